This design comes from an exercise in tuning for a short achievable clock period and few clock cycles on the open sky130 flow, not from production work. The RTL was checked by simulation tests, not by an equivalence proof against the original design. The runs stand in the order in which they began. Some may have run side by side, so a run need not build on the results above it, and the first need not be the original design. Some runs may be left out. An edit can pass the tests and still lose a function that they never use.

==> design/flow/run.sh <==
#!/bin/bash
# synth_recipe.tcl (not shown) runs the flow's synth.tcl, then flattens the netlist and writes it again
# the make line also repeats each setting of config.mk as NAME=value (left out here)
make -C /OpenROAD-flow-scripts/flow DESIGN_CONFIG=/design/flow/config.mk WORK_HOME=/design/flow/orfs CLKGATE_MAP_FILE= SYNTH_SCRIPT=/design/flow/synth_recipe.tcl finish
==> design/flow/design.v <==
module Alu #(parameter N = 32)(
    input [N-1 : 0] A, B,
    input [2:0] sel,
    output reg [N-1 : 0] out,
    output reg zero
);
    always@(*) begin
    case(sel)
        3'b000: out = A & B;
        3'b001: out = A | B;
        3'b010: out = A + B;
        3'b100: out = A - B;
        3'b101: out = A * B;
        3'b110: begin 
                  if(A<B)
                        out = 32'b1;
                  else
                        out = 32'b0;
                end
        default: out = 32'b0;   
    endcase
    end
    always@(*)
    begin
        if(out == 0)
            zero = 1;
        else
            zero = 0;
    end
endmodule
module Alu_decoder(
    input [5:0] funct,
    input [1:0] Alu_op,
    output reg [2:0]  Alu_control
);
    always@(*) begin
        if(Alu_op == 0 )
            Alu_control = 3'b010;  
        else if(Alu_op == 1)
            Alu_control = 3'b100;  
        else if(Alu_op == 2)
        begin
            case(funct)
                6'b100000: Alu_control = 3'b010;  
                6'b100010: Alu_control = 3'b100;  
                6'b101010: Alu_control = 3'b110;  
                6'b011100: Alu_control = 3'b101;  
                default: Alu_control = 3'b010;
            endcase
        end
        else
            Alu_control = 3'b010;
    end
endmodule
module main_decoder(
    input [5:0] opcode,
    output reg mem_write, reg_write,
    output reg reg_dest, alu_src,
    output reg memtoreg, branch, jump,
    output reg [1:0] alu_op
);
    always@(*) begin
        alu_op = 2'b00;
        mem_write = 1'b0;
        reg_write = 1'b0;
        reg_dest = 1'b0;
        alu_src = 1'b0;
        memtoreg = 1'b0;
        branch = 1'b0;
        jump = 1'b0;
        case(opcode)
            6'b000000: begin
                         alu_op = 2'b10;
                         reg_write = 1'b1;
                         reg_dest = 1'b1;
                       end
            6'b100011: begin
                         alu_src = 1'b1;
                         reg_write = 1'b1;
                         memtoreg = 1'b1;
                       end
            6'b101011: begin
                          mem_write = 1'b1;
                          alu_src = 1'b1;
                          memtoreg = 1'b1;
                       end
            6'b000100: begin
                         alu_op = 2'b01;
                         branch = 1'b1; 
                       end
            6'b001000: begin
                         reg_write = 1'b1;
                         alu_src = 1'b1;
                       end
            6'b000010: begin
                         jump = 1'b1;
                       end
            default: begin
                         alu_op = 2'b00;
                         mem_write = 1'b0;
                         reg_write = 1'b0;
                         reg_dest = 1'b0;
                         alu_src = 1'b0;
                         memtoreg = 1'b0;
                         branch = 1'b0;
                         jump = 1'b0;
                     end
        endcase 
    end
endmodule
module controller(
    input [5:0] funct, opcode,
    output mem_write, reg_write,
    output reg_dest, alu_src,
    output memtoreg, jump,
    output pcsrc,
    input zero,
    output [2:0] Alu_control
);
    wire [1:0] Alu_op;
    wire branch;
    main_decoder mde1(
        .opcode(opcode),
        .mem_write(mem_write),
        .reg_write(reg_write),
        .reg_dest(reg_dest),
        .alu_src(alu_src),
        .memtoreg(memtoreg),
        .branch(branch),
        .jump(jump),
        .alu_op(Alu_op)
    );
    Alu_decoder alucont1(
        .funct(funct),
        .Alu_op(Alu_op),
        .Alu_control(Alu_control)
    );
    assign pcsrc = branch & zero;
endmodule
module reg_file(
    input clk, we3, reset,
    input [4:0] A1, A2, A3,
    input [31:0] WD3,
    output reg [31:0] RD1, RD2
);
    reg [31:0] memory [31:0] ;
    integer I ;
    always @(posedge clk or negedge reset)
    begin
    if(reset==0)   
        begin
          for (I = 0 ; I < 32 ; I = I +1)
            begin
              memory[I] <= 32'b0; 
            end
         end
    else if (we3) 
       memory[A3] <= WD3 ;
    end 
    always @*
    begin
       RD1 = memory[A1] ;
       RD2 = memory[A2] ;
    end
endmodule 
module PC #(parameter N = 32)(
    input clk, reset,
    input [N-1:0] Pc_in,
    output reg [N-1:0] Pc_out
);
    always@(posedge clk, negedge reset)
    begin
        if(~reset)
            Pc_out <= 32'b0;
        else
            Pc_out <= Pc_in;
    end
endmodule
module adder(
    input [31:0] a,b,
    output [31:0] c
);
    assign c = a + b;
endmodule
module mux_2N #(parameter N = 2)(
    input  [N-1:0] a0, a1,
    input sel,
    output [N-1:0] y
);
    assign y = sel ? a1 : a0;
endmodule
module left_shifter(
    input [31:0] x,
    output [31:0] y
);
    assign y = x << 2;
endmodule
module sign_ex(
    input [15:0] x,
    output [31:0] y
);
    assign y = {{16{x[15]}}, x};
endmodule
module data_path(
    input clk, reset,
    input reg_write, reg_dest,
    input alu_src, pcsrc,
    input memtoreg, jump,
    input [2:0] Alu_control,
    input [31:0] read_data, instr,
    output [31:0] PC, Alu_Result,
    output [31:0] Witre_data,
    output zero
);
    wire [4:0] Write_reg;
    wire [31:0] SrcA, SrcB;
    wire [31:0] Result, Signlmm;
    wire [31:0] shift_out1, shift_out2;
    wire [31:0] PcBranch, PcPlus4;
    wire [31:0] mux_4out, mux_Pc;
    reg_file regfile1(
        .clk(clk),
        .reset(reset),
        .we3(reg_write),
        .A1(instr[25:21]),
        .A2(instr[20:16]),
        .A3(Write_reg),
        .WD3(Result),
        .RD1(SrcA),
        .RD2(Witre_data)
    );
    left_shifter sh1(
        .x(Signlmm),
        .y(shift_out1)
    );
    left_shifter sh2(
        .x({6'd0 ,instr[25:0]}),
        .y(shift_out2)
    );
    Alu #(.N(32)) ALu1(
        .A(SrcA),
        .B(SrcB),
        .sel(Alu_control),
        .out(Alu_Result),
        .zero(zero)
    );
    sign_ex sign_ex1(
        .x(instr[15:0]),
        .y(Signlmm)
    );
    mux_2N #(.N(32)) mux1(
        .a0(Alu_Result),
        .a1(read_data),
        .sel(memtoreg),
        .y(Result)
    );
    mux_2N #(.N(32)) mux2(
        .a0(Witre_data),
        .a1(Signlmm),
        .sel(alu_src),
        .y(SrcB)
    );
    mux_2N #(.N(5)) mux3(
        .a0(instr[20:16]),
        .a1(instr[15:11]),
        .sel(reg_dest),
        .y(Write_reg)
    );
    mux_2N #(.N(32)) mux4(
        .a0(PcPlus4),
        .a1(PcBranch),
        .sel(pcsrc),
        .y(mux_4out)
    );
    mux_2N #(.N(32)) mux5(
        .a0(mux_4out),
        .a1({PcPlus4[31:28] ,shift_out2[27:0]}),
        .sel(jump),
        .y(mux_Pc)
    );
    adder add1(
        .a(shift_out1),
        .b(PcPlus4),
        .c(PcBranch)
    );
    adder add2(
        .a(PC),
        .b(32'd4),
        .c(PcPlus4)
    );
    PC #(.N(32)) Pcm(
    .clk(clk),
    .reset(reset),
    .Pc_in(mux_Pc),
    .Pc_out(PC)
    );
endmodule
module Mips_Top(
    input clk, reset,
    output [31:0] imem_addr,
    input  [31:0] imem_rdata,
    output        dmem_we,
    output [31:0] dmem_addr,
    output [31:0] dmem_wdata,
    input  [31:0] dmem_rdata
    );
    wire mem_write, reg_write;
    wire reg_dest, alu_src;
    wire memtoreg, jump;
    wire pcsrc, zero;
    wire [2:0] Alu_control;
    wire [31:0] instr;
    wire [31:0] PC;
    wire [31:0] Alu_Result;
    wire [31:0] Witre_data;
    wire [31:0] Read_data;
    data_path datapath(
        .clk(clk),
        .reset(reset),
        .reg_write(reg_write),
        .reg_dest(reg_dest),
        .alu_src(alu_src),
        .pcsrc(pcsrc),
        .memtoreg(memtoreg),
        .jump(jump),
        .Alu_control(Alu_control),
        .read_data(Read_data),
        .instr(instr),
        .PC(PC),
        .Alu_Result(Alu_Result),
        .Witre_data(Witre_data),
        .zero(zero)
    );
    controller controll(
        .funct(instr [5:0]),
        .opcode(instr [31:26]),
        .mem_write(mem_write),
        .reg_write(reg_write),
        .reg_dest(reg_dest),
        .alu_src(alu_src),
        .memtoreg(memtoreg),
        .jump(jump),
        .pcsrc(pcsrc),
        .zero(zero),
        .Alu_control(Alu_control)
    );
    assign imem_addr  = PC;
    assign instr      = imem_rdata;
    assign dmem_we    = mem_write;
    assign dmem_addr  = Alu_Result;
    assign dmem_wdata = Witre_data;
    assign Read_data  = dmem_rdata;
endmodule
==> design/flow/constraint.sdc <==
create_clock -name core_clock -period 17.0 [get_ports {clk}]
set_input_delay 3.4000 -clock core_clock [delete_from_list [all_inputs] [get_ports {clk}]]
set_output_delay 3.4000 -clock core_clock [all_outputs]
set_load 0.01 [all_outputs]
==> design/flow/config.mk <==
export PLATFORM = sky130hd
export DESIGN_NAME = Mips_Top
export DESIGN_NICKNAME = Mips_Top
export VERILOG_FILES = /design/flow/design.v
export SDC_FILE = /design/flow/constraint.sdc
export NUM_CORES = 4
export LEC_CHECK = 0
export CAP_MARGIN = 20
export CORE_MARGIN = 2
export CORE_UTILIZATION = 25
export PLACE_DENSITY = 0.45
export SETUP_SLACK_MARGIN = 0.5
export SLEW_MARGIN = 20
==> results of run 1 <==
## cells in the mapped netlist, types with 38 or more instances
library cell / instances / area, um2
a22oi_1: 607 / 4560
nor2_1: 561 / 2110
nand2b_1: 39 / 244
nor3_1: 82 / 410
buf_2: 150 / 751
nor4_1: 50 / 313
a21oi_1: 201 / 1010
nand3_1: 430 / 2150
mux2i_1: 65 / 651
clkbuf_1: 458 / 1720
mux2_2: 106 / 1190
fa_1: 411 / 8230
a21o_1: 41 / 308
buf_1: 38 / 143
xnor2_1: 104 / 911
dfrtp_1: 1054 / 26400
ha_1: 216 / 2700
nand4_1: 176 / 1100
o21ai_0: 1012 / 5060
inv_1: 636 / 2390
nand2_1: 1357 / 5090
and3_1: 121 / 757
## state kept, by name, indices dropped and copies added (netlist names)
signal and flops:
datapath.Pcm.Pc_out 30, datapath.regfile1.memory 1024
## layout make-up
class,count,area [um2],area share
inverter,656,2470,0.0264
multi-input combinational,6214,43300,0.462
tap,3919,4900,0.0523
antenna,15,37.5,0.000400
sequential,1054,26400,0.281
clock buffer,184,3820,0.0407
timing repair buffer,1248,12000,0.128
clock inverter,55,815,0.00868
## worst max-delay path: cells and delay by family
kind	cells	cell delay (ps)
AO/OA/AOI/OAI	7	1950
XOR/XNOR	1	230
adder cells (fa/ha/maj)	9	3450
buffers and inverters	14	2410
multiplexers	1	290
AND/OR/NAND/NOR	6	1200
## per-layer routing
layer / share of wire / GRT usage / vias to the layer above / wire [um]
li1: - / - / 31261 / -
met1: 0.40 / 0.382 / 37800 / 183000
met2: 0.44 / 0.468 / 4742 / 203000
met3: 0.093 / 0.0698 / 1325 / 42800
met4: 0.070 / 0.172 / 16 / 32400
met5: 0.00023 / 0.000158 / - / 107
## kinds of logic after synthesis
logic type                 after synthesis
and+or+nand+nor                       3032
buffers and inverters                 1360
DFF                                   1054
muxes                                  172
xor gates and xnor gates               141
adders and majority gates              627
other                                    1
AOI/OAI and AO/OA                     2239
## worst paths after layout
kind	from	end
setup / recovery	imem_rdata[19]	dmem_addr[22]
max in group asynchronous	reset	datapath.Pcm.Pc_out[10]
hold reg to reg	datapath.regfile1.memory[10][16]	datapath.regfile1.memory[10][16]
setup reg to reg	datapath.regfile1.memory[12][8]	datapath.Pcm.Pc_out[30]
hold / removal	datapath.regfile1.memory[10][16]	datapath.regfile1.memory[10][16]
min in group asynchronous	reset	datapath.regfile1.memory[3][22]
## per-stage QoR
stage          setup WS [ps]  hold WS [ps]
4_1_cts                  437           500
3_5_place_dp            -369           487
2_1_floorplan           1300           455
6_report                 594           497
3_3_place_gp            -461           479
5_1_grt                  349           521
## timing repair
action | CTS | global route
endpoints found under the setup margin | 13 | 15
setup buffers | 19 | 9
hold endpoints to repair | 0 | 0
gates resized for setup | 60 | 53
pin swaps | 12 | 11
cloned | 1 | 0
==> impl_metrics.yaml, run 1 <==
synth:
  syn_area_um2: 74200
  async_flop_share: 1.00
  synthCells: 8626
  ys.warnings.count: 6
  synth_edf_count: 0
  ys.flop_type: "dfrtp_1"
  synth-simple-area-share: 0.186
  ys_seq_area_frac: 0.356
  synth-xor-area-share: 0.0185
  syn_area_per_cell_um2: 8.60
  synth_top_family_by_area: "compound AO/OA/AOI/OAI gates"
  synth_compound_area_frac: 0.191
  synth_fa_ha_area_frac: 0.147
  ys_seq_elements: 1054
  synth_cell_types: 110
  synthMuxAreaShare: 0.0251
critical_path:
  crit_fanout: 8
  crit_path_max_incr_delay_ps: 600
  cpMaxStageDelayCell: "clkdlybuf4s50_1"
  reg2reg_depth: 40
  rrSetupSlack_ps: 5510
  worstSetupEndpointType: "output port"
  crit_required_ps: 13600
  crit_type: "in2out"
  critical_path.most_common_cell: "buf_4"
  critPathArrivalTime_ps: 13010
  startpoint_type: "input pin"
floorplanning:
  ioPinCount: 163
  die_h_um: 549
  die_area_um2: 301000
  die_w_um: 549
  start_util: 0.252
  rows: 199
  placeableCoreArea_um2: 295000
route:
  drc_errors: 0
  wl_per_cell_um: 34.6
  antenna_left: 0
  vias_per_cell: 5.63
  drt-total-wl_um: 462000
  drt_first_pass_iters: 6
  vias: 75144
  drt_iter0_drc: 10165
cts:
  clk_pin_slew_worst_paths_ps: 60
  hold_buffers: 0
  cts_tree: "done"
  htree_levels: 4
  cts_sinks: 1054
  root_buffer: "clkbuf_16"
  cts_buffer_depth: 3
  clk-insertion-delay-late_ps: 850
  cts_buffers: 133
layout:
  area_delta_synth_final_pct: 26.5
  fillCellCount: 30761
  final_util: 0.318
  nets: 10000
  final_common_cell: "nand2_1"
  fin_cells: 13345
  stdcell_area_um2: 93800
  layout-drive-gt1-share: 0.179
  mostFrequentLayoutCells: "1354 x nand2_1, 1054 x dfrtp_1, 1001 x o21ai_0"
global_routing:
  grt_pass1_wl_um: 629000
  antenna_found_initial: 32
  grt_overflow: 0
  grt_pass1_vias: 73414
  track_usage: 0.301
  grt_max_degree: 156
timing:
  hold_viol: 0
  report.final.slew_viol_count: 0
  fin_skew_ps: 38.6
  period_minus_slack_ps: 16410
  finalCritPeriodShare: 0.965
  setup_viol: 0
  tightest_slew_ps: 1280
  rsz0062_at_grt: "true"
  tns_ps: 0
  slew_headroom: 0.137
  max_freq_ghz: 0.0610
placed_design:
  io_buffers: 160
  gp_congestion: 1.00
  place_area_um2: 88400
  detailed_place_hpwl_um: 343000
  dpl.cell_count: 13061
flow_run:
  cap_violations: 0
run_status:
  status: "complete, no violations"
hold_path:
  hold-path-cell-count: 2
  hold_class: "reg2reg"
Testbench counts, summed over its fixed seeds: cycles 17,389.
Power of run 1 is not shown: the default activity estimate is doubtful for this run.
==> run 2: changes to the inputs <==
==> design/flow/design.v (replaced) <==
module Alu(
    input  [31:0] A, B,
    input  [15:0] imm,
    input  useimm, sub, slt,
    output [31:0] out,
    output eq
);
    wire [31:0] bi   = useimm ? {{16{imm[15]}}, imm} : B;
    wire [31:0] sum  = A + bi;
    wire [31:0] diff = A - B;
    wire        ltu  = A < B;
    assign out = slt ? {31'd0, ltu} : sub ? diff : sum;
    assign eq  = A == B;
endmodule
module main_decoder(
    input  [31:0] ins,
    output wr,       
    output ld, st, mul,
    output br,       
    output jmp,      
    output useimm,   
    output sub, slt,
    output [4:0] dst
);
    wire [5:0] op = ins[31:26];
    wire [5:0] fn = ins[5:0];
    wire is_r    = op == 6'h00;
    wire is_addi = op == 6'h08;
    wire is_beq  = op == 6'h04;
    wire same    = ins[25:21] == ins[20:16];
    assign ld     = op == 6'h23;
    assign st     = op == 6'h2B;
    assign mul    = is_r & (fn == 6'h1C);
    assign sub    = is_r & (fn == 6'h22);
    assign slt    = is_r & (fn == 6'h2A);
    assign wr     = is_r | is_addi | ld;
    assign br     = is_beq & ~same;
    assign jmp    = (op == 6'h02) | (is_beq & same);
    assign useimm = ~is_r;
    assign dst    = is_r ? ins[15:11] : ins[20:16];
endmodule
module reg_file(
    input clk, reset, we,
    input [4:0] wa,
    input [31:0] wd,
    input [4:0] ra1, ra2,
    output [31:0] rd1, rd2
);
    reg [31:0] memory [31:0];
    integer I;
    always @(posedge clk or negedge reset) begin
        if (reset == 0) begin
            for (I = 0; I < 32; I = I + 1)
                memory[I] <= 32'b0;
        end else if (we)
            memory[wa] <= wd;
    end
    assign rd1 = memory[ra1];
    assign rd2 = memory[ra2];
endmodule
module mul_tree_a(
    input  [31:0] a, b,
    output [159:0] rows
);
    wire [31:0] pp0 = a & {32{b[0]}};
    wire [31:0] pp1 = {a[30:0] & {31{b[1]}}, 1'b0};
    wire [31:0] pp2 = {a[29:0] & {30{b[2]}}, 2'b0};
    wire [31:0] pp3 = {a[28:0] & {29{b[3]}}, 3'b0};
    wire [31:0] pp4 = {a[27:0] & {28{b[4]}}, 4'b0};
    wire [31:0] pp5 = {a[26:0] & {27{b[5]}}, 5'b0};
    wire [31:0] pp6 = {a[25:0] & {26{b[6]}}, 6'b0};
    wire [31:0] pp7 = {a[24:0] & {25{b[7]}}, 7'b0};
    wire [31:0] pp8 = {a[23:0] & {24{b[8]}}, 8'b0};
    wire [31:0] pp9 = {a[22:0] & {23{b[9]}}, 9'b0};
    wire [31:0] pp10 = {a[21:0] & {22{b[10]}}, 10'b0};
    wire [31:0] pp11 = {a[20:0] & {21{b[11]}}, 11'b0};
    wire [31:0] pp12 = {a[19:0] & {20{b[12]}}, 12'b0};
    wire [31:0] pp13 = {a[18:0] & {19{b[13]}}, 13'b0};
    wire [31:0] pp14 = {a[17:0] & {18{b[14]}}, 14'b0};
    wire [31:0] pp15 = {a[16:0] & {17{b[15]}}, 15'b0};
    wire [31:0] pp16 = {a[15:0] & {16{b[16]}}, 16'b0};
    wire [31:0] pp17 = {a[14:0] & {15{b[17]}}, 17'b0};
    wire [31:0] pp18 = {a[13:0] & {14{b[18]}}, 18'b0};
    wire [31:0] pp19 = {a[12:0] & {13{b[19]}}, 19'b0};
    wire [31:0] pp20 = {a[11:0] & {12{b[20]}}, 20'b0};
    wire [31:0] pp21 = {a[10:0] & {11{b[21]}}, 21'b0};
    wire [31:0] pp22 = {a[9:0] & {10{b[22]}}, 22'b0};
    wire [31:0] pp23 = {a[8:0] & {9{b[23]}}, 23'b0};
    wire [31:0] pp24 = {a[7:0] & {8{b[24]}}, 24'b0};
    wire [31:0] pp25 = {a[6:0] & {7{b[25]}}, 25'b0};
    wire [31:0] pp26 = {a[5:0] & {6{b[26]}}, 26'b0};
    wire [31:0] pp27 = {a[4:0] & {5{b[27]}}, 27'b0};
    wire [31:0] pp28 = {a[3:0] & {4{b[28]}}, 28'b0};
    wire [31:0] pp29 = {a[2:0] & {3{b[29]}}, 29'b0};
    wire [31:0] pp30 = {a[1:0] & {2{b[30]}}, 30'b0};
    wire [31:0] pp31 = {a[0:0] & {1{b[31]}}, 31'b0};
    wire [31:0] t_s0_0 = pp0 ^ pp1 ^ pp2;
    wire [31:0] t_m0_0 = (pp0 & pp1) | (pp0 & pp2) | (pp1 & pp2);
    wire [31:0] t_c0_0 = {t_m0_0[30:0], 1'b0};
    wire [31:0] t_s0_1 = pp3 ^ pp4 ^ pp5;
    wire [31:0] t_m0_1 = (pp3 & pp4) | (pp3 & pp5) | (pp4 & pp5);
    wire [31:0] t_c0_1 = {t_m0_1[30:0], 1'b0};
    wire [31:0] t_s0_2 = pp6 ^ pp7 ^ pp8;
    wire [31:0] t_m0_2 = (pp6 & pp7) | (pp6 & pp8) | (pp7 & pp8);
    wire [31:0] t_c0_2 = {t_m0_2[30:0], 1'b0};
    wire [31:0] t_s0_3 = pp9 ^ pp10 ^ pp11;
    wire [31:0] t_m0_3 = (pp9 & pp10) | (pp9 & pp11) | (pp10 & pp11);
    wire [31:0] t_c0_3 = {t_m0_3[30:0], 1'b0};
    wire [31:0] t_s0_4 = pp12 ^ pp13 ^ pp14;
    wire [31:0] t_m0_4 = (pp12 & pp13) | (pp12 & pp14) | (pp13 & pp14);
    wire [31:0] t_c0_4 = {t_m0_4[30:0], 1'b0};
    wire [31:0] t_s0_5 = pp15 ^ pp16 ^ pp17;
    wire [31:0] t_m0_5 = (pp15 & pp16) | (pp15 & pp17) | (pp16 & pp17);
    wire [31:0] t_c0_5 = {t_m0_5[30:0], 1'b0};
    wire [31:0] t_s0_6 = pp18 ^ pp19 ^ pp20;
    wire [31:0] t_m0_6 = (pp18 & pp19) | (pp18 & pp20) | (pp19 & pp20);
    wire [31:0] t_c0_6 = {t_m0_6[30:0], 1'b0};
    wire [31:0] t_s0_7 = pp21 ^ pp22 ^ pp23;
    wire [31:0] t_m0_7 = (pp21 & pp22) | (pp21 & pp23) | (pp22 & pp23);
    wire [31:0] t_c0_7 = {t_m0_7[30:0], 1'b0};
    wire [31:0] t_s0_8 = pp24 ^ pp25 ^ pp26;
    wire [31:0] t_m0_8 = (pp24 & pp25) | (pp24 & pp26) | (pp25 & pp26);
    wire [31:0] t_c0_8 = {t_m0_8[30:0], 1'b0};
    wire [31:0] t_s0_9 = pp27 ^ pp28 ^ pp29;
    wire [31:0] t_m0_9 = (pp27 & pp28) | (pp27 & pp29) | (pp28 & pp29);
    wire [31:0] t_c0_9 = {t_m0_9[30:0], 1'b0};
    wire [31:0] t_s1_0 = t_s0_0 ^ t_c0_0 ^ t_s0_1;
    wire [31:0] t_m1_0 = (t_s0_0 & t_c0_0) | (t_s0_0 & t_s0_1) | (t_c0_0 & t_s0_1);
    wire [31:0] t_c1_0 = {t_m1_0[30:0], 1'b0};
    wire [31:0] t_s1_1 = t_c0_1 ^ t_s0_2 ^ t_c0_2;
    wire [31:0] t_m1_1 = (t_c0_1 & t_s0_2) | (t_c0_1 & t_c0_2) | (t_s0_2 & t_c0_2);
    wire [31:0] t_c1_1 = {t_m1_1[30:0], 1'b0};
    wire [31:0] t_s1_2 = t_s0_3 ^ t_c0_3 ^ t_s0_4;
    wire [31:0] t_m1_2 = (t_s0_3 & t_c0_3) | (t_s0_3 & t_s0_4) | (t_c0_3 & t_s0_4);
    wire [31:0] t_c1_2 = {t_m1_2[30:0], 1'b0};
    wire [31:0] t_s1_3 = t_c0_4 ^ t_s0_5 ^ t_c0_5;
    wire [31:0] t_m1_3 = (t_c0_4 & t_s0_5) | (t_c0_4 & t_c0_5) | (t_s0_5 & t_c0_5);
    wire [31:0] t_c1_3 = {t_m1_3[30:0], 1'b0};
    wire [31:0] t_s1_4 = t_s0_6 ^ t_c0_6 ^ t_s0_7;
    wire [31:0] t_m1_4 = (t_s0_6 & t_c0_6) | (t_s0_6 & t_s0_7) | (t_c0_6 & t_s0_7);
    wire [31:0] t_c1_4 = {t_m1_4[30:0], 1'b0};
    wire [31:0] t_s1_5 = t_c0_7 ^ t_s0_8 ^ t_c0_8;
    wire [31:0] t_m1_5 = (t_c0_7 & t_s0_8) | (t_c0_7 & t_c0_8) | (t_s0_8 & t_c0_8);
    wire [31:0] t_c1_5 = {t_m1_5[30:0], 1'b0};
    wire [31:0] t_s1_6 = t_s0_9 ^ t_c0_9 ^ pp30;
    wire [31:0] t_m1_6 = (t_s0_9 & t_c0_9) | (t_s0_9 & pp30) | (t_c0_9 & pp30);
    wire [31:0] t_c1_6 = {t_m1_6[30:0], 1'b0};
    wire [31:0] t_s2_0 = t_s1_0 ^ t_c1_0 ^ t_s1_1;
    wire [31:0] t_m2_0 = (t_s1_0 & t_c1_0) | (t_s1_0 & t_s1_1) | (t_c1_0 & t_s1_1);
    wire [31:0] t_c2_0 = {t_m2_0[30:0], 1'b0};
    wire [31:0] t_s2_1 = t_c1_1 ^ t_s1_2 ^ t_c1_2;
    wire [31:0] t_m2_1 = (t_c1_1 & t_s1_2) | (t_c1_1 & t_c1_2) | (t_s1_2 & t_c1_2);
    wire [31:0] t_c2_1 = {t_m2_1[30:0], 1'b0};
    wire [31:0] t_s2_2 = t_s1_3 ^ t_c1_3 ^ t_s1_4;
    wire [31:0] t_m2_2 = (t_s1_3 & t_c1_3) | (t_s1_3 & t_s1_4) | (t_c1_3 & t_s1_4);
    wire [31:0] t_c2_2 = {t_m2_2[30:0], 1'b0};
    wire [31:0] t_s2_3 = t_c1_4 ^ t_s1_5 ^ t_c1_5;
    wire [31:0] t_m2_3 = (t_c1_4 & t_s1_5) | (t_c1_4 & t_c1_5) | (t_s1_5 & t_c1_5);
    wire [31:0] t_c2_3 = {t_m2_3[30:0], 1'b0};
    wire [31:0] t_s2_4 = t_s1_6 ^ t_c1_6 ^ pp31;
    wire [31:0] t_m2_4 = (t_s1_6 & t_c1_6) | (t_s1_6 & pp31) | (t_c1_6 & pp31);
    wire [31:0] t_c2_4 = {t_m2_4[30:0], 1'b0};
    wire [31:0] t_s3_0 = t_s2_0 ^ t_c2_0 ^ t_s2_1;
    wire [31:0] t_m3_0 = (t_s2_0 & t_c2_0) | (t_s2_0 & t_s2_1) | (t_c2_0 & t_s2_1);
    wire [31:0] t_c3_0 = {t_m3_0[30:0], 1'b0};
    wire [31:0] t_s3_1 = t_c2_1 ^ t_s2_2 ^ t_c2_2;
    wire [31:0] t_m3_1 = (t_c2_1 & t_s2_2) | (t_c2_1 & t_c2_2) | (t_s2_2 & t_c2_2);
    wire [31:0] t_c3_1 = {t_m3_1[30:0], 1'b0};
    wire [31:0] t_s3_2 = t_s2_3 ^ t_c2_3 ^ t_s2_4;
    wire [31:0] t_m3_2 = (t_s2_3 & t_c2_3) | (t_s2_3 & t_s2_4) | (t_c2_3 & t_s2_4);
    wire [31:0] t_c3_2 = {t_m3_2[30:0], 1'b0};
    wire [31:0] t_s4_0 = t_s3_0 ^ t_c3_0 ^ t_s3_1;
    wire [31:0] t_m4_0 = (t_s3_0 & t_c3_0) | (t_s3_0 & t_s3_1) | (t_c3_0 & t_s3_1);
    wire [31:0] t_c4_0 = {t_m4_0[30:0], 1'b0};
    wire [31:0] t_s4_1 = t_c3_1 ^ t_s3_2 ^ t_c3_2;
    wire [31:0] t_m4_1 = (t_c3_1 & t_s3_2) | (t_c3_1 & t_c3_2) | (t_s3_2 & t_c3_2);
    wire [31:0] t_c4_1 = {t_m4_1[30:0], 1'b0};
    assign rows = {t_c2_4, t_c4_1, t_s4_1, t_c4_0, t_s4_0};
endmodule
module mul_tree_b(
    input  [159:0] rows,
    output [31:0] p
);
    wire [31:0] r0 = rows[31:0];
    wire [31:0] r1 = rows[63:32];
    wire [31:0] r2 = rows[95:64];
    wire [31:0] r3 = rows[127:96];
    wire [31:0] r4 = rows[159:128];
    wire [31:0] u_s0_0 = r0 ^ r1 ^ r2;
    wire [31:0] u_m0_0 = (r0 & r1) | (r0 & r2) | (r1 & r2);
    wire [31:0] u_c0_0 = {u_m0_0[30:0], 1'b0};
    wire [31:0] u_s1_0 = u_s0_0 ^ u_c0_0 ^ r3;
    wire [31:0] u_m1_0 = (u_s0_0 & u_c0_0) | (u_s0_0 & r3) | (u_c0_0 & r3);
    wire [31:0] u_c1_0 = {u_m1_0[30:0], 1'b0};
    wire [31:0] u_s2_0 = u_s1_0 ^ u_c1_0 ^ r4;
    wire [31:0] u_m2_0 = (u_s1_0 & u_c1_0) | (u_s1_0 & r4) | (u_c1_0 & r4);
    wire [31:0] u_c2_0 = {u_m2_0[30:0], 1'b0};
    assign p = u_s2_0 + u_c2_0;
endmodule
module Mips_Top(
    input clk, reset,
    output [31:0] imem_addr,
    input  [31:0] imem_rdata,
    output        dmem_we,
    output [31:0] dmem_addr,
    output [31:0] dmem_wdata,
    input  [31:0] dmem_rdata
    );
    reg  [9:0] pc;
    wire [31:0] ins = imem_rdata;
    wire [4:0]  rs = ins[25:21];
    wire [4:0]  rt = ins[20:16];
    wire d_wr, d_ld, d_st, d_mul, d_br, d_jmp, d_useimm, d_sub, d_slt;
    wire [4:0] d_dst;
    main_decoder dec(
        .ins(ins),
        .wr(d_wr), .ld(d_ld), .st(d_st), .mul(d_mul), .br(d_br),
        .jmp(d_jmp), .useimm(d_useimm), .sub(d_sub), .slt(d_slt),
        .dst(d_dst)
    );
    reg        e_wr, e_ld, e_st, e_mul, e_br;
    reg  [4:0] e_rd;
    reg        e_useimm, e_sub, e_slt;
    reg        e_fam, e_faw, e_fbm, e_fbw;
    reg  [9:0] e_bt;
    reg [31:0] e_a, e_b;
    reg [15:0] e_imm;
    reg        m_wr, m_ld, m_mul, m_st;
    reg  [4:0] m_rd;
    reg [31:0] m_res, m_sd;
    reg [159:0] m_rows;
    reg [31:0] w_val;
    wire [31:0] rf_a, rf_b;
    wire [31:0] m_wd;
    reg_file regs(
        .clk(clk), .reset(reset),
        .we(m_wr), .wa(m_rd), .wd(m_wd),
        .ra1(rs), .ra2(rt),
        .rd1(rf_a), .rd2(rf_b)
    );
    wire hazard = e_wr & (e_ld | e_mul) & ((rs == e_rd) | (rt == e_rd)) & ~d_jmp;
    wire taken;
    wire [9:0] pc1 = pc + 10'd1;
    wire [9:0] tgt = pc1 + ins[9:0];
    wire [9:0] jtgt = (ins[31:26] == 6'h02) ? ins[9:0] : tgt;
    wire [9:0] pc_next = taken  ? e_bt :
                         hazard ? pc :
                         d_jmp  ? jtgt : pc1;
    wire issue = ~taken & ~hazard;
    always @(posedge clk or negedge reset) begin
        if (~reset) begin
            pc   <= 10'd0;
            e_wr <= 1'b0; e_ld <= 1'b0; e_st <= 1'b0; e_mul <= 1'b0; e_br <= 1'b0;
            m_wr <= 1'b0; m_ld <= 1'b0; m_mul <= 1'b0; m_st <= 1'b0;
        end else begin
            pc    <= pc_next;
            e_wr  <= issue & d_wr;
            e_ld  <= issue & d_ld;
            e_st  <= issue & d_st;
            e_mul <= issue & d_mul;
            e_br  <= issue & d_br;
            m_wr  <= e_wr;
            m_ld  <= e_ld;
            m_mul <= e_mul;
            m_st  <= e_st;
        end
    end
    always @(posedge clk) begin
        e_rd     <= d_dst;
        e_useimm <= d_useimm;
        e_sub    <= d_sub;
        e_slt    <= d_slt;
        e_bt     <= tgt;
        e_imm    <= ins[15:0];
        e_a      <= rf_a;
        e_b      <= rf_b;
        e_fam    <= e_wr & (rs == e_rd);
        e_faw    <= m_wr & (rs == m_rd);
        e_fbm    <= e_wr & (rt == e_rd);
        e_fbw    <= m_wr & (rt == m_rd);
    end
    wire [31:0] A = e_fam ? m_res : e_faw ? w_val : e_a;
    wire [31:0] B = e_fbm ? m_res : e_fbw ? w_val : e_b;
    wire [31:0] e_res;
    wire        e_eq;
    Alu alu(
        .A(A), .B(B), .imm(e_imm),
        .useimm(e_useimm), .sub(e_sub), .slt(e_slt),
        .out(e_res), .eq(e_eq)
    );
    assign taken = e_br & e_eq;
    wire [159:0] e_rows;
    mul_tree_a mta(.a(A), .b(B), .rows(e_rows));
    always @(posedge clk) begin
        m_rd   <= e_rd;
        m_res  <= e_res;
        m_sd   <= B;
        m_rows <= e_rows;
    end
    wire [31:0] m_prod;
    mul_tree_b mtb(.rows(m_rows), .p(m_prod));
    assign m_wd = m_ld ? dmem_rdata : m_mul ? m_prod : m_res;
    always @(posedge clk)
        w_val <= m_wd;
    assign imem_addr  = {20'd0, pc, 2'b00};
    assign dmem_we    = m_st;
    assign dmem_addr  = m_res;
    assign dmem_wdata = m_sd;
endmodule
==> design/flow/flow/run.sh (new file) <==
#!/bin/bash
# The standard layout, with timing repair aimed well below the clock period.
set -uo pipefail
bash standard.sh SETUP_SLACK_MARGIN=12.5 TNS_END_PERCENT=100 finish > orfs_make.log 2>&1
==> design/flow/standard.sh (new file) <==
#!/bin/bash
# synth_recipe.tcl (not shown) runs the flow's synth.tcl, then flattens the netlist and writes it again
# the make line also repeats each setting of config.mk as NAME=value (left out here)
make -C /OpenROAD-flow-scripts/flow DESIGN_CONFIG=/design/flow/config.mk WORK_HOME=/design/flow/orfs CLKGATE_MAP_FILE= SYNTH_SCRIPT=/design/flow/synth_recipe.tcl "${@:-finish}"
==> design/flow/config.mk (replaced) <==
export PLATFORM = sky130hd
export DESIGN_NAME = Mips_Top
export DESIGN_NICKNAME = Mips_Top
export VERILOG_FILES = /design/flow/design.v
export SDC_FILE = /design/flow/constraint.sdc
export NUM_CORES = 4
export LEC_CHECK = 0
export ABC_CLOCK_PERIOD_IN_PS = 4000
export CAP_MARGIN = 20
export CORE_MARGIN = 2
export CORE_UTILIZATION = 40
export PLACE_DENSITY = 0.6
export SETUP_SLACK_MARGIN = 0.5
export SLEW_MARGIN = 20
removed: design/flow/run.sh
==> run 2 against run 1 <==
Effect of this change:
- die area is 35% lower
- cell area is 3.2% higher
- still clean on timing, DRC and antenna
- count of clock-buffer cells in the layout is 29 higher
- hold slack worse by 150 ps
- cell count is 16% lower
- first-iteration DRC count is 33% higher
- routed wire length is 12% lower
- flip-flop and latch count is 278 higher
- via count is 0.52% higher
- global-route usage is 9.0 points higher
- utilization is 19 points higher
- area after synthesis is 2.9% higher
==> impl_metrics.yaml, run 2 <==
floorplanning:
  die_area_um2: 194000
  start_util: 0.402
  ioPinCount: 163
  die_h_um: 441
  die_w_um: 441
  rows: 160
  placeableCoreArea_um2: 190000
synth:
  ys_seq_area_frac: 0.418
  synth_edf_count: 0
  synth_cell_types: 87
  synth_area_leaders: "dfrtp_1 34%, fa_1 11%, dfxtp_1 7.6%"
  synthCells: 8214
  synth_top_area_cell: "dfrtp_1"
  syn_area_um2: 76300
  ys_seq_elements: 1332
  synth_top_area_share: 0.342
  ys.warnings.count: 3
  synth_commonest_cells: "1413 x nand2_1, 1043 x dfrtp_1, 1016 x o21ai_0"
  ys.flop_type: "dfrtp_1"
  syn_area_per_cell_um2: 9.29
  yosysMostFrequentCell: "nand2_1"
  async_flop_share: 0.783
critical_path:
  startpoint_type: "register"
  critPathArrivalTime_ps: 5680
  crit_required_ps: 17720
  crit_type: "reg2reg"
  worstSetupEndpointType: "register"
  crit_fanout: 8
global_routing:
  grt_overflow: 0
  grt_pass1_vias: 70540
  grt_pass1_wl_um: 538000
  antenna_found_initial: 33
  grt_max_degree: 167
  track_usage: 0.391
timing:
  tns_ps: 0
  max_freq_ghz: 0.202
  slew_headroom: 0.121
  finalCritPeriodShare: 0.292
  fin_skew_ps: 47.3
  rsz0062_at_grt: "true"
  setup_viol: 0
  finalWorstSetupSlack_ps: 12040
  period_minus_slack_ps: 4960
  tightest_slew_ps: 1320
  report.final.slew_viol_count: 0
  hold_viol: 0
layout:
  mostFrequentLayoutCells: "1370 x nand2_1, 1038 x dfrtp_1, 994 x o21ai_0"
  largestRegisters: "regs.memory x1024, m_rows x86"
  top_register: "regs.memory"
  regArea_um2: 32000
  layout-drive-gt1-share: 0.215
  final_common_cell: "nand2_1"
  fillCellCount: 16919
  multiInputGateArea_um2: 44200
  nets: 9242
  largest_reg_flops: 1024
  area_delta_synth_final_pct: 26.8
cts:
  clk-insertion-delay-late_ps: 840
  cts_tree: "done"
  cts_buffer_depth: 3
  htree_levels: 4
  root_buffer: "clkbuf_16"
  cts_buffers: 148
  hold_buffers: 0
  clk_pin_slew_worst_paths_ps: 60
  cts_sinks: 1332
route:
  antenna_left: 0
  vias_per_cell: 6.73
  wl_per_cell_um: 36.3
  drt-total-wl_um: 407000
  vias: 75532
  drc_errors: 0
  drt_first_pass_iters: 13
  drt_iter0_drc: 13496
hold_path:
  hold_class: "reg2reg"
placed_design:
  io_buffers: 140
  place_ws_ps: 10150
  gp_congestion: 0.983
  detailed_place_hpwl_um: 218000
flow_run:
  cap_violations: 0
run_status:
  status: "complete, no violations"
==> run 2: cell types whose count changed after synthesis, sizes merged, moves of 55 or more <==
cell / delta
buf: -146
dfxtp: +289
o32a: +61
a22oi: -279
clkbuf: +103
nor2: -84
mux2: -100
o21ai: +96
nand3: -340
nand2: +55
inv: -149
a221oi: +295
a22o: +285
and3: -98
==> run 2: path summary, 6_finish.rpt <==
check,slack [ps],startpoint,cells after the start,end
max,12040,e_fbw,20,m_rows[31]
min in group asynchronous,2580,reset,1,regs.memory[3][3]
min,350,e_st,0,m_st
min reg2reg,350,e_st,0,m_st
max reg2reg,12040,e_fbw,20,m_rows[31]
max in group asynchronous,12690,reset,4,regs.memory[2][25]
==> run 2: cells by family (layout without fill, tap and decap cells) <==
family | count (synthesis) | in the layout | synth area share
other | 1 | 51 | 0.0000491
adders and majority gates | 623 | 623 | 0.143
and+or+nand+nor | 2279 | 2280 | 0.124
buffers and inverters | 1166 | 1607 | 0.0596
muxes | 99 | 99 | 0.0131
DFF | 1332 | 1332 | 0.418
AOI/OAI and AO/OA | 2561 | 2563 | 0.225
xor gates and xnor gates | 153 | 153 | 0.0176
==> run 2: final cells by class <==
cell class,instances,area share
multi-input cells,5740,0.457
flip-flops and latches,1332,0.331
repair buffers,826,0.104
clock buffers,213,0.0447
well taps,2511,0.0325
inverters,505,0.0211
clock inverters,63,0.00880
diodes,29,0.000750
==> run 2: worst max-delay path: stages, from the launching register on <==
cell and delay (ps):
dfxtp_4 360, buf_12 200, buf_4 180, mux2i_2 260
o21a_4 180, buf_12 150, nor2_1 70, fa_1 530
inv_1 50, fa_1 510, inv_1 60, fa_1 550
inv_2 40, fa_2 360, xor2_2 190, xnor2_1 210
xnor2_1 160, xnor2_1 160, xnor2_1 180, xnor2_1 140
xnor2_1 240
==> run 2: timing repair <==
item,4_1_cts,5_1_grt
setup endpoints to repair,1376,1010
setup buffers,243,181
resized for setup,1043,442
pin swaps,111,189
gates cloned,20,36
==> run 2: layer usage <==
layer,up-vias,global-route usage,share of wire
met4,38,0.322,0.11
met2,7168,0.559,0.40
met1,36122,0.461,0.33
met3,2681,0.157,0.15
met5,-,0.00372,0.0019
li1,29523,-,-
==> run 2: through the flow <==
stage          utilization  area, um2  hold slack (ps)  cells
2_1_floorplan            -      79600              331   8235
3_3_place_gp         0.433      82200              334  10430
3_5_place_dp         0.434      82300              336  10432
4_1_cts              0.487      92300              350  10971
5_1_grt              0.510      96800              357  11204
6_report             0.510      96800              349  11219
Testbench counts for the RTL of run 2, summed over its fixed seeds: cycles 18,594.
Power of run 2 is not shown: the default activity estimate is doubtful for this run.
==> run 3: changes to the inputs <==
--- a/design/flow/design.v
+++ b/design/flow/design.v
@@ -28,13 +28,14 @@
     wire is_addi = op == 6'h08;
     wire is_beq  = op == 6'h04;
     wire same    = ins[25:21] == ins[20:16];
+    wire off0    = ins[15:0] == 16'd0;
     assign ld     = op == 6'h23;
     assign st     = op == 6'h2B;
     assign mul    = is_r & (fn == 6'h1C);
     assign sub    = is_r & (fn == 6'h22);
     assign slt    = is_r & (fn == 6'h2A);
     assign wr     = is_r | is_addi | ld;
-    assign br     = is_beq & ~same;
+    assign br     = is_beq & ~same & ~off0;
     assign jmp    = (op == 6'h02) | (is_beq & same);
     assign useimm = ~is_r;
     assign dst    = is_r ? ins[15:11] : ins[20:16];
--- a/design/flow/config.mk
+++ b/design/flow/config.mk
@@ -8,7 +8,7 @@
 export ABC_CLOCK_PERIOD_IN_PS = 4000
 export CAP_MARGIN = 20
 export CORE_MARGIN = 2
-export CORE_UTILIZATION = 40
-export PLACE_DENSITY = 0.6
+export CORE_UTILIZATION = 30
+export PLACE_DENSITY = 0.45
 export SETUP_SLACK_MARGIN = 0.5
 export SLEW_MARGIN = 20
==> run 3 against run 2 <==
Effect of this change:
- via count down 2.9%
- synthesized cell count about the same
- cell count up 8.3%
- largest cell class unchanged
- routed wire length is 10% higher
- clock skew up 14 ps
- fmax rose by 1.6%
- sequential share of layout area is 0.47 points lower
- cell area rose by 1.4%
- flip-flop and latch count did not move
- first-iteration DRC count is 20% lower
==> impl_metrics.yaml, run 3 <==
hold_path:
  min_to: "m_st"
  min-delay-start: "e_st"
  hold-path-cell-count: 0
  hold_class: "reg2reg"
route:
  drt_first_pass_iters: 9
  drc_errors: 0
  drt_iter0_drc: 10745
  vias_per_cell: 6.04
  drt-total-wl_um: 449000
  vias: 73339
  wl_per_cell_um: 37.0
  antenna_left: 0
critical_path:
  rrSetupSlack_ps: 12120
  worstSetupEndpointType: "register"
  critPathArrivalTime_ps: 5620
  crit_fanout: 9
  crit_required_ps: 17740
  r2r-start: "e_a[19]"
  startpoint_type: "register"
  reg2reg_depth: 15
  rr_endpoint: "m_rows[31]"
  crit_type: "reg2reg"
synth:
  synth_commonest_cells: "1300 x nand2_1, 1043 x dfrtp_1, 975 x o21ai_0"
  async_flop_share: 0.783
  ys_seq_elements: 1332
  ys_seq_area_frac: 0.418
  synth_cell_types: 80
  synthCells: 8220
  synth_top_area_cell: "dfrtp_1"
  syn_area_um2: 76400
  syn_area_per_cell_um2: 9.29
  synth_top_area_share: 0.342
  synth_edf_count: 0
  ys.warnings.count: 3
  yosysMostFrequentCell: "nand2_1"
  ys.flop_type: "dfrtp_1"
  synth_area_leaders: "dfrtp_1 34%, fa_1 11%, dfxtp_1 7.6%"
layout:
  fillCellCount: 24987
  nets: 9317
  top_register: "regs.memory"
  largest_reg_flops: 1024
  final_common_cell: "nand2_1"
  layout-drive-gt1-share: 0.211
  mostFrequentLayoutCells: "1258 x nand2_1, 1036 x dfrtp_1, 960 x o21ai_0"
  fin_cells: 12146
  area_delta_synth_final_pct: 28.6
  largestRegisters: "regs.memory x1024, m_rows x86"
  stdcell_area_um2: 98200
timing:
  tightest_slew_ps: 1280
  report.final.slew_viol_count: 0
  fin_skew_ps: 61.5
  slew_headroom: 0.150
  max_freq_ghz: 0.205
  hold_viol: 0
  whs_ps: 369
  setup_viol: 0
  rsz0062_at_grt: "true"
  tns_ps: 0
  finalCritPeriodShare: 0.287
  period_minus_slack_ps: 4880
floorplanning:
  die_h_um: 509
  start_util: 0.301
  rows: 185
  ioPinCount: 163
  placeableCoreArea_um2: 254000
  die_area_um2: 259000
  die_w_um: 509
cts:
  clk-insertion-delay-late_ps: 880
  clk_pin_slew_worst_paths_ps: 60
  root_buffer: "clkbuf_16"
  htree_levels: 4
  cts_sinks: 1332
  cts_buffer_depth: 3
  cts_buffers: 157
  cts_tree: "done"
flow_run:
  cap_violations: 0
placed_design:
  gp_congestion: 0.948
  dpl.cell_count: 11296
  place_area_um2: 83500
  detailed_place_hpwl_um: 244000
  io_buffers: 140
global_routing:
  track_usage: 0.322
  grt_max_degree: 160
  antenna_found_initial: 38
  grt_pass1_vias: 69479
  grt_overflow: 0
  grt_pass1_wl_um: 580000
run_status:
  status: "complete, no violations"
==> run 3: area by class of cell <==
type / count / area [um2] / share of cell area
antenna: 19 / 47.5 / 0.000484
multi-input combinational: 5749 / 43800 / 0.446
clock buffer: 244 / 4750 / 0.0484
clock inverter: 48 / 617 / 0.00628
inverter: 500 / 2060 / 0.0210
tap: 3366 / 4210 / 0.0429
sequential: 1332 / 32000 / 0.326
timing repair buffer: 887 / 10600 / 0.108
timing repair inverter: 1 / 7.51 / 0.0000765
==> run 3: metrics by stage <==
step / setup slack (ps) / util
3_5_place_dp: 10070 / 0.329
2_1_floorplan: 11750 / -
4_1_cts: 12030 / 0.368
6_report: 12120 / 0.387
3_3_place_gp: 10100 / 0.329
5_1_grt: 12000 / 0.387
==> run 3: logic make-up (layout without fill, tap and decap cells) <==
logic type,after synthesis,in the layout,share of synthesized area
DFF,1332,1332,0.418
muxes,127,127,0.0173
xor gates and xnor gates,166,166,0.0190
other,1,41,0.0000491
and+or+nand+nor,2295,2296,0.125
buffers and inverters,1162,1680,0.0588
AOI/OAI and AO/OA,2514,2515,0.220
adders and majority gates,623,623,0.143
==> run 3: layer usage <==
layer  vias to the layer above  GRT usage  wire length, um
li1                      29624          -                -
met1                     36437      0.392           162000
met2                      5386      0.487           190000
met3                      1864      0.102            53300
met4                        28      0.216            43400
met5                         -    0.00463              447
==> run 3: worst max-delay path, stage by stage, from the launching register on <==
cell     delay (ps)
dfxtp_1         590
mux2i_1         220
o21a_4          320
inv_1           310
nand2_1         130
fa_1            430
fa_1            550
fa_1            470
fa_2            430
xor2_2          160
xnor2_1         200
xnor2_1         110
xnor2_1         250
xnor2_1         200
xnor2_2         140
xnor2_2         230
==> run 3: how the worst max path moves through the flow <==
stage	from	endpoint	slack [ps]	cells past startpoint
3_5_place_dp	imem_rdata[25]	e_a[11]	10070	8
3_3_place_gp	imem_rdata[25]	e_a[11]	10100	8
6_report	e_a[19]	m_rows[31]	12120	15
2_1_floorplan	imem_rdata[1]	pc[9]	11750	11
4_1_cts	e_fbw	m_rows[31]	12030	20
5_1_grt	e_fbw	m_rows[31]	12000	20
==> run 3: repair_timing <==
action,4_1_cts,5_1_grt
hold buffers,0,0
pin swaps,91,212
gates resized for setup,971,448
cloned,19,39
setup buffers,246,234
endpoints found under the hold margin,0,0
endpoints found under the setup margin,1218,919
Testbench counts for the RTL of run 3, summed over its fixed seeds: cycles 18,486.
Power of run 3 is not shown: the default activity estimate is doubtful for this run.
==> run 4: changes to the inputs <==
--- a/design/flow/design.v
+++ b/design/flow/design.v
@@ -61,7 +61,7 @@
 endmodule
 module mul_tree_a(
     input  [31:0] a, b,
-    output [159:0] rows
+    output [223:0] rows
 );
     wire [31:0] pp0 = a & {32{b[0]}};
     wire [31:0] pp1 = {a[30:0] & {31{b[1]}}, 1'b0};
@@ -170,16 +170,10 @@
     wire [31:0] t_s3_2 = t_s2_3 ^ t_c2_3 ^ t_s2_4;
     wire [31:0] t_m3_2 = (t_s2_3 & t_c2_3) | (t_s2_3 & t_s2_4) | (t_c2_3 & t_s2_4);
     wire [31:0] t_c3_2 = {t_m3_2[30:0], 1'b0};
-    wire [31:0] t_s4_0 = t_s3_0 ^ t_c3_0 ^ t_s3_1;
-    wire [31:0] t_m4_0 = (t_s3_0 & t_c3_0) | (t_s3_0 & t_s3_1) | (t_c3_0 & t_s3_1);
-    wire [31:0] t_c4_0 = {t_m4_0[30:0], 1'b0};
-    wire [31:0] t_s4_1 = t_c3_1 ^ t_s3_2 ^ t_c3_2;
-    wire [31:0] t_m4_1 = (t_c3_1 & t_s3_2) | (t_c3_1 & t_c3_2) | (t_s3_2 & t_c3_2);
-    wire [31:0] t_c4_1 = {t_m4_1[30:0], 1'b0};
-    assign rows = {t_c2_4, t_c4_1, t_s4_1, t_c4_0, t_s4_0};
+    assign rows = {t_c2_4, t_c3_2, t_s3_2, t_c3_1, t_s3_1, t_c3_0, t_s3_0};
 endmodule
 module mul_tree_b(
-    input  [159:0] rows,
+    input  [223:0] rows,
     output [31:0] p
 );
     wire [31:0] r0 = rows[31:0];
@@ -187,16 +181,24 @@
     wire [31:0] r2 = rows[95:64];
     wire [31:0] r3 = rows[127:96];
     wire [31:0] r4 = rows[159:128];
+    wire [31:0] r5 = rows[191:160];
+    wire [31:0] r6 = rows[223:192];
     wire [31:0] u_s0_0 = r0 ^ r1 ^ r2;
     wire [31:0] u_m0_0 = (r0 & r1) | (r0 & r2) | (r1 & r2);
     wire [31:0] u_c0_0 = {u_m0_0[30:0], 1'b0};
-    wire [31:0] u_s1_0 = u_s0_0 ^ u_c0_0 ^ r3;
-    wire [31:0] u_m1_0 = (u_s0_0 & u_c0_0) | (u_s0_0 & r3) | (u_c0_0 & r3);
+    wire [31:0] u_s0_1 = r3 ^ r4 ^ r5;
+    wire [31:0] u_m0_1 = (r3 & r4) | (r3 & r5) | (r4 & r5);
+    wire [31:0] u_c0_1 = {u_m0_1[30:0], 1'b0};
+    wire [31:0] u_s1_0 = u_s0_0 ^ u_c0_0 ^ u_s0_1;
+    wire [31:0] u_m1_0 = (u_s0_0 & u_c0_0) | (u_s0_0 & u_s0_1) | (u_c0_0 & u_s0_1);
     wire [31:0] u_c1_0 = {u_m1_0[30:0], 1'b0};
-    wire [31:0] u_s2_0 = u_s1_0 ^ u_c1_0 ^ r4;
-    wire [31:0] u_m2_0 = (u_s1_0 & u_c1_0) | (u_s1_0 & r4) | (u_c1_0 & r4);
+    wire [31:0] u_s2_0 = u_s1_0 ^ u_c1_0 ^ u_c0_1;
+    wire [31:0] u_m2_0 = (u_s1_0 & u_c1_0) | (u_s1_0 & u_c0_1) | (u_c1_0 & u_c0_1);
     wire [31:0] u_c2_0 = {u_m2_0[30:0], 1'b0};
-    assign p = u_s2_0 + u_c2_0;
+    wire [31:0] u_s3_0 = u_s2_0 ^ u_c2_0 ^ r6;
+    wire [31:0] u_m3_0 = (u_s2_0 & u_c2_0) | (u_s2_0 & r6) | (u_c2_0 & r6);
+    wire [31:0] u_c3_0 = {u_m3_0[30:0], 1'b0};
+    assign p = u_s3_0 + u_c3_0;
 endmodule
 module Mips_Top(
     input clk, reset,
@@ -229,7 +231,7 @@
     reg        m_wr, m_ld, m_mul, m_st;
     reg  [4:0] m_rd;
     reg [31:0] m_res, m_sd;
-    reg [159:0] m_rows;
+    reg [223:0] m_rows;
     reg [31:0] w_val;
     wire [31:0] rf_a, rf_b;
     wire [31:0] m_wd;
@@ -240,13 +242,18 @@
         .rd1(rf_a), .rd2(rf_b)
     );
     wire hazard = e_wr & (e_ld | e_mul) & ((rs == e_rd) | (rt == e_rd)) & ~d_jmp;
+    localparam BI = 5;
+    reg  [1:0] bht [0:(1<<BI)-1];
+    wire       pred = bht[pc[BI-1:0]][1];
+    reg        e_pt;
+    reg [BI-1:0] e_bi;
     wire taken;
     wire [9:0] pc1 = pc + 10'd1;
     wire [9:0] tgt = pc1 + ins[9:0];
     wire [9:0] jtgt = (ins[31:26] == 6'h02) ? ins[9:0] : tgt;
     wire [9:0] pc_next = taken  ? e_bt :
                          hazard ? pc :
-                         d_jmp  ? jtgt : pc1;
+                         (d_jmp | (d_br & pred)) ? jtgt : pc1;
     wire issue = ~taken & ~hazard;
     always @(posedge clk or negedge reset) begin
         if (~reset) begin
@@ -271,7 +278,9 @@
         e_useimm <= d_useimm;
         e_sub    <= d_sub;
         e_slt    <= d_slt;
-        e_bt     <= tgt;
+        e_bt     <= pred ? pc1 : tgt;
+        e_pt     <= pred;
+        e_bi     <= pc[BI-1:0];
         e_imm    <= ins[15:0];
         e_a      <= rf_a;
         e_b      <= rf_b;
@@ -289,8 +298,20 @@
         .useimm(e_useimm), .sub(e_sub), .slt(e_slt),
         .out(e_res), .eq(e_eq)
     );
-    assign taken = e_br & e_eq;
-    wire [159:0] e_rows;
+    assign taken = e_br & (e_eq ^ e_pt);
+    integer k;
+    always @(posedge clk or negedge reset) begin
+        if (~reset) begin
+            for (k = 0; k < (1<<BI); k = k + 1)
+                bht[k] <= 2'b01;
+        end else if (e_br) begin
+            if (e_eq & (bht[e_bi] != 2'b11))
+                bht[e_bi] <= bht[e_bi] + 2'd1;
+            else if (~e_eq & (bht[e_bi] != 2'b00))
+                bht[e_bi] <= bht[e_bi] - 2'd1;
+        end
+    end
+    wire [223:0] e_rows;
     mul_tree_a mta(.a(A), .b(B), .rows(e_rows));
     always @(posedge clk) begin
         m_rd   <= e_rd;
==> run 4 against run 3 <==
Effect of this change:
- critical path type unchanged
- flip-flop and latch count rose by 101
- hold slack worse by 13 ps
- largest cell class unchanged
- count of clock-buffer cells in the layout rose by 9
- critical endpoint is now regs.memory[21][29]
- first-iteration DRC count rose by 3.9%
- highest routed layer unchanged
==> impl_metrics.yaml, run 4 <==
floorplanning:
  die_h_um: 526
  placeableCoreArea_um2: 271000
  rows: 191
  start_util: 0.302
  die_w_um: 526
  die_area_um2: 276000
  ioPinCount: 163
cts:
  hold_buffers: 0
  root_buffer: "clkbuf_16"
  cts_sinks: 1433
  clk-insertion-delay-late_ps: 880
  htree_levels: 4
  cts_tree: "done"
  cts_buffer_depth: 3
  clk_pin_slew_worst_paths_ps: 70
  cts_buffers: 172
synth:
  synth_edf_count: 0
  synth_top_area_cell: "dfrtp_1"
  syn_area_um2: 81600
  ys_seq_elements: 1433
  synth-simple-area-share: 0.122
  synth-xor-area-share: 0.0170
  synth_commonest_cells: "1168 x nand2_1, 1075 x dfrtp_1, 1046 x o21ai_0"
  synth_top_family_by_area: "compound AO/OA/AOI/OAI gates"
  synth_cell_types: 85
  ys.flop_type: "dfrtp_1"
  synthCells: 8667
  synth_top_area_share: 0.330
  ys_seq_area_frac: 0.420
  synth_fa_ha_area_frac: 0.135
  syn_area_per_cell_um2: 9.42
  synthMuxAreaShare: 0.0369
  synth_area_leaders: "dfrtp_1 33%, fa_1 10%, dfxtp_1 8.0%"
  async_flop_share: 0.773
  ys.warnings.count: 4
  yosysMostFrequentCell: "nand2_1"
  synth_compound_area_frac: 0.209
run_status:
  status: "complete, no violations"
global_routing:
  track_usage: 0.311
  grt_pass1_wl_um: 605000
  antenna_found_initial: 27
  grt_pass1_vias: 73780
  grt_overflow: 0
  grt_max_degree: 159
critical_path:
  crit_required_ps: 17720
  critPathArrivalTime_ps: 5710
  worstSetupEndpointType: "register"
  crit_fanout: 8
  startpoint_type: "register"
  crit_type: "reg2reg"
placed_design:
  io_buffers: 140
  gp_congestion: 0.940
  detailed_place_hpwl_um: 256000
layout:
  area_delta_synth_final_pct: 27.2
  final_util: 0.383
  largest_reg_flops: 1024
  final_common_cell: "nand2_1"
  layout-drive-gt1-share: 0.224
  largestRegisters: "regs.memory x1024, m_rows x117, bht x64"
  mostFrequentLayoutCells: "1127 x nand2_1, 1068 x dfrtp_1, 934 x o21ai_0"
  fillCellCount: 26756
  top_register: "regs.memory"
  nets: 9667
route:
  antenna_left: 0
  drt_iter0_drc: 11166
  vias_per_cell: 6.03
  drc_errors: 0
  vias: 76548
  drt_first_pass_iters: 9
  drt-total-wl_um: 452000
  wl_per_cell_um: 35.6
timing:
  tightest_slew_ps: 1230
  finalCritPeriodShare: 0.293
  rsz0062_at_grt: "true"
  hold_viol: 0
  period_minus_slack_ps: 4990
  setup_viol: 0
  slew_headroom: 0.177
  fin_skew_ps: 60.6
  report.final.slew_viol_count: 0
  max_freq_ghz: 0.200
  tns_ps: 0
hold_path:
  hold_class: "reg2reg"
flow_run:
  cap_violations: 0
[run 4: cell types whose count changed after synthesis, sizes merged, moves of 24 or more]
cell	before	now
mux2	38	173
nand2	1300	1168
inv	484	584
nor2	585	662
clkbuf	572	620
dfxtp	289	326
o21ai	1013	1049
dfrtp	1043	1075
dfstp	0	32
a21oi	260	236
[run 4: layout make-up]
cell class | instances | area (um2) | area share
multi-input cells | 5958 | 47200 | 0.454
flip-flops and latches | 1433 | 34400 | 0.332
repair buffers | 819 | 9400 | 0.0906
clock buffers | 253 | 4980 | 0.0480
well taps | 3570 | 4470 | 0.0430
inverters | 589 | 2300 | 0.0221
clock inverters | 69 | 1060 | 0.0103
diodes | 13 | 32.5 | 0.000313
[run 4: cells by family after synthesis]
family          after synthesis
simple gates               2314
flops                      1433
other cells                   1
buf+inv                    1300
mux                         277
compound gates             2556
xor+xnor                    158
fa+ha+maj                   628
[run 4: what timing repair did]
action | in CTS | in global routing
gates resized for setup | 1071 | 410
endpoints found under the setup margin | 1499 | 1108
setup buffers | 258 | 128
cloned | 25 | 29
pin swaps | 124 | 154
[run 4: path summary, 6_finish.rpt]
path | from | end | slack [ps] | cells after the start
setup / recovery | m_rows[23] | regs.memory[21][29] | 12010 | 21
hold / removal | e_st | m_st | 360 | 0
setup reg to reg | m_rows[23] | regs.memory[21][29] | 12010 | 21
hold reg to reg | e_st | m_st | 360 | 0
max in group asynchronous | reset | regs.memory[24][13] | 12730 | 3
min in group asynchronous | reset | regs.memory[15][23] | 2520 | 1
[run 4: per-stage QoR]
stage               setup WS [ps]  std cells  instance area, um2  hold WS [ps]
floorplan                   11740       8688               85100           331
global placement            10080      11927               89300           343
detailed placement          10040      11928               89300           340
CTS                         12010      12533              101000           353
global route                11960      12692              104000           363
finish                      12010      12704              104000           356
[run 4: critical path, cell delays in order (launching register included)]
cell and delay (ps):
dfxtp_2 310, inv_2 30, fa_1 530, inv_1 50, fa_1 470, inv_1 50, fa_2 550, inv_2 50
ha_4 270, ha_4 210, and3_4 160, and3_1 200, a22oi_2 170, nand4b_1 200, a31oi_2 280, xor2_2 370
o211ai_1 190, o21ai_4 280, buf_6 190, buf_6 110, buf_16 140, o21ai_2 50
[run 4: per-layer routing]
layer  global-route usage  wire [um]  up-vias
met3               0.0953      52700     1675
li1                     -          -    31029
met4                0.196      35200       26
met5              0.00658        353        -
met2                0.444     186000     5489
met1                0.407     178000    38329
Testbench counts for the RTL of run 4, summed over its fixed seeds: cycles 18,367.
Power of run 4 is not shown: the default activity estimate is doubtful for this run.
==> run 5: changes to the inputs <==
--- a/design/flow/design.v
+++ b/design/flow/design.v
@@ -20,6 +20,7 @@
     output jmp,      
     output useimm,   
     output sub, slt,
+    output usea, useb,  
     output [4:0] dst
 );
     wire [5:0] op = ins[31:26];
@@ -38,6 +39,8 @@
     assign br     = is_beq & ~same & ~off0;
     assign jmp    = (op == 6'h02) | (is_beq & same);
     assign useimm = ~is_r;
+    assign usea   = is_r | is_addi | ld | st | br;
+    assign useb   = is_r | st | br;
     assign dst    = is_r ? ins[15:11] : ins[20:16];
 endmodule
 module reg_file(
@@ -61,7 +64,7 @@
 endmodule
 module mul_tree_a(
     input  [31:0] a, b,
-    output [223:0] rows
+    output [191:0] rows
 );
     wire [31:0] pp0 = a & {32{b[0]}};
     wire [31:0] pp1 = {a[30:0] & {31{b[1]}}, 1'b0};
@@ -170,10 +173,13 @@
     wire [31:0] t_s3_2 = t_s2_3 ^ t_c2_3 ^ t_s2_4;
     wire [31:0] t_m3_2 = (t_s2_3 & t_c2_3) | (t_s2_3 & t_s2_4) | (t_c2_3 & t_s2_4);
     wire [31:0] t_c3_2 = {t_m3_2[30:0], 1'b0};
-    assign rows = {t_c2_4, t_c3_2, t_s3_2, t_c3_1, t_s3_1, t_c3_0, t_s3_0};
+    wire [31:0] t_s4_0 = t_s3_0 ^ t_c3_0 ^ t_s3_1;
+    wire [31:0] t_m4_0 = (t_s3_0 & t_c3_0) | (t_s3_0 & t_s3_1) | (t_c3_0 & t_s3_1);
+    wire [31:0] t_c4_0 = {t_m4_0[30:0], 1'b0};
+    assign rows = {t_c2_4, t_c3_2, t_s3_2, t_c3_1, t_c4_0, t_s4_0};
 endmodule
 module mul_tree_b(
-    input  [223:0] rows,
+    input  [191:0] rows,
     output [31:0] p
 );
     wire [31:0] r0 = rows[31:0];
@@ -182,7 +188,6 @@
     wire [31:0] r3 = rows[127:96];
     wire [31:0] r4 = rows[159:128];
     wire [31:0] r5 = rows[191:160];
-    wire [31:0] r6 = rows[223:192];
     wire [31:0] u_s0_0 = r0 ^ r1 ^ r2;
     wire [31:0] u_m0_0 = (r0 & r1) | (r0 & r2) | (r1 & r2);
     wire [31:0] u_c0_0 = {u_m0_0[30:0], 1'b0};
@@ -195,10 +200,7 @@
     wire [31:0] u_s2_0 = u_s1_0 ^ u_c1_0 ^ u_c0_1;
     wire [31:0] u_m2_0 = (u_s1_0 & u_c1_0) | (u_s1_0 & u_c0_1) | (u_c1_0 & u_c0_1);
     wire [31:0] u_c2_0 = {u_m2_0[30:0], 1'b0};
-    wire [31:0] u_s3_0 = u_s2_0 ^ u_c2_0 ^ r6;
-    wire [31:0] u_m3_0 = (u_s2_0 & u_c2_0) | (u_s2_0 & r6) | (u_c2_0 & r6);
-    wire [31:0] u_c3_0 = {u_m3_0[30:0], 1'b0};
-    assign p = u_s3_0 + u_c3_0;
+    assign p = u_s2_0 + u_c2_0;
 endmodule
 module Mips_Top(
     input clk, reset,
@@ -210,28 +212,31 @@
     input  [31:0] dmem_rdata
     );
     reg  [9:0] pc;
+    reg  [9:0] pc1;
     wire [31:0] ins = imem_rdata;
     wire [4:0]  rs = ins[25:21];
     wire [4:0]  rt = ins[20:16];
     wire d_wr, d_ld, d_st, d_mul, d_br, d_jmp, d_useimm, d_sub, d_slt;
+    wire d_usea, d_useb;
     wire [4:0] d_dst;
     main_decoder dec(
         .ins(ins),
         .wr(d_wr), .ld(d_ld), .st(d_st), .mul(d_mul), .br(d_br),
         .jmp(d_jmp), .useimm(d_useimm), .sub(d_sub), .slt(d_slt),
+        .usea(d_usea), .useb(d_useb),
         .dst(d_dst)
     );
     reg        e_wr, e_ld, e_st, e_mul, e_br;
     reg  [4:0] e_rd;
     reg        e_useimm, e_sub, e_slt;
     reg        e_fam, e_faw, e_fbm, e_fbw;
-    reg  [9:0] e_bt;
+    reg  [9:0] e_bt, e_bt1;
     reg [31:0] e_a, e_b;
     reg [15:0] e_imm;
     reg        m_wr, m_ld, m_mul, m_st;
     reg  [4:0] m_rd;
-    reg [31:0] m_res, m_sd;
-    reg [223:0] m_rows;
+    reg [31:0] m_res, m_addr, m_sd;
+    reg [191:0] m_rows;
     reg [31:0] w_val;
     wire [31:0] rf_a, rf_b;
     wire [31:0] m_wd;
@@ -241,27 +246,37 @@
         .ra1(rs), .ra2(rt),
         .rd1(rf_a), .rd2(rf_b)
     );
-    wire hazard = e_wr & (e_ld | e_mul) & ((rs == e_rd) | (rt == e_rd)) & ~d_jmp;
+    wire hazard = e_wr & (e_ld | e_mul) &
+                  ((d_usea & (rs == e_rd)) | (d_useb & (rt == e_rd)));
     localparam BI = 5;
     reg  [1:0] bht [0:(1<<BI)-1];
-    wire       pred = bht[pc[BI-1:0]][1];
+    wire       pred = bht[pc1[BI-1:0]][1];
     reg        e_pt;
     reg [BI-1:0] e_bi;
     wire taken;
-    wire [9:0] pc1 = pc + 10'd1;
-    wire [9:0] tgt = pc1 + ins[9:0];
-    wire [9:0] jtgt = (ins[31:26] == 6'h02) ? ins[9:0] : tgt;
-    wire [9:0] pc_next = taken  ? e_bt :
-                         hazard ? pc :
-                         (d_jmp | (d_br & pred)) ? jtgt : pc1;
+    wire [9:0] pc2   = pc1 + 10'd1;
+    wire [9:0] tgt   = pc1 + ins[9:0];
+    wire [9:0] tgt1  = pc2 + ins[9:0];
+    wire       is_j  = ins[31:26] == 6'h02;
+    wire [9:0] jtgt  = is_j ? ins[9:0] : tgt;
+    wire [9:0] jtgt1 = is_j ? ins[9:0] + 10'd1 : tgt1;
+    wire       redir = d_jmp | (d_br & pred);
+    wire [9:0] pc_next  = taken  ? e_bt  :
+                          hazard ? pc    :
+                          redir  ? jtgt  : pc1;
+    wire [9:0] pc1_next = taken  ? e_bt1 :
+                          hazard ? pc1   :
+                          redir  ? jtgt1 : pc2;
     wire issue = ~taken & ~hazard;
     always @(posedge clk or negedge reset) begin
         if (~reset) begin
             pc   <= 10'd0;
+            pc1  <= 10'd1;
             e_wr <= 1'b0; e_ld <= 1'b0; e_st <= 1'b0; e_mul <= 1'b0; e_br <= 1'b0;
             m_wr <= 1'b0; m_ld <= 1'b0; m_mul <= 1'b0; m_st <= 1'b0;
         end else begin
             pc    <= pc_next;
+            pc1   <= pc1_next;
             e_wr  <= issue & d_wr;
             e_ld  <= issue & d_ld;
             e_st  <= issue & d_st;
@@ -279,8 +294,9 @@
         e_sub    <= d_sub;
         e_slt    <= d_slt;
         e_bt     <= pred ? pc1 : tgt;
+        e_bt1    <= pred ? pc2 : tgt1;
         e_pt     <= pred;
-        e_bi     <= pc[BI-1:0];
+        e_bi     <= pc1[BI-1:0];
         e_imm    <= ins[15:0];
         e_a      <= rf_a;
         e_b      <= rf_b;
@@ -311,7 +327,7 @@
                 bht[e_bi] <= bht[e_bi] - 2'd1;
         end
     end
-    wire [223:0] e_rows;
+    wire [191:0] e_rows;
     mul_tree_a mta(.a(A), .b(B), .rows(e_rows));
     always @(posedge clk) begin
         m_rd   <= e_rd;
@@ -319,6 +335,9 @@
         m_sd   <= B;
         m_rows <= e_rows;
     end
+    always @(posedge clk)
+        if (e_ld | e_st)
+            m_addr <= e_res;
     wire [31:0] m_prod;
     mul_tree_b mtb(.rows(m_rows), .p(m_prod));
     assign m_wd = m_ld ? dmem_rdata : m_mul ? m_prod : m_res;
@@ -326,6 +345,6 @@
         w_val <= m_wd;
     assign imem_addr  = {20'd0, pc, 2'b00};
     assign dmem_we    = m_st;
-    assign dmem_addr  = m_res;
+    assign dmem_addr  = m_addr;
     assign dmem_wdata = m_sd;
 endmodule
==> run 5 against run 4 <==
Effect of this change:
- highest routed layer unchanged
- cell count up 2.5%
- still clean on timing, DRC and antenna
- utilization up 0.70 points
- synthesized cell count up 0.70%
- critical path type is now reg2out
- critical path depth down 20
==> impl_metrics.yaml, run 5 <==
run_status:
  status: "complete, no violations"
synth:
  syn_area_per_cell_um2: 9.53
  syn_area_um2: 83200
  synth_area_leaders: "dfrtp_1 33%, fa_1 10%, dfxtp_1 7.5%"
  synth_commonest_cells: "1294 x nand2_1, 1084 x dfrtp_1, 994 x o21ai_0"
  synth-xor-area-share: 0.0187
  synth_compound_area_frac: 0.205
  synthCells: 8728
  synth_top_area_share: 0.326
  synth-simple-area-share: 0.118
  synth_cell_types: 90
  ys.flop_type: "dfrtp_1"
  ys.warnings.count: 4
  async_flop_share: 0.764
  synth_edf_count: 32
  synth_top_family_by_area: "compound AO/OA/AOI/OAI gates"
  synth_fa_ha_area_frac: 0.133
  synth_top_area_cell: "dfrtp_1"
  synthMuxAreaShare: 0.0422
  ys_seq_area_frac: 0.423
  yosysMostFrequentCell: "nand2_1"
  ys_seq_elements: 1462
critical_path:
  setup.worst_path.end: "dmem_addr[21]"
  cpMaxStageDelayCell: "edfxtp_1"
  critPathArrivalTime_ps: 1630
  crit_path_max_incr_delay_ps: 560
  rrSetupSlack_ps: 12170
  critPathLaunch: "m_addr[21]"
  worstSetupEndpointType: "output port"
  crit_fanout: 1
  r2r-start: "e_faw"
  startpoint_type: "register"
  crit_type: "reg2out"
  critPathTopFamily: "flip-flops"
  path_buf_inv: 1
  reg2reg_depth: 20
  crit_chain: "buf_6"
  rr_endpoint: "m_rows[31]"
  cp_num_cells: 1
  crit_required_ps: 13600
timing:
  period_minus_slack_ps: 5030
  max_freq_ghz: 0.199
  tightest_slew_ps: 1240
  fin_skew_ps: 77.8
  hold_viol: 0
  slew_headroom: 0.174
  finalCritPeriodShare: 0.296
  tns_ps: 0
  rsz0062_at_grt: "true"
  report.final.slew_viol_count: 0
  setup_viol: 0
  finalWorstSetupSlack_ps: 11970
route:
  drt_iter0_drc: 10168
  vias: 78155
  drt_first_pass_iters: 7
  vias_per_cell: 6.00
  drc_errors: 0
  wl_per_cell_um: 35.7
  antenna_left: 0
  drt-total-wl_um: 464000
floorplanning:
  start_util: 0.301
  die_area_um2: 282000
  rows: 193
  ioPinCount: 163
  die_w_um: 531
  die_h_um: 531
  placeableCoreArea_um2: 276000
placed_design:
  gp_congestion: 0.921
  io_buffers: 140
  place_ws_ps: 10060
  detailed_place_hpwl_um: 258000
global_routing:
  grt_overflow: 0
  track_usage: 0.310
  grt_pass1_wl_um: 612000
  grt_pass1_vias: 74385
  grt_max_degree: 92
  antenna_found_initial: 25
layout:
  layout-drive-gt1-share: 0.254
  area_delta_synth_final_pct: 29.6
  mostFrequentLayoutCells: "1216 x nand2_1, 1081 x dfrtp_1, 963 x o21ai_0"
  final_common_cell: "nand2_1"
  largestRegisters: "regs.memory x1024, m_rows x94, bht x64"
  nets: 9863
  top_register: "regs.memory"
  largest_reg_flops: 1024
cts:
  hold_buffers: 0
  htree_levels: 4
  cts_buffer_depth: 4
  cts_buffers: 178
  cts_tree: "done"
  root_buffer: "clkbuf_16"
  clk-insertion-delay-late_ps: 920
  clk_pin_slew_worst_paths_ps: 60
  cts_sinks: 1462
hold_path:
  hold_class: "reg2reg"
flow_run:
  cap_violations: 0
[run 5: changes by cell type in the layout (fill, tap and decap cells not counted), moves of 31 or more]
cell      before   now
nor2_1       586   428
inv_1        560   465
nand2_1     1127  1216
mux2_2       126   212
o21ai_2       76    10
nand3_1      112   164
buf_12       118   169
inv_2          8    53
fa_2           8    52
fa_1         409   366
buf_2         26    66
edfxtp_1       0    32
dfxtp_4       33     2
[run 5: per-stage QoR]
stage / util / instance area [um2] / std cells / hold WS (ps)
after floorplan: - / 86900 / 8749 / 346
final: 0.390 / 108000 / 13021 / 365
after global routing: 0.390 / 108000 / 13009 / 378
after detailed placement: 0.329 / 90900 / 12097 / 355
after CTS: 0.374 / 103000 / 12751 / 361
after global placement: 0.329 / 90900 / 12097 / 355
[run 5: worst min-delay path by stage]
stage	startpoint	endpoint	slack (ps)	cells after the start
global placement	e_st	m_st	360	0
floorplan	e_st	m_st	350	0
CTS	e_st	m_st	360	0
global route	e_st	m_st	380	0
finish	e_st	m_st	360	0
detailed placement	e_st	m_st	350	0
[run 5: kinds of logic after synthesis]
family / after synthesis
AOI/OAI and AO/OA: 2533
xor gates and xnor gates: 178
adders and majority gates: 637
buffers and inverters: 1271
DFF: 1462
muxes: 323
other: 1
and+or+nand+nor: 2323
[run 5: area by class of cell]
| type | instances | area (um2) |
|---|---|---|
| Sequential cell | 1462 | 35200 |
| Fill cell | 27072 | 168000 |
| Inverter | 554 | 2210 |
| Tap cell | 3705 | 4640 |
| Timing Repair inverter | 1 | 16.3 |
| Antenna cell | 17 | 42.5 |
| Clock buffer | 245 | 5170 |
| Clock inverter | 74 | 930 |
| Multi-Input combinational cell | 6019 | 48300 |
| Timing Repair Buffer | 944 | 11400 |
[run 5: repair_timing]
item	4_1_cts	5_1_grt
buffers inserted	307	217
resized for setup	1232	437
pin swaps	199	216
endpoints found under the hold margin	0	0
cloned	28	36
setup endpoints to repair	1354	864
[run 5: routing by layer]
| metal | routed length, um | track usage | share of wire | vias to the layer above |
|---|---|---|---|---|
| met4 | 38200 | 0.204 | 0.082 | 30 |
| li1 | - | - | - | 31549 |
| met1 | 177000 | 0.395 | 0.38 | 39236 |
| met3 | 55700 | 0.0933 | 0.12 | 1780 |
| met2 | 192000 | 0.452 | 0.41 | 5560 |
| met5 | 656 | 0 | 0.0014 | - |
Testbench counts for the RTL of run 5, summed over its fixed seeds: cycles 18,360.
Power of run 5 is not shown: the default activity estimate is doubtful for this run.
==> run 6: changes to the inputs <==
--- a/design/flow/design.v
+++ b/design/flow/design.v
@@ -3,12 +3,13 @@
     input  [15:0] imm,
     input  useimm, sub, slt,
     output [31:0] out,
-    output eq
+    output eq,
+    output ltu
 );
     wire [31:0] bi   = useimm ? {{16{imm[15]}}, imm} : B;
     wire [31:0] sum  = A + bi;
     wire [31:0] diff = A - B;
-    wire        ltu  = A < B;
+    assign      ltu  = A < B;
     assign out = slt ? {31'd0, ltu} : sub ? diff : sum;
     assign eq  = A == B;
 endmodule
@@ -21,6 +22,8 @@
     output useimm,   
     output sub, slt,
     output usea, useb,  
+    output addi,
+    output bq,       
     output [4:0] dst
 );
     wire [5:0] op = ins[31:26];
@@ -39,8 +42,10 @@
     assign br     = is_beq & ~same & ~off0;
     assign jmp    = (op == 6'h02) | (is_beq & same);
     assign useimm = ~is_r;
-    assign usea   = is_r | is_addi | ld | st | br;
-    assign useb   = is_r | st | br;
+    assign addi   = is_addi;
+    assign bq     = is_beq & ~same;
+    assign usea   = is_r | is_addi | ld | st | is_beq;
+    assign useb   = is_r | st | is_beq;
     assign dst    = is_r ? ins[15:11] : ins[20:16];
 endmodule
 module reg_file(
@@ -217,18 +222,19 @@
     wire [4:0]  rs = ins[25:21];
     wire [4:0]  rt = ins[20:16];
     wire d_wr, d_ld, d_st, d_mul, d_br, d_jmp, d_useimm, d_sub, d_slt;
-    wire d_usea, d_useb;
+    wire d_usea, d_useb, d_addi, d_bq;
     wire [4:0] d_dst;
     main_decoder dec(
         .ins(ins),
         .wr(d_wr), .ld(d_ld), .st(d_st), .mul(d_mul), .br(d_br),
         .jmp(d_jmp), .useimm(d_useimm), .sub(d_sub), .slt(d_slt),
-        .usea(d_usea), .useb(d_useb),
+        .usea(d_usea), .useb(d_useb), .addi(d_addi), .bq(d_bq),
         .dst(d_dst)
     );
     reg        e_wr, e_ld, e_st, e_mul, e_br;
     reg  [4:0] e_rd;
-    reg        e_useimm, e_sub, e_slt;
+    reg        e_useimm, e_sub, e_slt, e_addi;
+    reg [31:0] e_nimm;
     reg        e_fam, e_faw, e_fbm, e_fbw;
     reg  [9:0] e_bt, e_bt1;
     reg [31:0] e_a, e_b;
@@ -253,6 +259,50 @@
     wire       pred = bht[pc1[BI-1:0]][1];
     reg        e_pt;
     reg [BI-1:0] e_bi;
+    reg  [31:0] zf;
+    wire        e_ltu, e_za;
+    wire        m_z  = m_ld ? (dmem_rdata == 32'd0) : (m_res == 32'd0);
+    wire        mr_z = m_res == 32'd0;
+    wire        m_k  = ~m_mul & ~m_ld;
+    wire        e_zk = e_slt | e_sub | e_addi;
+    wire        e_z  = e_slt ? ~e_ltu : e_sub ? e_eq : e_za;
+    reg  [31:0] kz, knz;
+    integer i;
+    always @* begin
+        for (i = 0; i < 32; i = i + 1) begin
+            if (m_wr & (m_rd == i)) begin
+                kz[i]  = m_k & mr_z;
+                knz[i] = m_k & ~mr_z;
+            end else begin
+                kz[i]  = zf[i];
+                knz[i] = ~zf[i];
+            end
+        end
+    end
+    reg  [10:0] bt [0:(1<<BI)-1];
+    reg  [10:0] bte;
+    reg         bseq;
+    wire        bv  = bte[10] & bseq;
+    wire [4:0]  brs = bte[9:5];
+    wire [4:0]  brt = bte[4:0];
+    reg  [4:0]  e_rs, e_rt;
+    wire xe = e_wr & (brs == e_rd);
+    wire ye = e_wr & (brt == e_rd);
+    wire kz_e  = e_zk & e_z;
+    wire knz_e = e_zk & ~e_z;
+    wire kzx  = xe ? kz_e  : kz[brs];
+    wire knzx = xe ? knz_e : knz[brs];
+    wire kzy  = ye ? kz_e  : kz[brt];
+    wire knzy = ye ? knz_e : knz[brt];
+    wire eqk = kzx & kzy;
+    wire nek = (kzx & knzy) | (knzx & kzy);
+    wire guess = bv ? (eqk | (~nek & pred)) : pred;
+    always @(posedge clk or negedge reset) begin
+        if (~reset)
+            zf <= 32'hffffffff;
+        else if (m_wr)
+            zf[m_rd] <= ~m_mul & m_z;
+    end
     wire taken;
     wire [9:0] pc2   = pc1 + 10'd1;
     wire [9:0] tgt   = pc1 + ins[9:0];
@@ -260,13 +310,21 @@
     wire       is_j  = ins[31:26] == 6'h02;
     wire [9:0] jtgt  = is_j ? ins[9:0] : tgt;
     wire [9:0] jtgt1 = is_j ? ins[9:0] + 10'd1 : tgt1;
-    wire       redir = d_jmp | (d_br & pred);
-    wire [9:0] pc_next  = taken  ? e_bt  :
-                          hazard ? pc    :
-                          redir  ? jtgt  : pc1;
-    wire [9:0] pc1_next = taken  ? e_bt1 :
-                          hazard ? pc1   :
-                          redir  ? jtgt1 : pc2;
+    wire       redir = d_jmp | (d_bq & guess);
+    wire [9:0] base     = taken  ? e_bt  : hazard ? pc  : pc1;
+    wire [9:0] base1    = taken  ? e_bt1 : hazard ? pc1 : pc2;
+    wire       go       = redir & ~taken & ~hazard;
+    always @(posedge clk or negedge reset) begin
+        if (~reset) begin
+            bte  <= 11'd0;
+            bseq <= 1'b0;
+        end else begin
+            bte  <= bt[pc2[BI-1:0]];
+            bseq <= ~taken & ~hazard & ~go;
+        end
+    end
+    wire [9:0] pc_next  = go ? jtgt  : base;
+    wire [9:0] pc1_next = go ? jtgt1 : base1;
     wire issue = ~taken & ~hazard;
     always @(posedge clk or negedge reset) begin
         if (~reset) begin
@@ -291,12 +349,16 @@
     always @(posedge clk) begin
         e_rd     <= d_dst;
         e_useimm <= d_useimm;
+        e_addi   <= d_addi;
+        e_nimm   <= -{{16{ins[15]}}, ins[15:0]};
         e_sub    <= d_sub;
         e_slt    <= d_slt;
-        e_bt     <= pred ? pc1 : tgt;
-        e_bt1    <= pred ? pc2 : tgt1;
-        e_pt     <= pred;
+        e_bt     <= guess ? pc1 : tgt;
+        e_bt1    <= guess ? pc2 : tgt1;
+        e_pt     <= guess;
         e_bi     <= pc1[BI-1:0];
+        e_rs     <= rs;
+        e_rt     <= rt;
         e_imm    <= ins[15:0];
         e_a      <= rf_a;
         e_b      <= rf_b;
@@ -312,15 +374,19 @@
     Alu alu(
         .A(A), .B(B), .imm(e_imm),
         .useimm(e_useimm), .sub(e_sub), .slt(e_slt),
-        .out(e_res), .eq(e_eq)
+        .out(e_res), .eq(e_eq), .ltu(e_ltu)
     );
     assign taken = e_br & (e_eq ^ e_pt);
+    assign e_za = A == e_nimm;
     integer k;
     always @(posedge clk or negedge reset) begin
         if (~reset) begin
-            for (k = 0; k < (1<<BI); k = k + 1)
+            for (k = 0; k < (1<<BI); k = k + 1) begin
                 bht[k] <= 2'b01;
+                bt[k]  <= 11'd0;
+            end
         end else if (e_br) begin
+            bt[e_bi] <= {1'b1, e_rs, e_rt};
             if (e_eq & (bht[e_bi] != 2'b11))
                 bht[e_bi] <= bht[e_bi] + 2'd1;
             else if (~e_eq & (bht[e_bi] != 2'b00))
==> run 6 against run 5 <==
Effect of this change:
- still clean
- non-clock buffer count is 329 higher
- critical path depth is 8 higher
- setup slack worse by 93 ps
- area after synthesis increased by 24%
- hold slack gained 41 ps
- cell area increased by 26%
- first-iteration DRC count is 46% higher
- flip-flop and latch count increased by 438
- global-route usage grew 0.82 points
- largest cell class unchanged
- highest routed layer unchanged
==> impl_metrics.yaml, run 6 <==
synth:
  synth_edf_count: 32
  async_flop_share: 0.796
  synth_area_leaders: "dfrtp_1 35%, fa_1 8.1%, dfxtp_1 6.9%"
  synth_top_area_share: 0.351
  synth_commonest_cells: "1448 x dfrtp_1, 1411 x nand2_1, 1157 x o21ai_0"
  ys_seq_area_frac: 0.445
  synth_top_area_cell: "dfrtp_1"
  synthCells: 10582
  ys_seq_elements: 1900
  syn_area_per_cell_um2: 9.77
  ys.flop_type: "dfrtp_1"
  syn_area_um2: 103000
  ys.warnings.count: 5
  yosysMostFrequentCell: "dfrtp_1"
  synth_cell_types: 93
layout:
  final_common_cell: "dfrtp_1"
  layout-drive-gt1-share: 0.284
  mostFrequentLayoutCells: "1442 x dfrtp_1, 1359 x nand2_1, 1025 x o21ai_0"
  largestRegisters: "regs.memory x1024, bt x352, m_rows x94"
  regArea_um2: 46100
  area_delta_synth_final_pct: 31.9
  largest_reg_flops: 1024
  fillCellCount: 33099
  multiInputGateArea_um2: 58100
  top_register: "regs.memory"
  nets: 11942
flow_run:
  cap_violations: 0
floorplanning:
  rows: 215
  start_util: 0.301
  die_h_um: 591
  die_area_um2: 349000
  ioPinCount: 163
  placeableCoreArea_um2: 343000
  die_w_um: 591
hold_path:
  hold-path-cell-count: 0
  min-delay-start: "e_mul"
  hold_class: "reg2reg"
  min_to: "m_mul"
timing:
  rsz0062_at_grt: "true"
  finalCritPeriodShare: 0.302
  finalWorstSetupSlack_ps: 11870
  report.final.slew_viol_count: 0
  tightest_slew_ps: 1230
  max_freq_ghz: 0.195
  period_minus_slack_ps: 5130
  setup_viol: 0
  hold_viol: 0
  slew_headroom: 0.177
  fin_skew_ps: 139
  tns_ps: 0
critical_path:
  startpoint_type: "input pin"
  rr_endpoint: "pc1[5]"
  crit_type: "in2reg"
  r2r-start: "m_res[14]"
  crit_required_ps: 17840
  critPathArrivalTime_ps: 5960
  worstSetupEndpointType: "register"
  rrSetupSlack_ps: 12200
  crit_fanout: 8
  reg2reg_depth: 15
route:
  antenna_left: 0
  drt_iter0_drc: 14813
  wl_per_cell_um: 36.7
  drt_first_pass_iters: 14
  drt-total-wl_um: 588000
  drc_errors: 0
  vias_per_cell: 6.13
  vias: 98310
placed_design:
  io_buffers: 140
  gp_congestion: 0.951
  detailed_place_hpwl_um: 327000
  place_ws_ps: 9330
cts:
  clk-insertion-delay-late_ps: 1010
  cts_buffers: 223
  cts_sinks: 1900
  htree_levels: 4
  clk_pin_slew_worst_paths_ps: 60
  root_buffer: "clkbuf_16"
  cts_buffer_depth: 4
  cts_tree: "done"
global_routing:
  grt_max_degree: 158
  grt_pass1_wl_um: 776000
  grt_pass1_vias: 92762
  antenna_found_initial: 55
  track_usage: 0.318
  grt_overflow: 0
run_status:
  status: "complete, no violations"
## run 6: logic make-up after synthesis
family | synth area share
simple gates | 0.114
compound gates | 0.196
flops | 0.445
mux | 0.0618
other cells | 0.0000363
buf+inv | 0.0538
fa+ha+maj | 0.108
xor+xnor | 0.0211
## run 6: how the worst max path moves through the flow
stage | start | end | slack (ps) | cells past startpoint
2_1_floorplan | imem_rdata[0] | pc[8] | 11670 | 14
3_3_place_gp | imem_rdata[22] | e_a[7] | 9290 | 8
3_5_place_dp | imem_rdata[22] | e_a[7] | 9330 | 8
4_1_cts | m_addr[20] | dmem_addr[20] | 11840 | 1
5_1_grt | m_addr[20] | dmem_addr[20] | 11860 | 1
6_report | dmem_rdata[0] | zf[25] | 11870 | 9
## run 6: layout make-up
cell class              count  area share
clock buffers             309      0.0471
multi-input cells        7266       0.426
repair buffers           1273       0.118
clock inverters           108      0.0108
inverters                 565      0.0171
diodes                     46    0.000845
well taps                4557      0.0418
flip-flops and latches   1900       0.338
repair inverters            2    0.000110
## run 6: metal layers
layer | wire length, um | global-route usage | vias up | share of wire
li1 | - | - | 38794 | -
met1 | 223000 | 0.404 | 49316 | 0.38
met2 | 242000 | 0.463 | 7784 | 0.41
met3 | 75100 | 0.108 | 2370 | 0.13
met4 | 46000 | 0.194 | 46 | 0.078
met5 | 663 | 0.00189 | - | 0.0011
## run 6: timing repair
action                      CTS  global route
hold buffers                  0             0
cloned                       69            43
resized for setup          1450           702
pin swaps                   237           378
setup endpoints to repair  1772           993
setup buffers               435           280
## run 6: metrics by stage
step	instance area, um2	instances	utilization	hold slack [ps]
global placement	112000	14734	0.328	390
detailed placement	112000	14735	0.328	388
global route	136000	15991	0.397	412
floorplan	107000	10603	-	346
CTS	130000	15656	0.380	402
finish	136000	16026	0.397	406
## run 6: worst max-delay path: stages
cell and delay [ps]:
buf_12 120, nor4_4 270, buf_6 200, nand4_1 640
o41ai_4 550, buf_6 200, buf_6 110, and3_4 270
a22o_1 180
Testbench counts for the RTL of run 6, summed over its fixed seeds: cycles 17,906.
Power of run 6 is not shown: the default activity estimate is doubtful for this run.
==> run 7: changes to the inputs <==
--- a/design/flow/config.mk
+++ b/design/flow/config.mk
@@ -8,7 +8,7 @@
 export ABC_CLOCK_PERIOD_IN_PS = 4000
 export CAP_MARGIN = 20
 export CORE_MARGIN = 2
-export CORE_UTILIZATION = 30
-export PLACE_DENSITY = 0.45
+export CORE_UTILIZATION = 35
+export PLACE_DENSITY = 0.5
 export SETUP_SLACK_MARGIN = 0.5
 export SLEW_MARGIN = 20
==> run 7 against run 6 <==
Effect of this change:
- count of clock-buffer cells in the layout decreased by 10
- area after synthesis unchanged
- cell area decreased by 2.9%
- register-to-register slack improved by 90 ps
- cell count decreased by 5.2%
- critical endpoint is now zf[15]
- largest cell class unchanged
==> impl_metrics.yaml, run 7 <==
route:
  wl_per_cell_um: 35.6
  drt_iter0_drc: 14393
  drt_first_pass_iters: 22
  drt-total-wl_um: 541000
  antenna_left: 0
  vias_per_cell: 6.30
  vias: 95821
  drc_errors: 0
critical_path:
  critPathLaunch: "dmem_rdata[31]"
  crit_required_ps: 17810
  worstSetupEndpointType: "register"
  crit_fanout: 8
  startpoint_type: "input pin"
  critPathArrivalTime_ps: 5810
  r2r-start: "e_faw"
  crit_type: "in2reg"
timing:
  hold_viol: 0
  fin_skew_ps: 106
  tightest_slew_ps: 1210
  tns_ps: 0
  rsz0062_at_grt: "true"
  report.final.slew_viol_count: 0
  slew_headroom: 0.193
  finalCritPeriodShare: 0.294
  period_minus_slack_ps: 5000
  whs_ps: 386
  setup_viol: 0
  max_freq_ghz: 0.200
synth:
  ys.warnings.count: 5
  synth_cell_types: 93
  synth_top_area_cell: "dfrtp_1"
  yosysMostFrequentCell: "dfrtp_1"
  ys.flop_type: "dfrtp_1"
  synth_edf_count: 32
  synth_area_leaders: "dfrtp_1 35%, fa_1 8.1%, dfxtp_1 6.9%"
  syn_area_per_cell_um2: 9.77
  syn_area_um2: 103000
  ys_seq_elements: 1900
  ys_seq_area_frac: 0.445
  synth_commonest_cells: "1448 x dfrtp_1, 1411 x nand2_1, 1157 x o21ai_0"
  async_flop_share: 0.796
  synth_top_area_share: 0.351
  synthCells: 10582
global_routing:
  grt_pass1_wl_um: 729000
  antenna_found_initial: 29
  track_usage: 0.343
  grt_pass1_vias: 91079
  grt_max_degree: 120
  grt_overflow: 0
floorplanning:
  placeableCoreArea_um2: 294000
  die_w_um: 547
  start_util: 0.352
  ioPinCount: 163
  die_area_um2: 300000
  rows: 199
  die_h_um: 547
cts:
  cts_buffers: 215
  hold_buffers: 0
  clk_pin_slew_worst_paths_ps: 60
  cts_buffer_depth: 4
  htree_levels: 4
  cts_sinks: 1900
  root_buffer: "clkbuf_16"
  clk-insertion-delay-late_ps: 970
  cts_tree: "done"
placed_design:
  dpl.cell_count: 14084
  detailed_place_hpwl_um: 310000
  gp_congestion: 0.969
  io_buffers: 140
flow_run:
  cap_violations: 0
layout:
  nets: 11774
  top_register: "regs.memory"
  area_delta_synth_final_pct: 28.1
  largestRegisters: "regs.memory x1024, bt x352, m_rows x94"
  mostFrequentLayoutCells: "1441 x dfrtp_1, 1358 x nand2_1, 1080 x o21ai_0"
  largest_reg_flops: 1024
  fin_cells: 15198
  layout-drive-gt1-share: 0.264
  final_common_cell: "dfrtp_1"
run_status:
  status: "complete, no violations"
hold_path:
  hold_class: "reg2reg"
  min-delay-start: "e_mul"
-- run 7: cell counts after synthesis --
No cell type changed its count.
-- run 7: logic make-up (layout without fill, tap and decap cells) --
family / Yosys count / count (layout) / share of synthesized area
simple gates: 2765 / 2770 / 0.114
other cells: 1 / 52 / 0.0000363
compound gates: 3009 / 3011 / 0.196
xor+xnor: 249 / 249 / 0.0211
flops: 1900 / 1900 / 0.445
fa+ha+maj: 645 / 645 / 0.108
mux: 571 / 571 / 0.0618
buf+inv: 1442 / 2081 / 0.0538
-- run 7: final cells by class --
cell class	count	area, um2
clock inverters	104	1470
diodes	30	75.1
well taps	3919	4900
clock buffers	299	6070
fillers	27507	161000
inverters	565	2300
multi-input cells	7268	57800
repair buffers	1111	13600
repair inverters	2	15.0
flip-flops and latches	1900	46100
-- run 7: repair_timing --
item / CTS / global route
endpoints found under the setup margin: 1871 / 971
gates cloned: 52 / 33
resized for setup: 1229 / 716
buffers inserted: 284 / 312
hold endpoints to repair: 0 / 0
pin swaps: 197 / 340
-- run 7: worst paths after layout --
kind / to / slack, ps / cells after the start
worst max-delay path: zf[15] / 12000 / 9
max in group asynchronous: bt[15][3] / 12700 / 4
worst min register to register: m_mul / 390 / 0
worst max register to register: m_addr[31] / 12290 / 22
min in group asynchronous: regs.memory[12][2] / 2480 / 1
worst min-delay path: m_mul / 390 / 0
-- run 7: stage by stage --
step	area [um2]	worst slack, ps	utilization
floorplan	107000	11670	-
global placement	112000	9620	0.380
detailed placement	112000	9630	0.380
CTS	126000	12030	0.429
global route	132000	12040	0.450
finish	132000	12000	0.451
-- run 7: critical path: stages --
cell	delay (ps)
buf_12	120
nor4_4	250
buf_6	200
nand4_1	590
o41ai_4	470
buf_6	210
nand2_4	70
nor2_4	270
a22o_1	200
-- run 7: per-layer routing --
layer | vias up | track usage | share of wire
met1 | 47681 | 0.439 | 0.38
met5 | - | 0.00665 | 0.00080
met3 | 2381 | 0.115 | 0.13
li1 | 38420 | - | -
met4 | 24 | 0.222 | 0.085
met2 | 7315 | 0.492 | 0.41
Power of run 7 is not shown: the default activity estimate is doubtful for this run.
==> run 8: changes to the inputs <==
--- a/design/flow/config.mk
+++ b/design/flow/config.mk
@@ -8,7 +8,7 @@
 export ABC_CLOCK_PERIOD_IN_PS = 4000
 export CAP_MARGIN = 20
 export CORE_MARGIN = 2
-export CORE_UTILIZATION = 35
-export PLACE_DENSITY = 0.5
+export CORE_UTILIZATION = 25
+export PLACE_DENSITY = 0.4
 export SETUP_SLACK_MARGIN = 0.5
 export SLEW_MARGIN = 20
==> run 8 against run 7 <==
Effect of this change:
- cell count rose by 11%
- fmax shrank 0.12%
- largest cell class unchanged
- global-route usage is 7.5 points lower
- critical path type unchanged
- first-iteration DRC count fell by 8.6%
- utilization fell by 12 points
- via count down 0.57%
- routed wire length increased by 9.4%
- cell area increased by 3.3%
- register-to-register slack worse by 120 ps
- synthesized cell count stayed put
==> impl_metrics.yaml, run 8 <==
synth:
  ys.warnings.count: 5
  yosysMostFrequentCell: "dfrtp_1"
  synth_commonest_cells: "1448 x dfrtp_1, 1411 x nand2_1, 1157 x o21ai_0"
  synth_top_area_share: 0.351
  ys_seq_area_frac: 0.445
  synth_cell_types: 93
  syn_area_um2: 103000
  synthCells: 10582
  ys.flop_type: "dfrtp_1"
  syn_area_per_cell_um2: 9.77
  synth_area_leaders: "dfrtp_1 35%, fa_1 8.1%, dfxtp_1 6.9%"
  ys_seq_elements: 1900
  synth_top_area_cell: "dfrtp_1"
  synth_edf_count: 32
  async_flop_share: 0.796
timing:
  hold_viol: 0
  tightest_slew_ps: 1350
  slew_headroom: 0.0968
  report.final.slew_viol_count: 0
  fin_skew_ps: 148
  finalCritPeriodShare: 0.295
  period_minus_slack_ps: 5010
  finalWorstSetupSlack_ps: 11990
  tns_ps: 0
  setup_viol: 0
  max_freq_ghz: 0.200
  rsz0062_at_grt: "true"
cts:
  htree_levels: 4
  clk-insertion-delay-late_ps: 1020
  hold_buffers: 0
  cts_buffer_depth: 4
  root_buffer: "clkbuf_16"
  clk_pin_slew_worst_paths_ps: 60
  cts_sinks: 1900
  cts_tree: "done"
  cts_buffers: 226
global_routing:
  track_usage: 0.268
  grt_max_degree: 164
  grt_pass1_wl_um: 785000
  grt_pass1_vias: 92981
  grt_overflow: 0
  antenna_found_initial: 48
floorplanning:
  start_util: 0.251
  die_h_um: 647
  die_area_um2: 419000
  die_w_um: 647
  rows: 236
  placeableCoreArea_um2: 413000
  ioPinCount: 163
layout:
  nets: 11921
  mostFrequentLayoutCells: "1440 x dfrtp_1, 1363 x nand2_1, 1087 x o21ai_0"
  top_register: "regs.memory"
  largest_reg_flops: 1024
  final_common_cell: "dfrtp_1"
  largestRegisters: "regs.memory x1024, bt x352, m_rows x94"
  final_util: 0.332
  area_delta_synth_final_pct: 32.3
  layout-drive-gt1-share: 0.283
  fin_cells: 16902
route:
  drc_errors: 0
  wl_per_cell_um: 35.0
  drt_first_pass_iters: 9
  antenna_left: 0
  drt_iter0_drc: 13149
  vias: 95271
  vias_per_cell: 5.64
  drt-total-wl_um: 591000
critical_path:
  crit_chain: "buf_12 > nor4_4 > buf_6 > nand4_1 > o41ai_4 > buf_6 > buf_6 > and3_4 > a22o_1"
  worstSetupEndpointType: "register"
  crit_type: "in2reg"
  critical_path.most_common_cell: "buf_6"
  reg2reg_depth: 23
  crit_required_ps: 17820
  cpMaxStageDelayCell: "nand4_1"
  crit_fanout: 8
  critPathArrivalTime_ps: 5830
  crit_path_max_incr_delay_ps: 550
  startpoint_type: "input pin"
placed_design:
  place_ws_ps: 9780
  io_buffers: 140
  dpl.cell_count: 15668
  detailed_place_hpwl_um: 340000
  gp_congestion: 0.921
flow_run:
  cap_violations: 0
run_status:
  status: "complete, no violations"
hold_path:
  hold_class: "reg2reg"
  hold-path-cell-count: 0
## run 8: cell counts after synthesis
No cell type changed its count.
## run 8: final timing paths
kind	slack, ps	from	endpoint
max	11990	dmem_rdata[31]	zf[17]
min	380	e_st	m_st
max reg2reg	12170	e_faw	pc1[3]
min reg2reg	380	e_st	m_st
max in group asynchronous	12700	reset	bt[28][3]
min in group asynchronous	2380	reset	regs.memory[26][11]
## run 8: timing repair
| item | in CTS | in global routing |
|---|---|---|
| cloned | 51 | 36 |
| buffers inserted | 406 | 294 |
| pin swaps | 207 | 335 |
| setup endpoints to repair | 1709 | 1148 |
| resized for setup | 1328 | 735 |
## run 8: per-stage QoR
step	instance area, um2	hold slack (ps)
floorplan	107000	346
global placement	114000	361
detailed placement	114000	376
CTS	130000	388
global route	137000	396
finish	137000	378
## run 8: logic make-up (layout without fill, tap and decap cells)
group,count (synthesis),after routing,synth area share
AOI/OAI and AO/OA,3009,3010,0.196
xor gates and xnor gates,249,249,0.0211
adders and majority gates,645,645,0.108
buffers and inverters,1442,2237,0.0538
DFF,1900,1900,0.445
muxes,571,571,0.0618
other,1,48,0.0000363
and+or+nand+nor,2765,2768,0.114
## run 8: layout make-up
type	count	area, um2
clock buffers	336	6620
clock inverters	84	1110
fillers	41721	276000
inverters	565	2310
well taps	5474	6850
repair inverters	1	7.51
diodes	26	65.1
repair buffers	1251	15400
multi-input cells	7265	58300
flip-flops and latches	1900	46100
## run 8: layer usage
| metal | share of wire | wire length [um] | track usage |
|---|---|---|---|
| met2 | 0.42 | 250000 | 0.402 |
| met5 | 0.00077 | 454 | 0.00416 |
| met1 | 0.40 | 235000 | 0.344 |
| met4 | 0.072 | 42400 | 0.147 |
| met3 | 0.11 | 64100 | 0.0795 |
## run 8: critical path: cells and delay by family
family	cells	cell delay (ps)
compound gates	2	680
buf+inv	4	640
simple gates	3	1090
Power of run 8 is not shown: the default activity estimate is doubtful for this run.

==> what the ideal ports hide <==
No port has a modelled driver above. Below, the same layouts with a new extraction and two added sets of constraints.
Step 1 sets driving cells, clkbuf_16 on the clock port and buf_2 on the other inputs (assumed; they add their load-dependent delay and slew).
Step 2 adds t to the input delays and takes it off the output delays; t is the mean of the earliest and latest rising clock arrival at the registers after step 1. Input paths then give back, and output paths get back, about the clock's delay inside the block.
a / b / c = no drivers / after step 1 / after step 2; a / b = the first two.
| run | t (ns) | setup WS [ns] | worst setup path at the end |
|---|---|---|---|
| run 1 | 0.930 | 0.594 / 0.468 / 0.468 | input to output |
| run 2 | 0.911 | 12.044 / 12.044 / 11.337 | input to register |
| run 3 | 0.942 | 12.121 / 12.044 / 11.423 | input to register |
| run 4 | 0.951 | 12.012 / 11.957 / 11.266 | input to register |
| run 5 | 0.974 | 11.967 / 11.871 / 11.278 | input to register |
| run 6 | 1.038 | 11.874 / 11.811 / 10.881 | input to register |
| run 7 | 1.002 | 11.997 / 11.988 / 11.035 | input to register |
| run 8 | 1.057 | 11.991 / 11.923 / 11.006 | input to register |
After both steps every run listed still meets setup and hold. For run 6, which loses most, drivers alone change the setup slack by -0.063 ns; drivers and shift together by -0.993 ns.
